Context: an optimization exercise on an open-source flow, tuned for small area and a short achievable clock period. The choices shown serve that exercise and are no tape-out recipe. At most, simulation tests tie the RTL to the original design; equivalence was not proved. The runs stand in the order in which they began. Some may have run side by side, so a run need not build on the results above it, and the first need not be the original design. The series may have gaps, and a smaller design here may also do less where the tests do not look. For run 1, only the layout was checked, not whether the RTL still works. No driver is modelled on the clock port, so clocking that relies on it looks cheaper here than on a real chip.

==> design.v <==
module ALU (data1, data2, cu_aluOp, zero,   shamt, aluOut);
  input [31:0] data1;  
  input signed [31:0] data2;
  input [4:0] cu_aluOp;   
  input [4:0] shamt;  
  output reg [31:0] aluOut;  
  output zero;
  always @ (*) begin
    case(cu_aluOp[4:0])
      5'b00000: aluOut = data1;  
      5'b00001: aluOut = data1 + data2;  
      5'b00010: aluOut = data1 - data2;  
      5'b00011: aluOut = data2 + 1;  
      5'b00100: aluOut = data2 - 1;  
      5'b00101: aluOut = data1 & data2;  
      5'b00110: aluOut = data1 | data2;  
      5'b00111: aluOut = data1 ^ data2;  
      5'b01000: aluOut = ~ data1;  
      5'b01001: aluOut = data1 << shamt;  
      5'b01010: aluOut = data1 >> shamt;  
      5'b01011: aluOut = data1 < data2 ? 1 : 0;  
      5'b01100: aluOut = data1 * data2;  
      5'b01101: aluOut = (data2 == 0) ? 32'hFFFFFFFF : data1 / data2;  
      5'b01110: aluOut = (data2 == 0) ? data1 : data1 % data2;  
		5'b01111: aluOut = data2 + 0;  
		5'b10000: aluOut = data1 < data2 ? 1 : 0;  
		5'b10001: aluOut = data1 <= data2 ? 1 : 0;  
		5'b10010: aluOut = data1 > data2 ? 1 : 0;  
		5'b10011: aluOut = data1 >= data2 ? 1 : 0;  
		default: aluOut = 32'b0;
	endcase
  end
  assign zero = (aluOut == 0);  
endmodule  
module andmux (zero, cu_Branch, pcScr, opcode);
  input zero;
  input cu_Branch;
  input [5:0] opcode;
  output reg pcScr;
  always @ (*) begin
  if(zero && cu_Branch)
    pcScr = 1;
	else if((zero == 0) && (cu_Branch == 1) && (opcode == 6'b001010))
	 pcScr = 1;
	else
	 pcScr = 0;
  end
endmodule  
module controlUnity (opcode, cu_writeReg, cu_regDest, cu_memtoReg, cu_Jump, cu_inSignal, cu_aluScr, cu_writeEnable, cu_readEnable, cu_Branch, cu_aluOp, cu_hlt, cu_reset, cu_showDisplay, enterFlag);
  input [5:0] opcode;
  input enterFlag;
  output reg cu_writeReg, cu_regDest, cu_memtoReg, cu_inSignal, cu_aluScr, cu_writeEnable, cu_readEnable, cu_Branch, cu_hlt, cu_reset, cu_showDisplay;
  output reg [4:0] cu_aluOp;
  output reg [1:0] cu_Jump;
  always @ (opcode) begin
    case(opcode)
    6'b000000: begin  
    cu_writeReg = 1'b1;
    cu_regDest = 1'b0;	
    cu_memtoReg = 1'b0;
    cu_Jump = 2'b00;
    cu_inSignal = 1'b0;
    cu_aluScr = 1'b0;
    cu_writeEnable = 1'b0;
    cu_readEnable = 1'b0;
    cu_Branch = 1'b0;
    cu_aluOp = 5'b00001;
    cu_hlt = 1'b0;
    cu_reset = 1'b0;
	 cu_showDisplay = 1'b0;
    end
    6'b000001: begin  
    cu_writeReg = 1'b1;
    cu_regDest = 1'b0;
    cu_memtoReg = 1'b0;
    cu_Jump = 2'b00;
    cu_inSignal = 1'b0;
    cu_aluScr = 1'b0;
    cu_writeEnable = 1'b0;
    cu_readEnable = 1'b0;
    cu_Branch = 1'b0;
	 cu_aluOp = 5'b00010;
    cu_hlt = 1'b0;
    cu_reset = 1'b0;
	 cu_showDisplay = 1'b0;
    end
    6'b000010: begin  
    cu_writeReg = 1'b1;
    cu_regDest = 1'b0;
    cu_memtoReg = 1'b0;
    cu_Jump = 2'b00;
    cu_inSignal = 1'b0;
    cu_aluScr = 1'b0;
    cu_writeEnable = 1'b0;
    cu_readEnable = 1'b0;
    cu_Branch = 1'b0;
    cu_aluOp = 5'b00101;
    cu_hlt = 1'b0;
    cu_reset = 1'b0;
	 cu_showDisplay = 1'b0;
    end
    6'b000011: begin  
    cu_writeReg = 1'b1;
    cu_regDest = 1'b0;
    cu_memtoReg = 1'b0;
    cu_Jump = 2'b00;
    cu_inSignal = 1'b0;
    cu_aluScr = 1'b0;
    cu_writeEnable = 1'b0;
    cu_readEnable = 1'b0;
    cu_Branch = 1'b0;
    cu_aluOp = 5'b00110;
    cu_hlt = 1'b0;
    cu_reset = 1'b0;
	 cu_showDisplay = 1'b0;
    end
    6'b000100: begin  
    cu_writeReg = 1'b1;
    cu_regDest = 1'b0;
    cu_memtoReg = 1'b0;
    cu_Jump = 2'b00;
    cu_inSignal = 1'b0;
    cu_aluScr = 1'b0;
    cu_writeEnable = 1'b0;
    cu_readEnable = 1'b0;
    cu_Branch = 1'b0;
    cu_aluOp = 5'b00111;
    cu_hlt = 1'b0;
    cu_reset = 1'b0;
	 cu_showDisplay = 1'b0;
    end
    6'b000101: begin  
    cu_writeReg = 1'b1;
    cu_regDest = 1'b0;
    cu_memtoReg = 1'b0;
    cu_Jump = 2'b00;
    cu_inSignal = 1'b0;
    cu_aluScr = 1'b0;
    cu_writeEnable = 1'b0;
    cu_readEnable = 1'b0;
    cu_Branch = 1'b0;
    cu_aluOp = 5'b01011;
    cu_hlt = 1'b0;
    cu_reset = 1'b0;
	 cu_showDisplay = 1'b0;
    end
    6'b000110: begin  
    cu_writeReg = 1'b1;
    cu_regDest = 1'b0;
    cu_memtoReg = 1'b0;
    cu_Jump = 2'b00;
    cu_inSignal = 1'b0;
    cu_aluScr = 1'b0;
    cu_writeEnable = 1'b0;
    cu_readEnable = 1'b0;
    cu_Branch = 1'b0;
    cu_aluOp = 5'b01100;
    cu_hlt = 1'b0;
    cu_reset = 1'b0;
	 cu_showDisplay = 1'b0;
    end
    6'b000111: begin  
    cu_writeReg = 1'b1;
    cu_regDest = 1'b0;
    cu_memtoReg = 1'b0;
    cu_Jump = 2'b00;
    cu_inSignal = 1'b0;
    cu_aluScr = 1'b0;
    cu_writeEnable = 1'b0;
    cu_readEnable = 1'b0;
    cu_Branch = 1'b0;
    cu_aluOp = 5'b01101;
    cu_hlt = 1'b0;
    cu_reset = 1'b0;
	 cu_showDisplay = 1'b0;
    end
    6'b001000: begin  
    cu_writeReg = 1'b1;
    cu_regDest = 1'b0;
    cu_memtoReg = 1'b0;
    cu_Jump = 2'b00;
    cu_inSignal = 1'b0;
    cu_aluScr = 1'b0;
    cu_writeEnable = 1'b0;
    cu_readEnable = 1'b0;
    cu_Branch = 1'b0;
    cu_aluOp = 5'b01110;
    cu_hlt = 1'b0;
    cu_reset = 1'b0;
	 cu_showDisplay = 1'b0;
    end
    6'b001001: begin  
    cu_writeReg = 1'b0;
    cu_regDest = 1'b1;
    cu_memtoReg = 1'b0;
    cu_Jump = 2'b00;
    cu_inSignal = 1'b0;
    cu_aluScr = 1'b0;
    cu_writeEnable = 1'b0;
    cu_readEnable = 1'b0;
    cu_Branch = 1'b1;
    cu_aluOp = 5'b00010;
    cu_hlt = 1'b0;
    cu_reset = 1'b0;
	 cu_showDisplay = 1'b0;
    end
    6'b001010: begin  
    cu_writeReg = 1'b0;
    cu_regDest = 1'b1;
    cu_memtoReg = 1'b0;
    cu_Jump = 2'b00;
    cu_inSignal = 1'b0;
    cu_aluScr = 1'b0;
    cu_writeEnable = 1'b0;
    cu_readEnable = 1'b0;
    cu_Branch = 1'b1;
    cu_aluOp = 5'b00010;
    cu_hlt = 1'b0;
    cu_reset = 1'b0;
	 cu_showDisplay = 1'b0;
    end
    6'b001011: begin  
    cu_writeReg = 1'b1;
    cu_regDest = 1'b1;
    cu_memtoReg = 1'b0;
    cu_Jump = 2'b00;
    cu_inSignal = 1'b0;
    cu_aluScr = 1'b1;
    cu_writeEnable = 1'b0;
    cu_readEnable = 1'b0;
    cu_Branch = 1'b0;
    cu_aluOp = 5'b00001;
    cu_hlt = 1'b0;
    cu_reset = 1'b0;
	 cu_showDisplay = 1'b0;
    end
    6'b001100: begin  
    cu_writeReg = 1'b1;
    cu_regDest = 1'b1;
    cu_memtoReg = 1'b0;
    cu_Jump = 2'b00;
    cu_inSignal = 1'b0;
    cu_aluScr = 1'b1;
    cu_writeEnable = 1'b0;
    cu_readEnable = 1'b0;
    cu_Branch = 1'b0;
    cu_aluOp = 5'b00010;
    cu_hlt = 1'b0;
    cu_reset = 1'b0;
	 cu_showDisplay = 1'b0;
    end
    6'b001101: begin  
    cu_writeReg = 1'b1;
    cu_regDest = 1'b1;
    cu_memtoReg = 1'b0;
    cu_Jump = 2'b00;
    cu_inSignal = 1'b0;
    cu_aluScr = 1'b0;
    cu_writeEnable = 1'b0;
    cu_readEnable = 1'b0;
    cu_Branch = 1'b0;
    cu_aluOp = 5'b00011;
    cu_hlt = 1'b0;
    cu_reset = 1'b0;
	 cu_showDisplay = 1'b0;
    end
    6'b001110: begin  
    cu_writeReg = 1'b1;
    cu_regDest = 1'b1;
    cu_memtoReg = 1'b0;
    cu_Jump = 2'b00;
    cu_inSignal = 1'b0;
    cu_aluScr = 1'b0;
    cu_writeEnable = 1'b0;
    cu_readEnable = 1'b0;
    cu_Branch = 1'b0;
    cu_aluOp = 5'b00100;
    cu_hlt = 1'b0;
    cu_reset = 1'b0;
	 cu_showDisplay = 1'b0;
    end
    6'b001111: begin  
    cu_writeReg = 1'b1;
    cu_regDest = 1'b1;
    cu_memtoReg = 1'b1;
    cu_Jump = 2'b00;
    cu_inSignal = 1'b0;
    cu_aluScr = 1'b1;
    cu_writeEnable = 1'b0;
    cu_readEnable = 1'b1;
    cu_Branch = 1'b0;
    cu_aluOp = 5'b00001;
    cu_hlt = 1'b0;
    cu_reset = 1'b0;
	 cu_showDisplay = 1'b0;
    end
    6'b010000: begin  
    cu_writeReg = 1'b0;
    cu_regDest = 1'b1;
    cu_memtoReg = 1'b0;
    cu_Jump = 2'b00;
    cu_inSignal = 1'b0;
    cu_aluScr = 1'b1;
    cu_writeEnable = 1'b1;
    cu_readEnable = 1'b0;
    cu_Branch = 1'b0;
    cu_aluOp = 5'b00001;
    cu_hlt = 1'b0;
    cu_reset = 1'b0;
	 cu_showDisplay = 1'b0;
    end
    6'b010001: begin  
    cu_writeReg = 1'b1;
    cu_regDest = 1'b1;
    cu_memtoReg = 1'b0;
    cu_Jump = 2'b00;
    cu_inSignal = 1'b0;
    cu_aluScr = 1'b0;
    cu_writeEnable = 1'b0;
    cu_readEnable = 1'b0;
    cu_Branch = 1'b0;
    cu_aluOp = 5'b01000;
    cu_hlt = 1'b0;
    cu_reset = 1'b0;
	 cu_showDisplay = 1'b0;
    end
    6'b010010: begin  
    cu_writeReg = 1'b1;
    cu_regDest = 1'b1;
    cu_memtoReg = 1'b0;
    cu_Jump = 2'b00;
    cu_inSignal = 1'b0;
    cu_aluScr = 1'b1;
    cu_writeEnable = 1'b0;
    cu_readEnable = 1'b0;
    cu_Branch = 1'b0;
    cu_aluOp = 5'b01001;
    cu_hlt = 1'b0;
    cu_reset = 1'b0;
	 cu_showDisplay = 1'b0;
    end
    6'b010011: begin  
    cu_writeReg = 1'b1;
    cu_regDest = 1'b1;
    cu_memtoReg = 1'b0;
    cu_Jump = 2'b00;
    cu_inSignal = 1'b0;
    cu_aluScr = 1'b1;
    cu_writeEnable = 1'b0;
    cu_readEnable = 1'b0;
    cu_Branch = 1'b0;
    cu_aluOp = 5'b01010;
    cu_hlt = 1'b0;
    cu_reset = 1'b0;
	 cu_showDisplay = 1'b0;
    end
    6'b010100: begin  
    cu_writeReg = 1'b1;
    cu_regDest = 1'b1;
    cu_memtoReg = 1'b0;
    cu_Jump = 2'b00;
    cu_inSignal = 1'b0;
    cu_aluScr = 1'b1;
    cu_writeEnable = 1'b0;
    cu_readEnable = 1'b0;
    cu_Branch = 1'b0;
    cu_aluOp = 5'b00001;
    cu_hlt = 1'b0;
    cu_reset = 1'b0;
	 cu_showDisplay = 1'b0;
    end
    6'b010101: begin  
    cu_writeReg = 1'b1;
    cu_regDest = 1'b1;
    cu_memtoReg = 1'b0;
    cu_Jump = 2'b00;
    cu_inSignal = 1'b1;
    cu_aluScr = 1'b1;
    cu_writeEnable = 1'b0;
    cu_readEnable = 1'b0;
    cu_Branch = 1'b0;
    cu_aluOp = 5'b00001;
	 if (enterFlag)
			cu_hlt = 1'b1;
		else
			cu_hlt = 1'b0;
    cu_reset = 1'b0;
	 cu_showDisplay = 1'b0;
    end
    6'b010110: begin  
    cu_writeReg = 1'b0;
    cu_regDest = 1'b0;
    cu_memtoReg = 1'b0;
    cu_Jump = 2'b00;
    cu_inSignal = 1'b0;
    cu_aluScr = 1'b0;
    cu_writeEnable = 1'b0;
    cu_readEnable = 1'b0;
    cu_Branch = 1'b0;
    cu_aluOp = 5'b00000;
	 if (enterFlag)
			cu_hlt = 1'b1;
		else
			cu_hlt = 1'b0;
    cu_reset = 1'b0;
	 cu_showDisplay = 1'b1;
    end
    6'b010111: begin  
    cu_writeReg = 1'b0;
    cu_regDest = 1'b0;
    cu_memtoReg = 1'b0;
    cu_Jump = 2'b01;
    cu_inSignal = 1'b0;
    cu_aluScr = 1'b0;
    cu_writeEnable = 1'b0;
    cu_readEnable = 1'b0;
    cu_Branch = 1'b0;
    cu_aluOp = 5'b00000;
    cu_hlt = 1'b0;
    cu_reset = 1'b0;
	 cu_showDisplay = 1'b0;
    end
    6'b011000: begin  
    cu_writeReg = 1'b0;
    cu_regDest = 1'b0;
    cu_memtoReg = 1'b0;
    cu_Jump = 2'b00;
    cu_inSignal = 1'b0;
    cu_aluScr = 1'b0;
    cu_writeEnable = 1'b0;
    cu_readEnable = 1'b0;
    cu_Branch = 1'b0;
    cu_aluOp = 5'b00000;
    cu_hlt = 1'b1;
    cu_reset = 1'b0;
	 cu_showDisplay = 1'b0;
    end
    6'b011001: begin  
    cu_writeReg = 1'b0;
    cu_regDest = 1'b0;
    cu_memtoReg = 1'b0;
    cu_Jump = 2'b00;
    cu_inSignal = 1'b0;
    cu_aluScr = 1'b0;
    cu_writeEnable = 1'b0;
    cu_readEnable = 1'b0;
    cu_Branch = 1'b0;
    cu_aluOp = 5'b00000;
    cu_hlt = 1'b0;
    cu_reset = 1'b1;
	 cu_showDisplay = 1'b0;
    end
	 6'b011010: begin  
    cu_writeReg = 1'b1;
    cu_regDest = 1'b0;
    cu_memtoReg = 1'b0;
    cu_Jump = 2'b01;
    cu_inSignal = 1'b0;
    cu_aluScr = 1'b0;
    cu_writeEnable = 1'b0;
    cu_readEnable = 1'b0;
    cu_Branch = 1'b0;
    cu_aluOp = 5'b00000;
    cu_hlt = 1'b0;
    cu_reset = 1'b0;
	 cu_showDisplay = 1'b0;
    end
	 6'b011011: begin  
    cu_writeReg = 1'b0;
    cu_regDest = 1'b0;
    cu_memtoReg = 1'b0;
    cu_Jump = 2'b10;
    cu_inSignal = 1'b0;
    cu_aluScr = 1'b0;
    cu_writeEnable = 1'b0;
    cu_readEnable = 1'b0;
    cu_Branch = 1'b0;
    cu_aluOp = 5'b00000;
    cu_hlt = 1'b0;
    cu_reset = 1'b0;
	 cu_showDisplay = 1'b0;
    end
	  6'b011100: begin  
    cu_writeReg = 1'b0;
    cu_regDest = 1'b1;
    cu_memtoReg = 1'b0;
    cu_Jump = 2'b00;
    cu_inSignal = 1'b0;
    cu_aluScr = 1'b0;
    cu_writeEnable = 1'b0;
    cu_readEnable = 1'b0;
    cu_Branch = 1'b1;
    cu_aluOp = 5'b10000;
    cu_hlt = 1'b0;
    cu_reset = 1'b0;
	 cu_showDisplay = 1'b0;
    end
	 6'b011101: begin  
    cu_writeReg = 1'b0;
    cu_regDest = 1'b1;
    cu_memtoReg = 1'b0;
    cu_Jump = 2'b00;
    cu_inSignal = 1'b0;
    cu_aluScr = 1'b0;
    cu_writeEnable = 1'b0;
    cu_readEnable = 1'b0;
    cu_Branch = 1'b1;
    cu_aluOp = 5'b10001;
    cu_hlt = 1'b0;
    cu_reset = 1'b0;
	 cu_showDisplay = 1'b0;
    end
	 6'b011110: begin  
    cu_writeReg = 1'b0;
    cu_regDest = 1'b1;
    cu_memtoReg = 1'b0;
    cu_Jump = 2'b00;
    cu_inSignal = 1'b0;
    cu_aluScr = 1'b0;
    cu_writeEnable = 1'b0;
    cu_readEnable = 1'b0;
    cu_Branch = 1'b1;
    cu_aluOp = 5'b10010;
    cu_hlt = 1'b0;
    cu_reset = 1'b0;
	 cu_showDisplay = 1'b0;
    end
	 6'b011111: begin  
    cu_writeReg = 1'b0;
    cu_regDest = 1'b1;
    cu_memtoReg = 1'b0;
    cu_Jump = 2'b00;
    cu_inSignal = 1'b0;
    cu_aluScr = 1'b0;
    cu_writeEnable = 1'b0;
    cu_readEnable = 1'b0;
    cu_Branch = 1'b1;
    cu_aluOp = 5'b10011;
    cu_hlt = 1'b0;
    cu_reset = 1'b0;
	 cu_showDisplay = 1'b0;
    end
	 6'b100000: begin  
    cu_writeReg = 1'b1;
    cu_regDest = 1'b1;
    cu_memtoReg = 1'b0;
    cu_Jump = 2'b00;
    cu_inSignal = 1'b0;
    cu_aluScr = 1'b0;
    cu_writeEnable = 1'b0;
    cu_readEnable = 1'b0;
    cu_Branch = 1'b0;
    cu_aluOp = 5'b00000;
    cu_hlt = 1'b0;
    cu_reset = 1'b0;
	 cu_showDisplay = 1'b0;
    end
	 6'b100001: begin  
    cu_writeReg = 1'b1;
    cu_regDest = 1'b1;
    cu_memtoReg = 1'b0;
    cu_Jump = 2'b00;
    cu_inSignal = 1'b0;
    cu_aluScr = 1'b1;
    cu_writeEnable = 1'b0;
    cu_readEnable = 1'b0;
    cu_Branch = 1'b0;
    cu_aluOp = 5'b00000;
    cu_hlt = 1'b0;
    cu_reset = 1'b0;
	 cu_showDisplay = 1'b0;
    end
	 default: begin  
    cu_writeReg = 1'b0;
    cu_regDest = 1'b0;
    cu_memtoReg = 1'b0;
    cu_Jump = 2'b00;
    cu_inSignal = 1'b0;
    cu_aluScr = 1'b0;
    cu_writeEnable = 1'b0;
    cu_readEnable = 1'b0;
    cu_Branch = 1'b0;
    cu_aluOp = 5'b00000;
    cu_hlt = 1'b0;
    cu_reset = 1'b0;
	 cu_showDisplay = 1'b0;
    end
  endcase
 end
endmodule  
module dataMemory (memoryAddy, writeData, cu_writeEnable, clock, dataRAMOutput, cu_readEnable);
  input [4:0] memoryAddy;
  input [31:0] writeData;
  input cu_writeEnable, clock, cu_readEnable;
  output [31:0] dataRAMOutput;
  reg [31:0] RAM[31:0];
  always @ (posedge clock) begin
    if (cu_writeEnable == 1)
      RAM[memoryAddy] <= writeData;
  end
  assign dataRAMOutput = RAM[memoryAddy];
endmodule  
module registerBench (readAddy1, readAddy2, writeAddy, writeData, data1, data2, data3, clock, cu_writeReg, cu_Jump, pC);
  input [4:0] readAddy1;   
  input [4:0] readAddy2;   
  input [4:0] writeAddy;   
  input [31:0] writeData;  
  input [32:0] pC;  
  input clock, cu_writeReg, cu_Jump;  
  output [31:0] data1;   
  output [31:0] data2;   
  output [31:0] data3;   
  reg [31:0] regBench [31:0];
  always @ (posedge clock) begin
    if(cu_writeReg)begin
      regBench[writeAddy] <= writeData;
	end
	if(cu_writeReg && cu_Jump)begin
      regBench[31] <= pC + 1;
	end
	 regBench[0] <= 32'b0;
  end
  assign data1 = (regBench[readAddy1]);
  assign data2 = (regBench[readAddy2]);
  assign data3 = (regBench[writeAddy]);
endmodule  
module programCounter (inAddy, outAddy, hlt, clock, reset);
  input clock, reset;
  input [15:0] inAddy;
  input hlt;
  reg[15:0] novo;
  output reg [15:0] outAddy;
  always @ ( * ) begin
    novo = inAddy;
  end
  always @ (posedge clock) begin
    if(reset)begin
		outAddy <= 0;
    end  
    else if(hlt) begin
		 end 
    else
      outAddy <= novo;
  end
endmodule  
module muxPCScr (extenderOutputA, outAddy, out, pcScr);
  input pcScr;
  input [15:0] outAddy;
  input [31:0] extenderOutputA;
  output reg [31:0] out;
  always @ ( * ) begin
    if(pcScr)
      out = extenderOutputA;
    else
      out = outAddy + 1;
  end
endmodule  
module muxJump (muxPCScr, signExtenderJ, out, cu_Jump, data1);
  input [1:0] cu_Jump;
  input [31:0] muxPCScr;
  input [31:0] signExtenderJ;
  input [31:0] data1;
  output reg [31:0] out;
  always @ ( * ) begin
    if(cu_Jump == 2'b01)
      out = signExtenderJ;
    else if(cu_Jump == 2'b10)
      out = data1;
		else
			 out = muxPCScr;
  end
endmodule  
module muxALUScr (data2, extenderOutputA, out, cu_aluScr);
  input cu_aluScr;
  input [31:0] data2;
  input [31:0] extenderOutputA;
  output reg [31:0] out;
  always @ ( * ) begin
    if(cu_aluScr)
      out = extenderOutputA;
    else
      out = data2;
  end
endmodule  
module muxInSignal (immediate, switches, out, cu_inSignal);
  input cu_inSignal;
  input [15:0] immediate;
  input [15:0] switches;
  output reg [15:0] out;
  always @ ( * ) begin
    if(cu_inSignal)
      out = switches;
    else
      out = immediate;
  end
endmodule  
module muxMemtoReg (aluOut, dataRAMOutput, out, cu_memtoReg);
  input cu_memtoReg;
  input [31:0] aluOut;
  input [31:0] dataRAMOutput;
  output reg [31:0] out;
  always @ ( * ) begin
    if(cu_memtoReg)
      out = dataRAMOutput;
    else
      out = aluOut;
  end
endmodule  
module muxRegDest (readAddy2, writeAddy, out, cu_regDest);
  input cu_regDest;
  input [4:0] readAddy2;
  input [4:0] writeAddy;
  output reg [4:0] out;
  always @ ( * ) begin
    if(cu_regDest)
      out = readAddy2;
    else
      out = writeAddy;
  end
endmodule  
module signExtenderJ (inputB, extenderOutputB);
    input [25:0] inputB;   
    output reg [31:0] extenderOutputB;
    always @ ( * ) begin  
      extenderOutputB = inputB;
      if(inputB[25]) begin
        extenderOutputB = {{6{1'b1}}, inputB};
        end
      else begin
        extenderOutputB = {{6{1'b0}}, inputB};
		  end
	 end	  
endmodule  
module signExtenderR (inputA, extenderOutputA);
  input [15:0] inputA;   
  output reg [31:0] extenderOutputA;
  always @ ( * ) begin  
        extenderOutputA = inputA;
        if(inputA[15]) begin
          extenderOutputA = {{16{1'b1}}, inputA};
          end
        else begin
          extenderOutputA = {{16{1'b0}}, inputA};
		  end
  end
endmodule  
module binToBCD (in, centena, dezena, unidade, negative);
	input [7:0] in;
	reg [7:0] in2;
	output reg [3:0] centena, dezena, unidade;
	output reg negative;
	integer i ;
	always@(in)
		begin
			if(in[7])
				begin
					in2 = ~in + 1;
				end
			else
				begin
					in2 = in;
				end
		centena = 4'd0;
		dezena = 4'd0;
		unidade = 4'd0;
		for(i = 7; i >= 0; i = i - 1)
			begin
				if(centena >= 5)
					centena = centena + 4'd3;
				if(dezena >= 5)
					dezena = dezena + 4'd3;
				if(unidade >= 5)
					unidade = unidade + 4'd3;
				centena = centena << 1;
				centena [0] = dezena [3];
				dezena = dezena << 1;
				dezena [0] = unidade [3];
				unidade = unidade << 1;
				unidade [0] = in2 [i];
			end
	end
endmodule
module display (Entrada, Saida, cu_showDisplay) ;
	input [3:0] Entrada;
	output reg [6:0] Saida;
	input cu_showDisplay;
	always@( * )
		begin
			if(cu_showDisplay)begin
			case (Entrada)
				4'b0000 : Saida = 7'b0000001 ;
				4'b0001 : Saida = 7'b1001111 ;
				4'b0010 : Saida = 7'b0010010 ;
				4'b0011 : Saida = 7'b0000110 ;
				4'b0100 : Saida = 7'b1001100 ;
				4'b0101 : Saida = 7'b0100100 ;
				4'b0110 : Saida = 7'b0100000 ;
				4'b0111 : Saida = 7'b0001111 ;
				4'b1000 : Saida = 7'b0000000 ;
				4'b1001 : Saida = 7'b0001100 ;
				default : Saida = 7'b1111111 ;
			endcase
			end
			else
				Saida = 7'b1111111 ;
		end
endmodule
module outModule(in, out1, out2, out3, negative, cu_showDisplay);
	input [32:0] in;
	input cu_showDisplay;
	wire [3:0] centena, dezena, unidade;
	output wire negative;
	output wire [6:0] out1, out2, out3;
		binToBCD b2bcd(.in(in [7:0]), .centena(centena), .dezena(dezena), .unidade(unidade));
		assign negative = (in[7] && cu_showDisplay) ? 0 : 1;
		display d1(.Entrada(centena), .Saida(out1), .cu_showDisplay(cu_showDisplay));
		display d2(.Entrada(dezena), .Saida(out2), .cu_showDisplay(cu_showDisplay));
		display d3(.Entrada(unidade), .Saida(out3), .cu_showDisplay(cu_showDisplay));
endmodule
module bbtronenhancedCPU (clock, reset, switches, instr_addr, instr_data, wire_out1, wire_out2, wire_out3, wire_negative);
  input clock;
  input reset;
  input [15:0] switches;
  output [15:0] instr_addr;
  input [31:0] instr_data;
  wire wire_cu_writeReg;
  wire wire_cu_regDest;
  wire wire_cu_memtoReg;
  wire [1:0] wire_cu_Jump;
  wire wire_cu_inSignal;
  wire wire_cu_aluScr;
  wire wire_cu_writeEnable;
  wire wire_cu_readEnable;
  wire wire_cu_Branch;
  wire [4:0] wire_cu_aluOp;
  wire wire_cu_hlt;
  wire wire_cu_reset;
  wire wire_cu_showDisplay;
  wire [15:0] wire_outAddy;
  wire [31:0] wire_RAMOutput;
  wire [31:0] wire_extenderOutputA;
  wire [31:0] wire_extenderOutputB;
  wire [31:0] wire_data1;
  wire [31:0] wire_data2;
  wire [31:0] wire_data3;
  wire [31:0] wire_dataRAMOutput;
  wire [31:0] wire_aluOut;
  wire wire_zero;
  output wire [6:0] wire_out1;
  output wire [6:0] wire_out2;
  output wire [6:0] wire_out3;
  output wire wire_negative;
  wire [4:0] wire_out_regdest;
  wire [31:0] wire_out_memtoreg;
  wire [31:0] wire_out_jump;
  wire [15:0] wire_out_insignal;
  wire [31:0] wire_out_aluscr;
  wire wire_out_andmux;
  wire [31:0] wire_out_pcsrc;
  wire wire_enterFlag;
  wire wire_clock;
  assign wire_clock = clock;
  assign wire_RAMOutput = instr_data;
  assign instr_addr = wire_outAddy;
  assign wire_enterFlag = 1'b0;
  programCounter inst_programCounter(.inAddy(wire_out_jump [15:0]), .outAddy(wire_outAddy [15:0]), .hlt(wire_cu_hlt), .clock(wire_clock), .reset(reset));
  signExtenderR inst_signExtenderR(.inputA(wire_out_insignal [15:0]), .extenderOutputA(wire_extenderOutputA [31:0]));
  signExtenderJ inst_signExtenderJ(.inputB(wire_RAMOutput [25:0]), .extenderOutputB(wire_extenderOutputB [31:0]));
  registerBench inst_registerBench(.readAddy1(wire_RAMOutput [25:21]), .readAddy2(wire_RAMOutput [20:16]), .writeAddy(wire_out_regdest [4:0]), .writeData(wire_out_memtoreg [31:0]), .data1(wire_data1 [31:0]), .data2(wire_data2 [31:0]), .data3(wire_data3 [31:0]), .clock(wire_clock), .cu_writeReg(wire_cu_writeReg), .cu_Jump(wire_cu_Jump[0]), .pC({17'b0, wire_outAddy [15:0]}));
  controlUnity inst_controlUnity(.opcode(wire_RAMOutput [31:26]), .cu_writeReg(wire_cu_writeReg), .cu_regDest(wire_cu_regDest), .cu_memtoReg(wire_cu_memtoReg), .cu_Jump(wire_cu_Jump[1:0]), .cu_inSignal(wire_cu_inSignal), .cu_aluScr(wire_cu_aluScr), .cu_writeEnable(wire_cu_writeEnable), .cu_readEnable(wire_cu_readEnable), .cu_Branch(wire_cu_Branch), .cu_aluOp(wire_cu_aluOp[4:0]), .cu_hlt(wire_cu_hlt), .cu_reset(wire_cu_reset), .cu_showDisplay(wire_cu_showDisplay), .enterFlag(wire_enterFlag));
  dataMemory inst_dataMemory(.memoryAddy(wire_aluOut [4:0]), .writeData(wire_data2 [31:0]), .cu_writeEnable(wire_cu_writeEnable), .clock(wire_clock), .dataRAMOutput(wire_dataRAMOutput [31:0]), .cu_readEnable(wire_cu_readEnable));
  ALU inst_ALU(.data1(wire_data1 [31:0]), .data2(wire_out_aluscr [31:0]), .cu_aluOp(wire_cu_aluOp [4:0]), .zero(wire_zero), .shamt(wire_RAMOutput [10:6]), .aluOut(wire_aluOut [31:0]));
  outModule inst_outModule(.in({1'b0, wire_data1 [31:0]}), .out1(wire_out1 [6:0]), .out2(wire_out2 [6:0]), .out3(wire_out3 [6:0]), .negative(wire_negative), .cu_showDisplay(wire_cu_showDisplay));
  muxRegDest inst_muxRegDest(.readAddy2(wire_RAMOutput [20:16]), .writeAddy(wire_RAMOutput [15:11]), .out(wire_out_regdest [4:0]), .cu_regDest(wire_cu_regDest));
  muxMemtoReg inst_muxMemtoReg(.aluOut(wire_aluOut [31:0]), .dataRAMOutput(wire_dataRAMOutput [31:0]), .out(wire_out_memtoreg [31:0]), .cu_memtoReg(wire_cu_memtoReg));
  muxJump inst_muxJump(.muxPCScr(wire_out_pcsrc [31:0]), .signExtenderJ(wire_extenderOutputB [31:0]), .out(wire_out_jump[31:0]), .cu_Jump(wire_cu_Jump[1:0]), .data1(wire_data1[31:0]));
  muxInSignal inst_muxInSignal(.immediate(wire_RAMOutput [15:0]), .switches(switches), .out(wire_out_insignal [15:0]), .cu_inSignal(wire_cu_inSignal));
  muxALUScr inst_muxALUScr(.data2(wire_data2 [31:0]), .extenderOutputA(wire_extenderOutputA [31:0]), .out(wire_out_aluscr [31:0]), .cu_aluScr(wire_cu_aluScr));
  andmux inst_andmux(.zero(wire_zero), .cu_Branch(wire_cu_Branch), .pcScr(wire_out_andmux), .opcode(wire_RAMOutput [31:26]));
  muxPCScr inst_muxPCScr(.extenderOutputA(wire_extenderOutputA [31:0]), .outAddy(wire_outAddy [15:0]), .out(wire_out_pcsrc [31:0]), .pcScr(wire_out_andmux));
endmodule  
==> run.sh <==
#!/bin/bash
# synth_recipe.tcl (not shown) runs the flow's synth.tcl, then flattens the netlist and writes it again
# the make line also repeats each setting of config.mk as NAME=value (left out here)
make -C /OpenROAD-flow-scripts/flow DESIGN_CONFIG=/design/flow/config.mk WORK_HOME=/design/flow/orfs CLKGATE_MAP_FILE= SYNTH_SCRIPT=/design/flow/synth_recipe.tcl finish
==> config.mk <==
export PLATFORM = sky130hd
export DESIGN_NAME = bbtronenhancedCPU
export DESIGN_NICKNAME = bbtronenhancedCPU
export VERILOG_FILES = /design/flow/design.v
export SDC_FILE = /design/flow/constraint.sdc
export NUM_CORES = 4
export LEC_CHECK = 0
export CAP_MARGIN = 20
export CORE_MARGIN = 2
export CORE_UTILIZATION = 40
export PLACE_DENSITY = 0.6
export SLEW_MARGIN = 20
==> constraint.sdc <==
create_clock -name core_clock -period 140.0 [get_ports {clock}]
set_input_delay 28.0000 -clock core_clock [delete_from_list [all_inputs] [get_ports {clock}]]
set_output_delay 28.0000 -clock core_clock [all_outputs]
set_load 0.01 [all_outputs]
==> results.txt, run 1 <==
* Clk latency of the worst-skew pair at 0.87 ns
* Fraction of layout cells with a size suffix above 1 at 0.118
* Crit end category: flip-flop
* Reg2reg setup slack at 37.05 ns
* WHS Path Cells at 1
* Most frequent cells in the layout: edfxtp_1, nand2_1, nor2_1
* FF/Latch Area at 0.0607 mm²
* Wire per inst at 36.4 µm
* Area growth syn-to-layout at 9.98%
* Clock-pin slew on the worst setup and hold paths at 0.07 ns
* Final GP Congestion at 1.09
* CTS Buffer Depth at 4
* Slew @ Worst Pin at 1.31 ns
* TNS Setup at 0 ns
* CP required at 140.60 ns
* Num rows at 224
* Number of max-cap violations at 0
* Max incr delay on CP at 1.06 ns
* DRT Pass-1 Iters at 6
* Syn Area/Cell at 10.5 µm²
* Pin count of the biggest net entering global routing at 148
* Most common cell on crit path: ha_1
* Synth unique cells at 126
* Core area at 0.373 mm²
* CP arrival at 132.26 ns
* Fill cells at 35001
* Reg2reg end: inst_registerBench.regBench[31][6]$_DFFE_PP_
* Final worst slack at 8.34 ns
* Die span in y at 617 µm
* Die ar. at 0.380 mm²
* CP max FO at 112
* Period utilization at 0.940
* Final Util at 0.443
* Most used DFF post-synth: edfxtp_1
* Min-delay src: inst_registerBench.regBench[31][29]$_SDFFE_PP0P_
* Post-route antenna net violation count at 0
* Post-DP HPWL at 499000 µm
* Clk_skew at 0.0658 ns
* Worst hold path class: reg -> reg
* Post-cts sizing count at 0
* Final routed DRC violation total at 0
* Crit path launch type: input port
* # setup viols final at 0
* Starting Density at 0.403
* Cell depth of the worst flop-to-flop path at 345
* Max-slew headroom at 0.114
* Status: no timing/DRC/antenna violations
* IO Port Bufs at 87
* # nets final at 15596
* Post-synthesis register bit count at 2032
* Commonest non-fill, non-tap cell in the layout: edfxtp_1
* Vias per cell at 6.66
* Clk sink count at 2032
* DR vias at 129757
* H-Tree Level Count at 4
* RSZ-0062 raised after global routing: false
* I/O pin count at 88
* CTS Hold Bufs at 0
* Crit path time final at 131.66 ns
* Global-route wire length before repair at 975000 µm
* Final Max Slew Viols at 0
* TritonCTS Buffers at 194
* DRT iter0 DRCs at 18577
* Root Driver: clkbuf_16
* Hold worst-path end: inst_registerBench.regBench[31][29]$_SDFFE_PP0P_
* Net Count, Synth at 15625
* R2r startpoint: inst_registerBench.regBench[29][22]$_DFFE_PP_
* WS Path Type: in -> reg
* Register area share after synthesis at 0.404
* Slowest CP cell: o41ai_4
* Antenna violations before repair at 62
* Die span in x at 617 µm
* Final hold viol count at 0
* Ys Warns at 16
* Total global routing track utilization at 0.362
* Cell Area, Synth at 0.150 mm²
* Drt total wl at 709000 µm
* Global route overflow at 0
* Number of flops mapped to enable cells by yosys at 2001
* Vias in the first global route at 122241
* Pre-CTS WS at 11.31 ns
* Fmax at 7.60 MHz
* TritonCTS clock tree: yes
* Multi-input logic area at 0.0844 mm²
* Post-Synthesis Cells at 14353
* Synth async-reset ratio at 0
* Post-CTS setup buffer count at 0
-- sequential cells by signal, indices dropped and copies added, names as in the netlist --
name,count
inst_dataMemory.RAM,1024
inst_registerBench.regBench,992
inst_programCounter.outAddy,16
-- cell families after synthesis --
kind of cell    count (synthesis)  synth area share
flops                        2032             0.404
xor+xnor                      523            0.0305
compound gates               3519             0.161
simple gates                 4289             0.132
mux                          1208             0.107
buf+inv                      1560            0.0430
fa+ha+maj                    1222             0.122
-- area by class of cell --
class,count,area share
sequential,2032,0.368
clock buffer,236,0.0308
inverter,716,0.0163
multi-input combinational,10761,0.511
antenna,32,0.000485
timing repair buffer,619,0.0301
clock inverter,108,0.00583
tap,4972,0.0377
-- how the worst max path moves through the flow --
stage / slack [ns] / startpoint / depth (start not counted) / endpoint
6_report: 8.34 / instr_data[16] / 348 / inst_registerBench.regBench[31][6]$_DFFE_PP_
5_1_grt: 3.67 / instr_data[16] / 349 / inst_registerBench.regBench[31][6]$_DFFE_PP_
4_1_cts: 11.90 / instr_data[16] / 344 / inst_registerBench.regBench[31][6]$_DFFE_PP_
3_5_place_dp: 11.31 / instr_data[16] / 344 / inst_registerBench.regBench[31][6]$_DFFE_PP_
3_3_place_gp: 12.38 / instr_data[16] / 343 / inst_registerBench.regBench[31][18]$_SDFFE_PP0P_
2_1_floorplan: 31.75 / instr_data[16] / 370 / inst_registerBench.regBench[10][1]$_DFFE_PP_
-- synthesized netlist by cell type (80+ instances only) --
| master | number | share of area |
|---|---|---|
| mux4_2 | 295 | 0.044 |
| a22oi_1 | 190 | 0.0095 |
| nor2_1 | 1386 | 0.035 |
| nand2b_1 | 91 | 0.0038 |
| nor3_1 | 240 | 0.0080 |
| inv_1 | 703 | 0.018 |
| a221oi_1 | 93 | 0.0054 |
| buf_2 | 231 | 0.0077 |
| mux2i_1 | 719 | 0.048 |
| and3_1 | 243 | 0.010 |
| o21a_1 | 162 | 0.0081 |
| o22ai_1 | 138 | 0.0057 |
| a211oi_1 | 201 | 0.010 |
| buf_1 | 126 | 0.0031 |
| fa_1 | 412 | 0.055 |
| a31oi_1 | 153 | 0.0064 |
| o21ai_0 | 517 | 0.017 |
| nand4_1 | 87 | 0.0036 |
| edfxtp_1 | 2001 | 0.40 |
| and2_1 | 80 | 0.0033 |
| o211ai_1 | 117 | 0.0058 |
| a21oi_1 | 772 | 0.026 |
| mux2_2 | 185 | 0.014 |
| a21o_1 | 231 | 0.012 |
| ha_1 | 810 | 0.067 |
| nand3_1 | 260 | 0.0087 |
| nand2_1 | 1398 | 0.035 |
| nor2b_1 | 101 | 0.0042 |
| xor2_1 | 204 | 0.012 |
| clkbuf_1 | 427 | 0.011 |
| xnor2_1 | 319 | 0.019 |
-- through the flow --
step | cell area (µm²) | hold WS (ns) | std cells
6_report | 165000 | 0.502 | 19476
5_1_grt | 165000 | 0.515 | 19455
4_1_cts | 165000 | 0.503 | 19442
3_5_place_dp | 159000 | 0.480 | 19098
3_3_place_gp | 159000 | 0.479 | 19097
2_1_floorplan | 150000 | 0.454 | 14353
-- worst max-delay path, delay by kind of cell --
family                   cells  cell delay [ns]
buffers and inverters       33            10.45
multiplexers                 6             1.91
AO/OA/AOI/OAI              160            47.23
adder cells (fa/ha/maj)     31            10.27
AND/OR/NAND/NOR            118            33.63
-- layer usage --
metal  global-route usage  share of wire  vias to the layer above
li1                     -              -                    53809
met1                0.459           0.37                    64622
met2                0.539           0.43                     9066
met3                0.101           0.12                     2224
met4                0.245          0.081                       36
met5                    0        0.00053                        -
Power of run 1 is left out: the tool's default activity adds up to more than one toggle a clock period on the data nets, which glitch-free logic cannot reach.
==> run 2: changes to the inputs <==
==> design.v (replaced) <==
module mdu_sel (est, dk, p2, p1, m1, m2);
  input [6:0] est;
  input [3:0] dk;
  output p2, p1, m1, m2;
  reg [6:0] t2, t1, t0, tm;
  wire [6:0] eu = est ^ 7'h40;
  always @(*) begin
    case (dk)
      4'd0: begin t2 = 76; t1 = 68; t0 = 60; tm = 51; end
      4'd1: begin t2 = 77; t1 = 68; t0 = 59; tm = 50; end
      4'd2: begin t2 = 77; t1 = 68; t0 = 59; tm = 50; end
      4'd3: begin t2 = 78; t1 = 69; t0 = 59; tm = 49; end
      4'd4: begin t2 = 79; t1 = 69; t0 = 59; tm = 48; end
      4'd5: begin t2 = 80; t1 = 69; t0 = 59; tm = 48; end
      4'd6: begin t2 = 81; t1 = 69; t0 = 58; tm = 47; end
      4'd7: begin t2 = 82; t1 = 70; t0 = 58; tm = 46; end
      4'd8: begin t2 = 82; t1 = 70; t0 = 58; tm = 46; end
      4'd9: begin t2 = 83; t1 = 70; t0 = 57; tm = 45; end
      4'd10: begin t2 = 84; t1 = 70; t0 = 57; tm = 44; end
      4'd11: begin t2 = 84; t1 = 70; t0 = 57; tm = 43; end
      4'd12: begin t2 = 85; t1 = 71; t0 = 57; tm = 42; end
      4'd13: begin t2 = 86; t1 = 71; t0 = 56; tm = 41; end
      4'd14: begin t2 = 86; t1 = 71; t0 = 56; tm = 41; end
      default: begin t2 = 87; t1 = 72; t0 = 56; tm = 40; end
    endcase
  end
  wire g2 = eu >= t2;
  wire g1 = eu >= t1;
  wire g0 = eu >= t0;
  wire gm = eu >= tm;
  assign p2 = g2;
  assign p1 = g1 & ~g2;
  assign m1 = gm & ~g0;
  assign m2 = ~gm;
endmodule
module mdu (a, b, mul, prod, quo, rem);
  input [31:0] a, b;
  input mul;
  output [31:0] prod, quo, rem;
  wire z16 = ~|b[31:16];
  wire [31:0] b1 = z16 ? {b[15:0], 16'b0} : b;
  wire [63:0] a1 = z16 ? {16'b0, a, 16'b0} : {32'b0, a};
  wire z8 = ~|b1[31:24];
  wire [31:0] b2 = z8 ? {b1[23:0], 8'b0} : b1;
  wire [63:0] a2 = z8 ? {a1[55:0], 8'b0} : a1;
  wire z4 = ~|b2[31:28];
  wire [31:0] b3 = z4 ? {b2[27:0], 4'b0} : b2;
  wire [63:0] a3 = z4 ? {a2[59:0], 4'b0} : a2;
  wire z2 = ~|b3[31:30];
  wire [31:0] b4 = z2 ? {b3[29:0], 2'b0} : b3;
  wire [63:0] a4 = z2 ? {a3[61:0], 2'b0} : a3;
  wire z1 = ~b4[31];
  wire [31:0] dn = z1 ? {b4[30:0], 1'b0} : b4;
  wire [63:0] xn = z1 ? {a4[62:0], 1'b0} : a4;
  wire [4:0] s = {z16, z8, z4, z2, z1};
  wire [31:0] dm = mul ? a : dn;
  wire [63:0] x = mul ? 64'b0 : xn;
  wire [32:0] ws [0:17];
  wire [32:0] wc [0:17];
  wire [33:0] qp, qn;
  assign ws[0] = {3'b0, x[63:34]};
  assign wc[0] = 33'b0;
  wire [32:0] d1 = {1'b0, dm};
  wire [32:0] d2 = {dm, 1'b0};
  genvar j;
  generate
    for (j = 1; j <= 17; j = j + 1) begin : row
      wire [34:0] ts = {ws[j-1], x[35-2*j:34-2*j]};
      wire [34:0] tc = {wc[j-1], 2'b00};
      wire [6:0] est = ts[34:28] + tc[34:28];
      wire sp2, sp1, sm1, sm2;
      mdu_sel sel (.est(est), .dk(dm[30:27]), .p2(sp2), .p1(sp1), .m1(sm1), .m2(sm2));
      wire bh = (2*(17-j)+1 <= 31) ? b[(2*(17-j)+1 <= 31) ? 2*(17-j)+1 : 0] : 1'b0;
      wire bm = (2*(17-j) <= 31) ? b[(2*(17-j) <= 31) ? 2*(17-j) : 0] : 1'b0;
      wire bl = (j == 17) ? 1'b0 : b[(j == 17) ? 0 : 2*(17-j)-1];
      wire bp2 = bh & ~bm & ~bl;
      wire bp1 = bh & (bm ^ bl);
      wire bm1 = ~bh & (bm ^ bl);
      wire bm2 = ~bh & bm & bl;
      wire p2 = mul ? bp2 : sp2;
      wire p1 = mul ? bp1 : sp1;
      wire m1 = mul ? bm1 : sm1;
      wire m2 = mul ? bm2 : sm2;
      wire [32:0] o = ({33{p2}} & ~d2) | ({33{p1}} & ~d1) | ({33{m1}} & d1) | ({33{m2}} & d2);
      wire [32:0] t3s = ts[32:0];
      wire [32:0] t3c = tc[32:0];
      assign ws[j] = t3s ^ t3c ^ o;
      wire [32:0] cy = (t3s & t3c) | (t3s & o) | (t3c & o);
      assign wc[j] = {cy[31:0], p2 | p1};
      assign qp[2*(17-j)+1 : 2*(17-j)] = {p2, p1};
      assign qn[2*(17-j)+1 : 2*(17-j)] = {m2, m1};
    end
  endgenerate
  wire [32:0] w = ws[17] + wc[17];
  wire neg = w[32];
  wire [32:0] rs3 = ws[17] ^ wc[17] ^ d1;
  wire [32:0] rc3 = (ws[17] & wc[17]) | (ws[17] & d1) | (wc[17] & d1);
  wire [32:0] wd = rs3 + {rc3[31:0], 1'b0};
  wire [31:0] r = neg ? wd[31:0] : w[31:0];
  wire [31:0] q = qp[31:0] + ~qn[31:0] + {31'b0, ~neg};
  wire bz = ~|b;
  assign prod = w[31:0];
  assign quo = bz ? 32'hFFFFFFFF : q;
  assign rem = bz ? a : (r >> s);
endmodule
module outModule (v, show, out1, out2, out3, negative);
  input [7:0] v;
  input show;
  output [6:0] out1, out2, out3;
  output negative;
  wire [7:0] m = v[7] ? (~v + 8'd1) : v;
  wire [3:0] hun = (m >= 8'd100) ? 4'd1 : 4'd0;
  wire [6:0] r = (m >= 8'd100) ? m - 8'd100 : m;
  wire [3:0] ten = r / 7'd10;
  wire [3:0] uni = r % 7'd10;
  assign out1 = show ? seg(hun) : 7'b1111111;
  assign out2 = show ? seg(ten) : 7'b1111111;
  assign out3 = show ? seg(uni) : 7'b1111111;
  assign negative = ~(v[7] & show);
  function [6:0] seg;
    input [3:0] d;
    case (d)
      4'd0: seg = 7'b0000001;
      4'd1: seg = 7'b1001111;
      4'd2: seg = 7'b0010010;
      4'd3: seg = 7'b0000110;
      4'd4: seg = 7'b1001100;
      4'd5: seg = 7'b0100100;
      4'd6: seg = 7'b0100000;
      4'd7: seg = 7'b0001111;
      4'd8: seg = 7'b0000000;
      default: seg = 7'b0001100;
    endcase
  endfunction
endmodule
module bbtronenhancedCPU (clock, reset, switches, instr_addr, instr_data, wire_out1, wire_out2, wire_out3, wire_negative);
  input clock;
  input reset;
  input [15:0] switches;
  output [15:0] instr_addr;
  input [31:0] instr_data;
  output [6:0] wire_out1;
  output [6:0] wire_out2;
  output [6:0] wire_out3;
  output wire_negative;
  reg [15:0] pc;
  reg [31:0] regBench [1:31];
  reg [31:0] RAM [0:31];
  wire [5:0] op = instr_data[31:26];
  wire [4:0] rs = instr_data[25:21];
  wire [4:0] rt = instr_data[20:16];
  wire [4:0] rd = instr_data[15:11];
  wire [4:0] sh = instr_data[10:6];
  wire [15:0] imm = instr_data[15:0];
  wire o_add  = op == 6'h00;
  wire o_sub  = op == 6'h01;
  wire o_and  = op == 6'h02;
  wire o_or   = op == 6'h03;
  wire o_xor  = op == 6'h04;
  wire o_slt  = op == 6'h05;
  wire o_mul  = op == 6'h06;
  wire o_div  = op == 6'h07;
  wire o_rem  = op == 6'h08;
  wire o_beq  = op == 6'h09;
  wire o_bne  = op == 6'h0A;
  wire o_addi = op == 6'h0B;
  wire o_subi = op == 6'h0C;
  wire o_inc  = op == 6'h0D;
  wire o_dec  = op == 6'h0E;
  wire o_lw   = op == 6'h0F;
  wire o_sw   = op == 6'h10;
  wire o_not  = op == 6'h11;
  wire o_sll  = op == 6'h12;
  wire o_srl  = op == 6'h13;
  wire o_lwi  = op == 6'h14;
  wire o_in   = op == 6'h15;
  wire o_out  = op == 6'h16;
  wire o_j    = op == 6'h17;
  wire o_halt = op == 6'h18;
  wire o_jal  = op == 6'h1A;
  wire o_jr   = op == 6'h1B;
  wire o_blt  = op == 6'h1C;
  wire o_ble  = op == 6'h1D;
  wire o_bgt  = op == 6'h1E;
  wire o_bge  = op == 6'h1F;
  wire o_mov  = op == 6'h20;
  wire o_la   = op == 6'h21;
  wire rtype = op <= 6'h08;
  wire wr = rtype | o_addi | o_subi | o_inc | o_dec | o_lw | o_not | o_sll | o_srl |
            o_lwi | o_in | o_jal | o_mov | o_la;
  wire [4:0] wa = (rtype | o_jal) ? rd : rt;
  wire [31:0] A = (rs == 5'd0) ? 32'd0 : regBench[rs];
  wire [31:0] B = (rt == 5'd0) ? 32'd0 : regBench[rt];
  wire cmp = o_sub | o_slt | o_beq | o_blt | o_ble | o_bgt | o_bge;
  wire [15:0] ins = o_in ? switches : imm;
  wire [31:0] simm = {{16{ins[15]}}, ins};
  wire useB = o_add | cmp;
  wire useI = o_addi | o_subi | o_lwi | o_in;
  wire inv = cmp | o_subi | o_dec;
  wire [31:0] y = ((useB ? B : 32'd0) | (useI ? simm : 32'd0)) ^ {32{inv}};
  wire [31:0] x = (o_inc | o_dec) ? B : A;
  wire cin = cmp | o_subi | o_inc;
  wire [32:0] sum = {1'b0, x} + {1'b0, y} + {32'd0, cin};
  wire lt = ~sum[32];
  wire eq = sum[31:0] == 32'd0;
  wire [31:0] prod, quo, remd;
  mdu u_mdu (.a(A), .b(B), .mul(o_mul), .prod(prod), .quo(quo), .rem(remd));
  wire [4:0] maddr = A[4:0] + imm[4:0];
  wire [31:0] mrd = RAM[maddr];
  wire [31:0] shl = A << sh;
  wire [31:0] shr = A >> sh;
  wire arith = o_add | o_sub | o_addi | o_subi | o_inc | o_dec | o_lwi | o_in;
  wire pass = o_jal | o_mov | o_la;
  wire [31:0] wdata =
      ({32{arith}} & sum[31:0]) |
      ({32{o_and}} & (A & B)) |
      ({32{o_or}}  & (A | B)) |
      ({32{o_xor}} & (A ^ B)) |
      ({32{o_not}} & ~A) |
      ({32{o_slt}} & {31'd0, lt}) |
      ({32{o_mul}} & prod) |
      ({32{o_div}} & quo) |
      ({32{o_rem}} & remd) |
      ({32{o_sll}} & shl) |
      ({32{o_srl}} & shr) |
      ({32{o_lw}}  & mrd) |
      ({32{pass}}  & A);
  wire [16:0] pc1 = {1'b0, pc} + 17'd1;
  integer i;
  always @(posedge clock) begin
    for (i = 1; i < 32; i = i + 1)
      if (wr && wa == i)
        regBench[i] <= wdata;
    if (o_jal)
      regBench[31] <= {15'd0, pc1};
    if (o_sw)
      RAM[maddr] <= B;
  end
  wire taken = o_bne | (o_beq & eq) | (o_blt & ~lt) | (o_ble & ~lt & ~eq) |
               (o_bgt & (lt | eq)) | (o_bge & lt);
  always @(posedge clock) begin
    if (reset)
      pc <= 16'd0;
    else if (o_halt)
      pc <= pc;
    else if (o_j | o_jal | taken)
      pc <= imm;
    else if (o_jr)
      pc <= A[15:0];
    else
      pc <= pc1[15:0];
  end
  assign instr_addr = pc;
  outModule u_out (.v(A[7:0]), .show(o_out), .out1(wire_out1), .out2(wire_out2), .out3(wire_out3), .negative(wire_negative));
endmodule
--- a/config.mk
+++ b/config.mk
@@ -7,2 +7,3 @@
 export LEC_CHECK = 0
+export ABC_AREA = 1
 export CAP_MARGIN = 20
==> results.txt, run 2 <==
* Most common cell on crit path: inv_1
* Post-cts sizing count at 0
* Synth unique cells at 100
* CP required at 140.56 ns
* Clk_skew at 0.108 ns
* R2r startpoint: regBench[15][25]$_DFFE_PP_
* CTS Buffer Depth at 4
* Post-synth top cells: nand2_1, edfxtp_1, inv_1, o21ai_0, o22ai_1
* Antenna violations before repair at 58
* Vias per cell at 6.46
* Post-CTS setup buffer count at 0
* Commonest non-fill, non-tap cell in the layout: nand2_1
* Xor and xnor area share after synthesis at 0.0154
* Most frequent cells in the layout: nand2_1, edfxtp_1, inv_1
* Clk sink count at 2032
* Pin count of the biggest net entering global routing at 140
* Most used DFF post-synth: edfxtp_1
* Slowest CP cell: clkdlybuf4s50_1
* Design Area, Final at 0.155 mm²
* Die span in y at 602 µm
* Clock-pin slew on the worst setup and hold paths at 0.06 ns
* Final Max Slew Viols at 0
* DRT iter0 DRCs at 20944
* Wire per inst at 35.1 µm
* Synth Area in Adders at 0.131
* Fill cells at 34326
* Starting Density at 0.402
* Met2 wire len at 289000 µm
* DR vias at 125871
* TritonCTS clock tree: yes
* Worst hold path class: reg -> reg
* Num rows at 219
* Final Util at 0.436
* Final GP Congestion at 1.06
* CP startpoint: instr_data[16]
* Ranking of synthesized cells by area: edfxtp_1, fa_1, nand2_1
* Final routed DRC violation total at 0
* # setup viols final at 0
* Ys Warns at 37
* Fraction of layout cells with a size suffix above 1 at 0.121
* Count leader, synth: nand2_1
* Total global routing track utilization at 0.367
* TritonCTS Buffers at 212
* Global-route wire length before repair at 942000 µm
* CTS Hold Bufs at 0
* Post-DP Area at 0.148 mm²
* Number of flops mapped to enable cells by yosys at 2001
* WS Path Type: in -> reg
* Synth async-reset ratio at 0
* CP max FO at 76
* Cell depth of the worst flop-to-flop path at 379
* Post-DP HPWL at 481000 µm
* Crit path launch type: input port
* Max reg flops at 1024
* Post-synthesis register bit count at 2032
* Core area at 0.356 mm²
* Crit end category: flip-flop
* Root Driver: clkbuf_16
* I/O pin count at 88
* Number of max-cap violations at 0
* RSZ-0062 raised after global routing: false
* Cell Area, Synth at 0.143 mm²
* Die span in x at 602 µm
* Main combinational cell family by area after synthesis: compound AO/OA/AOI/OAI gates
* DRT Pass-1 Iters at 10
* Yosys top cell area share at 0.420
* Die ar. at 0.363 mm²
* Reg2reg end: regBench[21][27]$_DFFE_PP_
* Register area share after synthesis at 0.424
* Post-synthesis compound-gate area fraction at 0.180
* H-Tree Level Count at 4
* Status: no timing/DRC/antenna violations
* Simple-gate share of the synthesized area at 0.160
* Period utilization at 0.821
* Max-slew headroom at 0.157
* Global route overflow at 0
* Vias in the first global route at 117381
* # nets final at 15764
* Post-synth top area cell: edfxtp_1
* CP endpoint: regBench[21][27]$_DFFE_PP_
* Mux contribution to synthesized area at 0.00217
* Slew @ Worst Pin at 1.26 ns
* Clk latency of the worst-skew pair at 0.95 ns
* TNS Setup at 0 ns
* Highest routing layer actually used: met5
* Max incr delay on CP at 0.79 ns
* M1 WL at 258000 µm
* Post-route antenna net violation count at 0
* Reg2reg setup slack at 54.06 ns
* Drt total wl at 685000 µm
* CP arrival at 115.56 ns
* Net Count, Synth at 15966
* Largest reg by FF count: RAM
* Crit path time final at 115.00 ns
* Top flop regs: RAM: 1024 flops, regBench: 992 flops, pc: 16 flops
* Syn Area/Cell at 9.71 µm²
* Post-Synthesis Cells at 14735
* Fmax at 8.70 MHz
* Area growth syn-to-layout at 8.44%
* Final hold viol count at 0
* Met3 WL at 86700 µm
* IO Port Bufs at 86
==> run 2: metrics by stage <==
step	worst slack (ns)	hold slack, ns	instances
6_report	25.00	0.487	19489
5_1_grt	19.59	0.502	19457
4_1_cts	26.72	0.483	19451
3_5_place_dp	26.02	0.465	19067
3_3_place_gp	26.60	0.462	19066
2_1_floorplan	41.85	0.443	14735
==> run 2: cells by family (layout without fill, tap and decap cells) <==
kind of cell / count (synthesis) / count (layout)
XOR/XNOR: 251 / 251
adder cells (fa/ha/maj): 1181 / 1181
other: 1 / 36
flip-flops: 2032 / 2032
AND/OR/NAND/NOR: 4640 / 4640
multiplexers: 29 / 29
AO/OA/AOI/OAI: 4027 / 4027
buffers and inverters: 2574 / 2542
==> run 2: worst max-delay path: cells and delay by family <==
family	cells	cell delay (ns)
AND/OR/NAND/NOR	113	17.14
buffers and inverters	65	15.13
adder cells (fa/ha/maj)	70	27.57
AO/OA/AOI/OAI	123	22.40
XOR/XNOR	14	4.69
==> run 2: worst min path at each step <==
stage | cells past startpoint | slack [ns] | startpoint | to
after floorplan | 2 | 0.44 | regBench[31][27]$_SDFFE_PP0P_ | regBench[31][27]$_SDFFE_PP0P_
final | 2 | 0.49 | regBench[31][28]$_SDFFE_PP0P_ | regBench[31][28]$_SDFFE_PP0P_
after CTS | 2 | 0.48 | regBench[31][28]$_SDFFE_PP0P_ | regBench[31][28]$_SDFFE_PP0P_
after detailed placement | 2 | 0.47 | regBench[31][23]$_SDFFE_PP0P_ | regBench[31][23]$_SDFFE_PP0P_
after global placement | 2 | 0.46 | regBench[31][17]$_SDFFE_PP0P_ | regBench[31][17]$_SDFFE_PP0P_
after global routing | 2 | 0.50 | regBench[31][28]$_SDFFE_PP0P_ | regBench[31][28]$_SDFFE_PP0P_
==> run 2: final cells by class <==
cell class	instances	area, µm²	share of cell area
well taps	4751	5940	0.0383
repair buffers	558	4490	0.0289
flip-flops and latches	2032	60700	0.391
diodes	35	87.6	0.000564
multi-input cells	10129	71100	0.458
clock inverters	119	1140	0.00733
clock buffers	265	5530	0.0357
inverters	1600	6160	0.0397
==> run 2: metal layers <==
metal,vias up,GRT usage
li1,52874,-
met4,36,0.227
met5,-,0
met2,9288,0.541
met1,61616,0.474
met3,2057,0.104
Power of run 2 is left out for the same reason.
==> run 3: changes to the inputs <==
--- a/design.v
+++ b/design.v
@@ -26,6 +26,20 @@
   end
-  wire g2 = eu >= t2;
-  wire g1 = eu >= t1;
-  wire g0 = eu >= t0;
-  wire gm = eu >= tm;
+  wire [7:0] c2, c1, c0, cm;
+  assign c2[0] = 1'b1;
+  assign c1[0] = 1'b1;
+  assign c0[0] = 1'b1;
+  assign cm[0] = 1'b1;
+  genvar i;
+  generate
+    for (i = 0; i < 7; i = i + 1) begin : cmp
+      assign c2[i+1] = (eu[i] & ~t2[i]) | (eu[i] & c2[i]) | (~t2[i] & c2[i]);
+      assign c1[i+1] = (eu[i] & ~t1[i]) | (eu[i] & c1[i]) | (~t1[i] & c1[i]);
+      assign c0[i+1] = (eu[i] & ~t0[i]) | (eu[i] & c0[i]) | (~t0[i] & c0[i]);
+      assign cm[i+1] = (eu[i] & ~tm[i]) | (eu[i] & cm[i]) | (~tm[i] & cm[i]);
+    end
+  endgenerate
+  wire g2 = c2[7];
+  wire g1 = c1[7];
+  wire g0 = c0[7];
+  wire gm = cm[7];
   assign p2 = g2;
@@ -146,4 +160,2 @@
   reg [15:0] pc;
-  reg [31:0] regBench [1:31];
-  reg [31:0] RAM [0:31];
   wire [5:0] op = instr_data[31:26];
@@ -191,4 +203,15 @@
   wire [4:0] wa = (rtype | o_jal) ? rd : rt;
-  wire [31:0] A = (rs == 5'd0) ? 32'd0 : regBench[rs];
-  wire [31:0] B = (rt == 5'd0) ? 32'd0 : regBench[rt];
+  wire [31:0] rv [0:31];
+  wire [31:0] mv [0:31];
+  assign rv[0] = 32'd0;
+  reg [31:0] A, B, mrd;
+  integer k;
+  always @(*) begin
+    A = 32'd0;
+    B = 32'd0;
+    for (k = 1; k < 32; k = k + 1) begin
+      A = A | (rv[k] & {32{rs == k}});
+      B = B | (rv[k] & {32{rt == k}});
+    end
+  end
   wire cmp = o_sub | o_slt | o_beq | o_blt | o_ble | o_bgt | o_bge;
@@ -208,3 +231,7 @@
   wire [4:0] maddr = A[4:0] + imm[4:0];
-  wire [31:0] mrd = RAM[maddr];
+  always @(*) begin
+    mrd = 32'd0;
+    for (k = 0; k < 32; k = k + 1)
+      mrd = mrd | (mv[k] & {32{maddr == k}});
+  end
   wire [31:0] shl = A << sh;
@@ -228,12 +255,22 @@
   wire [16:0] pc1 = {1'b0, pc} + 17'd1;
-  integer i;
-  always @(posedge clock) begin
-    for (i = 1; i < 32; i = i + 1)
-      if (wr && wa == i)
-        regBench[i] <= wdata;
-    if (o_jal)
-      regBench[31] <= {15'd0, pc1};
-    if (o_sw)
-      RAM[maddr] <= B;
-  end
+  genvar g;
+  generate
+    for (g = 1; g < 32; g = g + 1) begin : rf
+      reg [31:0] r;
+      always @(posedge clock) begin
+        if (g == 31 && o_jal)
+          r <= {15'd0, pc1};
+        else if (wr && wa == g)
+          r <= wdata;
+      end
+      assign rv[g] = r;
+    end
+    for (g = 0; g < 32; g = g + 1) begin : dm
+      reg [31:0] m;
+      always @(posedge clock)
+        if (o_sw && maddr == g)
+          m <= B;
+      assign mv[g] = m;
+    end
+  endgenerate
   wire taken = o_bne | (o_beq & eq) | (o_blt & ~lt) | (o_ble & ~lt & ~eq) |
==> results.txt, run 3 <==
* Status: no timing/DRC/antenna violations
* # nets final at 15227
* Root Driver: clkbuf_16
* Global-route wire length before repair at 883000 µm
* H-Tree Level Count at 4
* Die span in y at 582 µm
* Worst hold path class: reg -> reg
* Net Count, Synth at 15422
* Syn Area/Cell at 9.23 µm²
* Fmax at 9.01 MHz
* TritonCTS clock tree: yes
* CP arrival at 111.41 ns
* Clk latency of the worst-skew pair at 0.90 ns
* Clock-pin slew on the worst setup and hold paths at 0.06 ns
* CTS Hold Bufs at 0
* IO Port Bufs at 86
* Total global routing track utilization at 0.367
* Fraction of layout cells with a size suffix above 1 at 0.0781
* M1 WL at 225000 µm
* Starting Density at 0.401
* Most common cell on crit path: inv_1
* DRT iter0 DRCs at 22265
* Final Max Slew Viols at 0
* CP required at 140.41 ns
* Crit end category: flip-flop
* Area growth syn-to-layout at 10.4%
* Number of flops mapped to enable cells by yosys at 2001
* TNS Setup at 0 ns
* Die span in x at 582 µm
* Combined buffer and inverter count along the critical path at 96
* Ys Warns at 4
* TritonCTS Buffers at 202
* Post-synth top area cell: edfxtp_1
* Post-synth top cells: nand2_1, edfxtp_1, inv_1, nand3_1, nor2_1
* WS Path Type: in -> reg
* Post-Synthesis Cells at 14471
* CTS Buffer Depth at 4
* Register area share after synthesis at 0.455
* I/O pin count at 88
* Core area at 0.333 mm²
* Vias in the first global route at 113982
* Reg2reg setup slack at 58.65 ns
* Crit path time final at 111.01 ns
* Count leader, synth: nand2_1
* DRT Pass-1 Iters at 13
* Met2 wire len at 264000 µm
* # setup viols final at 0
* Antenna violations before repair at 53
* Clk_skew at 0.0748 ns
* Post-CTS setup buffer count at 0
* Yosys top cell area share at 0.450
* Max incr delay on CP at 1.00 ns
* Synth unique cells at 73
* Pre-CTS WS at 29.98 ns
* Die ar. at 0.338 mm²
* Period utilization at 0.793
* Largest reg by FF count: dm.m
* Met3 WL at 92000 µm
* Synth async-reset ratio at 0
* Final hold viol count at 0
* Pin count of the biggest net entering global routing at 99
* Post-DP HPWL at 434000 µm
* Post-route antenna net violation count at 0
* Ranking of synthesized cells by area: edfxtp_1, nand2_1, fa_1
* Final GP Congestion at 1.09
* Top flop regs: dm.m: 1024 flops, rf.r: 992 flops, pc: 16 flops
* Final worst slack at 28.99 ns
* Post-synthesis register bit count at 2032
* Wire per inst at 34.1 µm
* DR vias at 124179
* Post-DP Area at 0.141 mm²
* Most used DFF post-synth: edfxtp_1
* RSZ-0062 raised after global routing: false
* Worst path top cell family by delay: compound AO/OA/AOI/OAI gates
* Clk sink count at 2032
* Commonest non-fill, non-tap cell in the layout: nand2_1
* Slew @ Worst Pin at 1.28 ns
* Number of max-cap violations at 0
* Design Area, Final at 0.147 mm²
* Final routed DRC violation total at 0
* Highest routing layer actually used: met5
* Num rows at 212
* Drt total wl at 644000 µm
* Crit path launch type: input port
* Hold WS at 0.475 ns
* Slowest CP cell: nand2_2
* Cell Area, Synth at 0.134 mm²
* Max reg flops at 1024
* Max-slew headroom at 0.142
* Vias per cell at 6.58
* Global route overflow at 0
* CP max FO at 89
* Post-cts sizing count at 0
* Most frequent cells in the layout: nand2_1, edfxtp_1, inv_1
==> run 3: cell types whose count changed in the layout (fill, tap and decap cells not counted), moves of 142 or more <==
cell      previous run  this run
o21ai_0           1124       745
o22ai_1           1071       710
nand4_1            169       335
nand3_2            155        11
nand2_2            241        61
nand3_1            656       798
nor2_1             526       694
inv_1             1508      1308
a221oi_1           567       721
ha_1               648       368
nand2_1           2281      3331
==> run 3: area by class of cell <==
| type | count | area, µm² |
|---|---|---|
| Antenna cell | 46 | 115 |
| Clock buffer | 249 | 5310 |
| Fill cell | 31939 | 186000 |
| Clock inverter | 111 | 1220 |
| Tap cell | 4387 | 5490 |
| Timing Repair Buffer | 560 | 4510 |
| Inverter | 1398 | 5250 |
| Sequential cell | 2032 | 60700 |
| Multi-Input combinational cell | 10082 | 64800 |
==> run 3: path summary, 6_finish.rpt <==
kind                        startpoint                   endpoint  cells past startpoint
max                     instr_data[18]     rf[26].r[27]$_DFFE_PP_                    396
min          rf[31].r[23]$_SDFFE_PP0P_  rf[31].r[23]$_SDFFE_PP0P_                      2
max reg2reg      rf[2].r[20]$_DFFE_PP_     rf[26].r[27]$_DFFE_PP_                    390
min reg2reg  rf[31].r[23]$_SDFFE_PP0P_  rf[31].r[23]$_SDFFE_PP0P_                      2
==> run 3: stage by stage <==
step | instances | util
finish | 18865 | 0.443
detailed placement | 18453 | 0.422
CTS | 18813 | 0.442
floorplan | 14471 | -
global placement | 18450 | 0.422
global route | 18824 | 0.442
==> run 3: kinds of logic (layout without fill, tap and decap cells) <==
kind of cell | Yosys count | after routing | synth area share
other | 1 | 47 | 0.0000281
multiplexers | 46 | 46 | 0.00346
AO/OA/AOI/OAI | 3276 | 3276 | 0.164
buffers and inverters | 2357 | 2318 | 0.0686
AND/OR/NAND/NOR | 5587 | 5587 | 0.177
flip-flops | 2032 | 2032 | 0.455
adder cells (fa/ha/maj) | 916 | 916 | 0.116
XOR/XNOR | 256 | 256 | 0.0168
==> run 3: worst reg2reg max path, delay by kind of cell, from the launching register on <==
family          cells  cell delay [ns]
buf+inv            93            15.96
fa+ha+maj          51            19.20
compound gates    120            26.20
xor+xnor           16             3.22
simple gates      110            15.81
flops               1             0.41
==> run 3: routing by layer <==
metal,global-route usage,up-vias
met4,0.286,30
met2,0.526,10079
met1,0.445,59596
li1,-,51468
met5,0.00595,-
met3,0.134,3006
Power of run 3 is left out for the same reason.
==> run 4: changes to the inputs <==
==> flow/run.sh (new file) <==
#!/bin/bash
# The standard layout (standard.sh) with one extra step: after clock tree
# synthesis, flow/post_cts.tcl runs a further setup repair pass (ORFS's
# POST_CTS_TCL hook). Each tool's output goes to a log file in this folder.
set -euo pipefail
here=$(pwd)
export POST_CTS_TCL="$here/flow/post_cts.tcl"
bash standard.sh synth > "$here/standard_synth.log" 2>&1
bash standard.sh > "$here/standard_layout.log" 2>&1
==> flow/post_cts.tcl (new file) <==
# Extra setup repair after CTS. The design's clock period leaves positive
# slack, so ORFS's own repair pass stops at once; this one keeps resizing and
# buffering the critical paths until they gain the margin below (or no move
# helps), then legalises the placement again.
if { [env_var_exists_and_non_empty DONT_USE_CELLS] } {
  set_dont_use $::env(DONT_USE_CELLS)
}
estimate_parasitics -placement
report_worst_slack -max
repair_timing -setup -setup_margin 80 -repair_tns 0 -verbose
detailed_placement
check_placement -verbose
estimate_parasitics -placement
report_worst_slack -max
report_worst_slack -min
==> standard.sh (new file) <==
#!/bin/bash
# synth_recipe.tcl (not shown) runs the flow's synth.tcl, then flattens the netlist and writes it again
# the make line also repeats each setting of config.mk as NAME=value (left out here)
make -C /OpenROAD-flow-scripts/flow DESIGN_CONFIG=/design/flow/config.mk WORK_HOME=/design/flow/orfs CLKGATE_MAP_FILE= SYNTH_SCRIPT=/design/flow/synth_recipe.tcl "${@:-finish}"
removed: run.sh
==> results.txt, run 4 <==
* Synth async-reset ratio at 0
* Worst path top cell family by delay: compound AO/OA/AOI/OAI gates
* TritonCTS clock tree: yes
* Global route overflow at 0
* Cell Area, Synth at 0.134 mm²
* Max-slew headroom at 0.136
* Clock-pin slew on the worst setup and hold paths at 0.07 ns
* Final routed DRC violation total at 0
* Drt total wl at 674000 µm
* I/O pin count at 88
* IO Port Bufs at 86
* Final Max Slew Viols at 0
* Fraction of layout cells with a size suffix above 1 at 0.133
* Die ar. at 0.338 mm²
* Slew @ Worst Pin at 1.30 ns
* Starting Density at 0.401
* DRT iter0 DRCs at 23024
* # nets final at 15702
* Crit path time final at 90.63 ns
* Num rows at 212
* Antenna violations before repair at 58
* Top flop regs: dm.m: 1024 flops, rf.r: 992 flops, pc: 16 flops
* Pin count of the biggest net entering global routing at 99
* Multi-input logic area at 0.0674 mm²
* Most used DFF post-synth: edfxtp_1
* DR vias at 128525
* Area growth syn-to-layout at 16.5%
* TNS Setup at 0 ns
* Crit end category: flip-flop
* Hold WS at 0.476 ns
* Post-synthesis register bit count at 2032
* Vias in the first global route at 118787
* Number of flops mapped to enable cells by yosys at 2001
* CP arrival at 91.22 ns
* CP required at 140.60 ns
* Count leader, synth: nand2_1
* Clk_skew at 0.0744 ns
* FF/Latch Area at 0.0607 mm²
* Wire per inst at 34.8 µm
* Post-DP Area at 0.141 mm²
* Max incr delay on CP at 1.00 ns
* Final hold viol count at 0
* Global-route wire length before repair at 922000 µm
* Fmax at 11.0 MHz
* Max reg flops at 1024
* Syn Area/Cell at 9.23 µm²
* Fill cells at 31216
* Worst hold path class: reg -> reg
* Clk sink count at 2032
* Commonest non-fill, non-tap cell in the layout: nand2_1
* Crit path launch type: input port
* Final GP Congestion at 1.09
* Register area share after synthesis at 0.455
* Reg2reg setup slack at 77.56 ns
* Status: no timing/DRC/antenna violations
* Post-Synthesis Cells at 14471
* Core area at 0.333 mm²
* Yosys top cell area share at 0.450
* Post-route antenna net violation count at 0
* Ranking of synthesized cells by area: edfxtp_1, nand2_1, fa_1
* Net Count, Synth at 15422
* Largest reg by FF count: dm.m
* Synth unique cells at 73
* # setup viols final at 0
* Post-DP HPWL at 434000 µm
* DRT Pass-1 Iters at 8
* CP max FO at 31
* Most common cell on crit path: inv_1
* Post-synth top area cell: edfxtp_1
* Die span in y at 582 µm
* Final Util at 0.467
* Total global routing track utilization at 0.384
* Post-synth top cells: nand2_1, edfxtp_1, inv_1, nand3_1, nor2_1
* WS Path Type: in -> reg
* RSZ-0062 raised after global routing: false
* Die span in x at 582 µm
* Design Area, Final at 0.156 mm²
* Slowest CP cell: nand3_1
* Number of max-cap violations at 0
* Period utilization at 0.647
* Ys Warns at 4
* Most frequent cells in the layout: nand2_1, edfxtp_1, inv_1
* Clk latency of the worst-skew pair at 0.90 ns
* Combined buffer and inverter count along the critical path at 103
* Vias per cell at 6.65
## run 4: layout make-up
cell class	count	area share
sequential	2032	0.390
multi-input combinational	10108	0.433
antenna	35	0.000563
clock buffer	249	0.0342
clock inverter	111	0.00782
timing repair inverter	14	0.000595
timing repair buffer	995	0.0630
tap	4387	0.0353
inverter	1398	0.0353
## run 4: worst paths after layout
kind,startpoint,endpoint,depth (start not counted)
worst min register to register,rf[31].r[25]$_SDFFE_PP0P_,rf[31].r[25]$_SDFFE_PP0P_,2
worst max register to register,rf[19].r[19]$_DFFE_PP_,rf[1].r[24]$_DFFE_PP_,381
worst min-delay path,rf[31].r[25]$_SDFFE_PP0P_,rf[31].r[25]$_SDFFE_PP0P_,2
worst max-delay path,instr_data[19],rf[1].r[24]$_DFFE_PP_,384
## run 4: metrics by stage
step / instances / setup slack [ns]
6_report: 19329 / 49.37
5_1_grt: 19295 / 45.35
3_5_place_dp: 18453 / 29.98
3_3_place_gp: 18450 / 31.22
2_1_floorplan: 14471 / 47.25
## run 4: tightest hold or removal path, delay by kind of cell, from the launching register on
kind             cells  cell delay (ns)
DFF                  1             0.32
and+or+nand+nor      2             0.12
## run 4: metal layers
metal  routed length [µm]  vias up  track usage  share of wire
li1                     -    52490            -              -
met1               229000    61512        0.457           0.34
met2               272000    11051        0.547           0.40
met3               101000     3430        0.151           0.15
met4                70200       42        0.310           0.10
met5                  496        -      0.00425        0.00074
## run 4: kinds of logic (layout without fill, tap and decap cells)
family	count (synthesis)	in the layout	synth area share
multiplexers	46	46	0.00346
AND/OR/NAND/NOR	5587	5608	0.177
buffers and inverters	2357	2767	0.0686
adder cells (fa/ha/maj)	916	916	0.116
XOR/XNOR	256	256	0.0168
other	1	36	0.0000281
flip-flops	2032	2032	0.455
AO/OA/AOI/OAI	3276	3281	0.164
Power of run 4 is left out for the same reason.
==> run 5: changes to the inputs <==
--- a/flow/post_cts.tcl
+++ b/flow/post_cts.tcl
@@ -3,3 +3,5 @@
 # buffering the critical paths until they gain the margin below (or no move
-# helps), then legalises the placement again.
+# helps), then legalises the placement again. Only resizing and buffering:
+# no pin swaps, gate clones or buffer removal, so the netlist keeps the
+# synthesized logic structure gate for gate.
 if { [env_var_exists_and_non_empty DONT_USE_CELLS] } {
@@ -9,3 +11,3 @@
 report_worst_slack -max
-repair_timing -setup -setup_margin 80 -repair_tns 0 -verbose
+repair_timing -setup -setup_margin 80 -repair_tns 0 -skip_pin_swap -skip_gate_cloning -skip_buffer_removal -verbose
 detailed_placement
==> results.txt, run 5 <==
* Status: no timing/DRC/antenna violations
* Vias per cell at 6.66
* Final routed DRC violation total at 0
* Final hold viol count at 0
* Final Max Slew Viols at 0
* Pre-CTS WS at 29.98 ns
* RSZ-0062 raised after global routing: false
* Number of flops mapped to enable cells by yosys at 2001
* Period utilization at 0.637
* Antenna violations before repair at 80
* Fmax at 11.2 MHz
* Num rows at 212
* Area growth syn-to-layout at 19.0%
* Cell Area, Synth at 0.134 mm²
* Net Count, Synth at 15422
* Post-synthesis register bit count at 2032
* Slowest CP cell: nand2_1
* DR vias at 130908
* Crit end category: flip-flop
* Die span in y at 582 µm
* Register area share after synthesis at 0.455
* Syn Area/Cell at 9.23 µm²
* CP arrival at 89.43 ns
* Max incr delay on CP at 0.78 ns
* Post-Synthesis Cells at 14471
* Die span in x at 582 µm
* Final Util at 0.477
* Most frequent cells in the layout: nand2_1, edfxtp_1, inv_1
* # setup viols final at 0
* Yosys top cell area share at 0.450
* Slew @ Worst Pin at 1.28 ns
* Die ar. at 0.338 mm²
* Drt total wl at 686000 µm
* Synth async-reset ratio at 0
* Max reg flops at 1024
* Synth unique cells at 73
* Final GP Congestion at 1.09
* Largest reg by FF count: dm.m
* CP required at 140.28 ns
* Most used DFF post-synth: edfxtp_1
* Fill cells at 30745
* Final worst slack at 50.84 ns
* Clk latency of the worst-skew pair at 0.90 ns
* Starting Density at 0.401
* Clock-pin slew on the worst setup and hold paths at 0.07 ns
* Ys Warns at 4
* DRT iter0 DRCs at 24020
* Worst hold path class: reg -> reg
* Crit path time final at 89.16 ns
* IO Port Bufs at 86
* Post-synth top area cell: edfxtp_1
* Global route overflow at 0
* Most common cell on crit path: inv_1
* Crit path launch type: input port
* Vias in the first global route at 121462
* I/O pin count at 88
* Max-slew headroom at 0.146
* Commonest non-fill, non-tap cell in the layout: nand2_1
* Total global routing track utilization at 0.392
* Number of max-cap violations at 0
* TNS Setup at 0 ns
* Count leader, synth: nand2_1
* Ranking of synthesized cells by area: edfxtp_1, nand2_1, fa_1
* # nets final at 15974
* Post-DP HPWL at 434000 µm
* Clk_skew at 0.0742 ns
* Clk sink count at 2032
* Pin count of the biggest net entering global routing at 99
* Post-synth top cells: nand2_1, edfxtp_1, inv_1, nand3_1, nor2_1
* Post-route antenna net violation count at 0
* Fraction of layout cells with a size suffix above 1 at 0.159
* Core area at 0.333 mm²
* Top flop regs: dm.m: 1024 flops, rf.r: 992 flops, pc: 16 flops
* Global-route wire length before repair at 940000 µm
* WS Path Type: in -> reg
* TritonCTS clock tree: yes
* DRT Pass-1 Iters at 13
* Wire per inst at 34.9 µm
* CP max FO at 31
-- run 5: final cells by class --
type / instances / area (µm²) / area share
sequential: 2032 / 60700 / 0.382
clock buffer: 249 / 5310 / 0.0334
inverter: 1398 / 5540 / 0.0349
clock inverter: 111 / 1220 / 0.00765
timing repair buffer: 1307 / 12600 / 0.0794
tap: 4387 / 5490 / 0.0345
multi-input combinational: 10082 / 67800 / 0.427
antenna: 81 / 203 / 0.00128
-- run 5: layer usage --
layer	wire, µm	GRT usage	vias up
met5	969	0.0135	-
met4	73600	0.325	46
met1	231000	0.458	62271
li1	-	-	53043
met3	105000	0.170	3913
met2	275000	0.552	11635
-- run 5: cells by family (layout without fill, tap and decap cells) --
family,after synthesis,count (layout),synth area share
other,1,82,0.0000281
multiplexers,46,46,0.00346
flip-flops,2032,2032,0.455
AND/OR/NAND/NOR,5587,5587,0.177
AO/OA/AOI/OAI,3276,3276,0.164
buffers and inverters,2357,3065,0.0686
adder cells (fa/ha/maj),916,916,0.116
XOR/XNOR,256,256,0.0168
-- run 5: critical path: cells and delay by family --
family,cells,cell delay (ns)
AOI/OAI and AO/OA,108,16.58
buffers and inverters,118,13.08
xor gates and xnor gates,15,2.97
and+or+nand+nor,91,12.09
adders and majority gates,43,16.49
-- run 5: path summary, 6_finish.rpt --
| path | end | slack [ns] | cells past startpoint | start |
|---|---|---|---|---|
| min | rf[31].r[25]$_SDFFE_PP0P_ | 0.47 | 2 | rf[31].r[25]$_SDFFE_PP0P_ |
| max reg2reg | rf[11].r[20]$_DFFE_PP_ | 78.76 | 389 | rf[24].r[28]$_DFFE_PP_ |
| max | rf[16].r[20]$_DFFE_PP_ | 50.84 | 375 | instr_data[22] |
| min reg2reg | rf[31].r[25]$_SDFFE_PP0P_ | 0.47 | 2 | rf[31].r[25]$_SDFFE_PP0P_ |
-- run 5: metrics by stage --
step                hold WS (ns)  instance area [µm²]  cells
floorplan                  0.445               134000  14471
global placement           0.461               141000  18450
detailed placement         0.463               141000  18453
global route               0.487               159000  19568
finish                     0.473               159000  19647
Power of run 5 is left out for the same reason.
==> run 6: changes to the inputs <==
--- a/design.v
+++ b/design.v
@@ -53,18 +53,28 @@
   output [31:0] prod, quo, rem;
-  wire z16 = ~|b[31:16];
-  wire [31:0] b1 = z16 ? {b[15:0], 16'b0} : b;
-  wire [63:0] a1 = z16 ? {16'b0, a, 16'b0} : {32'b0, a};
-  wire z8 = ~|b1[31:24];
-  wire [31:0] b2 = z8 ? {b1[23:0], 8'b0} : b1;
-  wire [63:0] a2 = z8 ? {a1[55:0], 8'b0} : a1;
-  wire z4 = ~|b2[31:28];
-  wire [31:0] b3 = z4 ? {b2[27:0], 4'b0} : b2;
-  wire [63:0] a3 = z4 ? {a2[59:0], 4'b0} : a2;
-  wire z2 = ~|b3[31:30];
-  wire [31:0] b4 = z2 ? {b3[29:0], 2'b0} : b3;
-  wire [63:0] a4 = z2 ? {a3[61:0], 2'b0} : a3;
-  wire z1 = ~b4[31];
-  wire [31:0] dn = z1 ? {b4[30:0], 1'b0} : b4;
-  wire [63:0] xn = z1 ? {a4[62:0], 1'b0} : a4;
+  wire [15:0] pz;
+  wire [7:0] nz;
+  wire [3:0] yz;
+  genvar i;
+  generate
+    for (i = 0; i < 16; i = i + 1) begin : lz2
+      assign pz[i] = ~|b[2*i+1:2*i];
+    end
+    for (i = 0; i < 8; i = i + 1) begin : lz4
+      assign nz[i] = ~|b[4*i+3:4*i];
+    end
+    for (i = 0; i < 4; i = i + 1) begin : lz8
+      assign yz[i] = ~|b[8*i+7:8*i];
+    end
+  endgenerate
+  wire z16 = yz[3] & yz[2];
+  wire z8 = z16 ? yz[1] : yz[3];
+  wire [1:0] bi = {~z16, ~z8};
+  wire z4 = nz[{bi, 1'b1}];
+  wire [2:0] ni = {bi, ~z4};
+  wire z2 = pz[{ni, 1'b1}];
+  wire [3:0] pi = {ni, ~z2};
+  wire z1 = ~b[{pi, 1'b1}];
   wire [4:0] s = {z16, z8, z4, z2, z1};
+  wire [31:0] dn = b << s;
+  wire [63:0] xn = {32'b0, a} << s;
   wire [31:0] dm = mul ? a : dn;
@@ -229,3 +239,6 @@
   wire [31:0] prod, quo, remd;
-  mdu u_mdu (.a(A), .b(B), .mul(o_mul), .prod(prod), .quo(quo), .rem(remd));
+  wire shift = o_sll | o_srl;
+  wire [31:0] bsh = 32'd1 << sh;
+  wire [31:0] bm = shift ? bsh : B;
+  mdu u_mdu (.a(A), .b(bm), .mul(o_mul | o_sll), .prod(prod), .quo(quo), .rem(remd));
   wire [4:0] maddr = A[4:0] + imm[4:0];
@@ -236,4 +249,2 @@
   end
-  wire [31:0] shl = A << sh;
-  wire [31:0] shr = A >> sh;
   wire arith = o_add | o_sub | o_addi | o_subi | o_inc | o_dec | o_lwi | o_in;
@@ -247,7 +258,5 @@
       ({32{o_slt}} & {31'd0, lt}) |
-      ({32{o_mul}} & prod) |
-      ({32{o_div}} & quo) |
+      ({32{o_mul | o_sll}} & prod) |
+      ({32{o_div | o_srl}} & quo) |
       ({32{o_rem}} & remd) |
-      ({32{o_sll}} & shl) |
-      ({32{o_srl}} & shr) |
       ({32{o_lw}}  & mrd) |
==> results.txt, run 6 <==
* Ranking of synthesized cells by area: edfxtp_1, nand2_1, fa_1
* CP arrival at 95.03 ns
* Global-route wire length before repair at 897000 µm
* DR vias at 124799
* Count leader, synth: nand2_1
* Largest reg by FF count: dm.m
* Worst hold path class: reg -> reg
* Final Util at 0.461
* Reg2reg setup slack at 73.19 ns
* Synth unique cells at 72
* Global route overflow at 0
* Clk_skew at 0.0878 ns
* Final GP Congestion at 1.05
* WS Path Type: in -> reg
* Most frequent cells in the layout: nand2_1, edfxtp_1, inv_1
* Starting Density at 0.401
* R2r startpoint: rf[31].r[12]$_DFFE_PP_
* Fmax at 10.6 MHz
* CP required at 140.54 ns
* Area growth syn-to-layout at 14.8%
* Drt total wl at 655000 µm
* Antenna violations before repair at 68
* Total global routing track utilization at 0.380
* Crit end category: flip-flop
* Final routed DRC violation total at 0
* Wire per inst at 34.5 µm
* Crit path time final at 94.49 ns
* Top flop regs: dm.m: 1024 flops, rf.r: 992 flops, pc: 16 flops
* Post-synthesis register bit count at 2032
* TritonCTS clock tree: yes
* Post-DP HPWL at 426000 µm
* Most used DFF post-synth: edfxtp_1
* Cell Area, Synth at 0.132 mm²
* Die span in y at 579 µm
* Clock-pin slew on the worst setup and hold paths at 0.06 ns
* Final Max Slew Viols at 0
* Commonest non-fill, non-tap cell in the layout: nand2_1
* Core area at 0.330 mm²
* Clk sink count at 2032
* Synth async-reset ratio at 0
* Crit path launch type: input port
* WHS Path Cells at 2
* Pin count of the biggest net entering global routing at 83
* CP startpoint: instr_data[20]
* Fraction of layout cells with a size suffix above 1 at 0.118
* Ys Warns at 4
* Post-DP Area at 0.139 mm²
* IO Port Bufs at 86
* Max incr delay on CP at 0.62 ns
* Status: no timing/DRC/antenna violations
* Final hold viol count at 0
* Number of max-cap violations at 0
* DRT iter0 DRCs at 23137
* Post-route antenna net violation count at 0
* TNS Setup at 0 ns
* Die ar. at 0.336 mm²
* Max reg flops at 1024
* CP max FO at 35
* Vias per cell at 6.57
* Syn Area/Cell at 9.27 µm²
* Vias in the first global route at 113588
* Number of flops mapped to enable cells by yosys at 2001
* Most common cell on crit path: inv_1
* CP endpoint: rf[27].r[23]$_DFFE_PP_
* Design Area, Final at 0.152 mm²
* Register area share after synthesis at 0.458
* Reg2reg end: rf[27].r[23]$_DFFE_PP_
* # nets final at 15397
* Min-delay src: rf[31].r[21]$_SDFFE_PP0P_
* Hold WS at 0.481 ns
* I/O pin count at 88
* Yosys top cell area share at 0.454
* Slew @ Worst Pin at 1.26 ns
* Post-Synthesis Cells at 14280
* Num rows at 211
* Post-synth top cells: nand2_1, edfxtp_1, inv_1, nand3_1, nor2_1
* Post-synth top area cell: edfxtp_1
* Die span in x at 579 µm
* Net Count, Synth at 15234
* DRT Pass-1 Iters at 10
* # setup viols final at 0
* RSZ-0062 raised after global routing: false
* Max-slew headroom at 0.152
* Slowest CP cell: fa_1
* Clk latency of the worst-skew pair at 0.90 ns
* Period utilization at 0.675
* Cell depth of the worst flop-to-flop path at 394
==> run 6: changes by cell type in the layout (fill, tap and decap cells not counted), sizes merged, moves of 31 or more <==
cell,before,now
inv,1340,1294
buf,1203,805
nand2,3404,3697
diode,81,50
nand3,811,884
a21oi,500,396
nor2,823,746
o22ai,711,634
o221ai,18,76
o21ai,781,657
==> run 6: worst min path at each step <==
stage / endpoint / slack [ns]
after floorplan: rf[31].r[17]$_SDFFE_PP0P_ / 0.44
after global placement: rf[31].r[28]$_SDFFE_PP0P_ / 0.46
after detailed placement: rf[31].r[21]$_SDFFE_PP0P_ / 0.46
after global routing: rf[31].r[22]$_SDFFE_PP0P_ / 0.49
final: rf[31].r[21]$_SDFFE_PP0P_ / 0.48
==> run 6: worst max-delay path: cells and delay by family <==
family                   cells  cell delay (ns)
AND/OR/NAND/NOR            120            13.73
AO/OA/AOI/OAI              110            16.99
buffers and inverters      114            13.25
XOR/XNOR                     6             1.49
adder cells (fa/ha/maj)     51            21.21
==> run 6: kinds of logic after synthesis <==
logic type	count (synthesis)	synth area share
buffers and inverters	2256	0.0679
other	1	0.0000283
adder cells (fa/ha/maj)	923	0.117
AND/OR/NAND/NOR	5828	0.185
flip-flops	2032	0.458
AO/OA/AOI/OAI	2956	0.152
XOR/XNOR	267	0.0177
multiplexers	17	0.00129
==> run 6: metal layers <==
metal	GRT usage	up-vias	part of all wire
met1	0.497	60097	0.36
met5	0.000993	-	0.00073
met3	0.137	2531	0.16
met4	0.249	42	0.082
met2	0.526	10831	0.40
li1	-	51298	-
==> run 6: metrics by stage <==
stage / setup WS [ns] / std cells
detailed placement: 26.56 / 18251
floorplan: 43.05 / 14280
finish: 45.51 / 19009
global placement: 27.32 / 18240
global route: 40.72 / 18978
==> run 6: layout make-up <==
| cell class | count | area [µm²] |
|---|---|---|
| clock inverters | 108 | 967 |
| clock buffers | 238 | 5050 |
| well taps | 4366 | 5460 |
| fillers | 31336 | 178000 |
| repair buffers | 894 | 8710 |
| diodes | 50 | 125 |
| inverters | 1329 | 5210 |
| multi-input cells | 9992 | 65800 |
| flip-flops and latches | 2032 | 60700 |
Power of run 6 is left out for the same reason.
==> run 7: changes to the inputs <==
--- a/design.v
+++ b/design.v
@@ -53,28 +53,18 @@
   output [31:0] prod, quo, rem;
-  wire [15:0] pz;
-  wire [7:0] nz;
-  wire [3:0] yz;
-  genvar i;
-  generate
-    for (i = 0; i < 16; i = i + 1) begin : lz2
-      assign pz[i] = ~|b[2*i+1:2*i];
-    end
-    for (i = 0; i < 8; i = i + 1) begin : lz4
-      assign nz[i] = ~|b[4*i+3:4*i];
-    end
-    for (i = 0; i < 4; i = i + 1) begin : lz8
-      assign yz[i] = ~|b[8*i+7:8*i];
-    end
-  endgenerate
-  wire z16 = yz[3] & yz[2];
-  wire z8 = z16 ? yz[1] : yz[3];
-  wire [1:0] bi = {~z16, ~z8};
-  wire z4 = nz[{bi, 1'b1}];
-  wire [2:0] ni = {bi, ~z4};
-  wire z2 = pz[{ni, 1'b1}];
-  wire [3:0] pi = {ni, ~z2};
-  wire z1 = ~b[{pi, 1'b1}];
+  wire z16 = ~|b[31:16];
+  wire [31:0] b1 = z16 ? {b[15:0], 16'b0} : b;
+  wire [63:0] a1 = z16 ? {16'b0, a, 16'b0} : {32'b0, a};
+  wire z8 = ~|b1[31:24];
+  wire [31:0] b2 = z8 ? {b1[23:0], 8'b0} : b1;
+  wire [63:0] a2 = z8 ? {a1[55:0], 8'b0} : a1;
+  wire z4 = ~|b2[31:28];
+  wire [31:0] b3 = z4 ? {b2[27:0], 4'b0} : b2;
+  wire [63:0] a3 = z4 ? {a2[59:0], 4'b0} : a2;
+  wire z2 = ~|b3[31:30];
+  wire [31:0] b4 = z2 ? {b3[29:0], 2'b0} : b3;
+  wire [63:0] a4 = z2 ? {a3[61:0], 2'b0} : a3;
+  wire z1 = ~b4[31];
+  wire [31:0] dn = z1 ? {b4[30:0], 1'b0} : b4;
+  wire [63:0] xn = z1 ? {a4[62:0], 1'b0} : a4;
   wire [4:0] s = {z16, z8, z4, z2, z1};
-  wire [31:0] dn = b << s;
-  wire [63:0] xn = {32'b0, a} << s;
   wire [31:0] dm = mul ? a : dn;
@@ -239,6 +229,3 @@
   wire [31:0] prod, quo, remd;
-  wire shift = o_sll | o_srl;
-  wire [31:0] bsh = 32'd1 << sh;
-  wire [31:0] bm = shift ? bsh : B;
-  mdu u_mdu (.a(A), .b(bm), .mul(o_mul | o_sll), .prod(prod), .quo(quo), .rem(remd));
+  mdu u_mdu (.a(A), .b(B), .mul(o_mul), .prod(prod), .quo(quo), .rem(remd));
   wire [4:0] maddr = A[4:0] + imm[4:0];
@@ -249,2 +236,4 @@
   end
+  wire [31:0] shl = A << sh;
+  wire [31:0] shr = A >> sh;
   wire arith = o_add | o_sub | o_addi | o_subi | o_inc | o_dec | o_lwi | o_in;
@@ -258,5 +247,7 @@
       ({32{o_slt}} & {31'd0, lt}) |
-      ({32{o_mul | o_sll}} & prod) |
-      ({32{o_div | o_srl}} & quo) |
+      ({32{o_mul}} & prod) |
+      ({32{o_div}} & quo) |
       ({32{o_rem}} & remd) |
+      ({32{o_sll}} & shl) |
+      ({32{o_srl}} & shr) |
       ({32{o_lw}}  & mrd) |
--- a/config.mk
+++ b/config.mk
@@ -10,4 +10,4 @@
 export CORE_MARGIN = 2
-export CORE_UTILIZATION = 40
-export PLACE_DENSITY = 0.6
+export CORE_UTILIZATION = 45
+export PLACE_DENSITY = 0.65
 export SLEW_MARGIN = 20
==> results.txt, run 7 <==
* Status: no timing/DRC/antenna violations
* Crit path launch type: input port
* # nets final at 15824
* R2r startpoint: rf[23].r[30]$_DFFE_PP_
* Clk_skew at 0.112 ns
* Crit path time final at 89.30 ns
* CP startpoint: instr_data[24]
* Number of max-cap violations at 0
* CP arrival at 89.94 ns
* Clock-pin slew on the worst setup and hold paths at 0.06 ns
* Global route overflow at 0
* Fraction of layout cells with a size suffix above 1 at 0.147
* Reg2reg end: rf[12].r[24]$_DFFE_PP_
* Antenna violations before repair at 79
* Cell depth of the worst flop-to-flop path at 380
* Hold WS at 0.478 ns
* Max incr delay on CP at 0.86 ns
* TNS Setup at 0 ns
* Vias per cell at 6.93
* Post-Synthesis Cells at 14471
* Crit end category: flip-flop
* Slew @ Worst Pin at 1.32 ns
* Cell Area, Synth at 0.134 mm²
* Post-route antenna net violation count at 0
* DR vias at 132050
* Post-synthesis register bit count at 2032
* Slowest CP cell: a31oi_1
* Die span in y at 549 µm
* Syn Area/Cell at 9.23 µm²
* Num rows at 200
* Max-slew headroom at 0.119
* Period utilization at 0.638
* Post-synth top area cell: edfxtp_1
* # setup viols final at 0
* DRT Pass-1 Iters at 13
* Reg2reg setup slack at 78.25 ns
* Most frequent cells in the layout: nand2_1, edfxtp_1, inv_1
* Drt total wl at 677000 µm
* Largest reg by FF count: dm.m
* Post-DP HPWL at 423000 µm
* Final routed DRC violation total at 0
* Clk latency of the worst-skew pair at 0.96 ns
* Core area at 0.296 mm²
* Commonest non-fill, non-tap cell in the layout: nand2_1
* DRT iter0 DRCs at 26288
* Area growth syn-to-layout at 17.8%
* Most used DFF post-synth: edfxtp_1
* Most common cell on crit path: inv_1
* CP required at 140.64 ns
* Ranking of synthesized cells by area: edfxtp_1, nand2_1, fa_1
* Top flop regs: dm.m: 1024 flops, rf.r: 992 flops, pc: 16 flops
* Count leader, synth: nand2_1
* Worst hold path class: reg -> reg
* Max reg flops at 1024
* Final GP Congestion at 1.14
* CP max FO at 31
* Number of flops mapped to enable cells by yosys at 2001
* Global-route wire length before repair at 927000 µm
* Final hold viol count at 0
* Fill cells at 26372
* Wire per inst at 35.5 µm
* Synth unique cells at 73
* WS Path Type: in -> reg
* Net Count, Synth at 15422
* RSZ-0062 raised after global routing: false
* Fmax at 11.2 MHz
* Pin count of the biggest net entering global routing at 101
* Starting Density at 0.451
* Register area share after synthesis at 0.455
* CP endpoint: rf[12].r[24]$_DFFE_PP_
* Total global routing track utilization at 0.436
* Yosys top cell area share at 0.450
* TritonCTS clock tree: yes
* Die span in x at 549 µm
* Vias in the first global route at 120794
* Synth async-reset ratio at 0
* Final Max Slew Viols at 0
* Ys Warns at 4
* IO Port Bufs at 86
* Clk sink count at 2032
* Post-synth top cells: nand2_1, edfxtp_1, inv_1, nand3_1, nor2_1
* Die ar. at 0.301 mm²
* I/O pin count at 88
run 7: cell count changes after synthesis, moves of 25 or more:
cell and delta:
nand2_1 -296, o21ai_0 +151, a21oi_1 +103, clkbuf_1 +100, o22ai_1 +77, nor2_1 +73, nand3_1 -70, o221ai_1 -58
inv_1 +53, buf_4 -49, buf_2 -42, mux2i_1 +29, a221oi_1 +28, a21o_1 -25
run 7: layout make-up:
class                      count  area, µm²  share of cell area
multi-input combinational  10082      67500               0.429
sequential                  2032      60700               0.386
timing repair buffer        1154      11600              0.0739
inverter                    1398       5580              0.0355
clock buffer                 240       5400              0.0343
tap                         3939       4930              0.0313
clock inverter               131       1390             0.00882
antenna                       85        213             0.00135
run 7: per-stage QoR:
step / cells / utilization / area [µm²] / setup WS [ns]
after floorplan: 14471 / - / 134000 / 47.25
after detailed placement: 17994 / 0.473 / 140000 / 30.07
after global routing: 18983 / 0.531 / 157000 / 46.83
after global placement: 17992 / 0.473 / 140000 / 31.38
final: 19061 / 0.532 / 157000 / 50.70
run 7: layer usage:
metal,vias to the layer above,share of wire,GRT usage
met3,4191,0.16,0.201
met2,12635,0.39,0.600
li1,52780,-,-
met5,-,0.0018,0.0264
met1,62390,0.33,0.511
met4,54,0.11,0.370
run 7: kinds of logic (layout without fill, tap and decap cells):
logic type                 count (synthesis)  after routing  share of synthesized area
adders and majority gates                916            916                      0.116
xor gates and xnor gates                 256            256                     0.0168
muxes                                     46             46                    0.00346
AOI/OAI and AO/OA                       3276           3276                      0.164
and+or+nand+nor                         5587           5587                      0.177
DFF                                     2032           2032                      0.455
buffers and inverters                   2357           2923                     0.0686
other                                      1             86                  0.0000281
run 7: how the worst min path moves through the flow:
stage / startpoint / to / slack, ns / cells after the start
floorplan: rf[31].r[18]$_SDFFE_PP0P_ / rf[31].r[18]$_SDFFE_PP0P_ / 0.44 / 2
global placement: rf[31].r[21]$_SDFFE_PP0P_ / rf[31].r[21]$_SDFFE_PP0P_ / 0.46 / 2
detailed placement: rf[31].r[21]$_SDFFE_PP0P_ / rf[31].r[21]$_SDFFE_PP0P_ / 0.46 / 2
global route: rf[31].r[30]$_SDFFE_PP0P_ / rf[31].r[30]$_SDFFE_PP0P_ / 0.50 / 2
finish: rf[31].r[18]$_SDFFE_PP0P_ / rf[31].r[18]$_SDFFE_PP0P_ / 0.48 / 2
run 7: worst max-delay path, delay by kind of cell:
kind	cells	cell delay [ns]
xor+xnor	17	3.63
simple gates	96	10.63
compound gates	112	17.67
fa+ha+maj	48	17.80
buf+inv	104	11.97
Power of run 7 is left out for the same reason.
==> run 8: changes to the inputs <==
==> flow/post_cts.tcl (replaced) <==
if { [env_var_exists_and_non_empty DONT_USE_CELLS] } {
  set_dont_use $::env(DONT_USE_CELLS)
}
estimate_parasitics -placement
report_worst_slack -max
repair_timing -setup -setup_margin 53 -repair_tns 0 -skip_pin_swap -skip_gate_cloning -skip_buffer_removal -verbose
detailed_placement
check_placement -verbose
estimate_parasitics -placement
report_worst_slack -max
report_worst_slack -min
--- a/config.mk
+++ b/config.mk
@@ -10,4 +10,4 @@
 export CORE_MARGIN = 2
-export CORE_UTILIZATION = 45
-export PLACE_DENSITY = 0.65
+export CORE_UTILIZATION = 40
+export PLACE_DENSITY = 0.6
 export SLEW_MARGIN = 20
==> results.txt, run 8 <==
* Status: no timing/DRC/antenna violations
* Crit path time final at 89.49 ns
* Syn Area/Cell at 9.23 µm²
* Simple-gate share of the synthesized area at 0.177
* Largest reg by FF count: dm.m
* Clk sink count at 2032
* WS Path Type: in -> reg
* Min-delay src: rf[31].r[23]$_SDFFE_PP0P_
* TNS Setup at 0 ns
* TritonCTS clock tree: yes
* Fraction of layout cells with a size suffix above 1 at 0.134
* # setup viols final at 0
* Top flop regs: dm.m: 1024 flops, rf.r: 992 flops, pc: 16 flops
* I/O pin count at 88
* Die span in y at 582 µm
* Commonest non-fill, non-tap cell in the layout: nand2_1
* Global route overflow at 0
* Ranking of synthesized cells by area: edfxtp_1, nand2_1, fa_1
* Slew @ Worst Pin at 1.22 ns
* Main combinational cell family by area after synthesis: simple AND/OR/NAND/NOR gates
* Clk latency of the worst-skew pair at 0.90 ns
* Post-synth top area cell: edfxtp_1
* Global-route wire length before repair at 923000 µm
* Ys Warns at 4
* Starting Density at 0.401
* Crit end category: flip-flop
* Fmax at 11.2 MHz
* CP arrival at 90.21 ns
* # nets final at 15724
* CP required at 140.72 ns
* Fill cells at 31098
* RSZ-0062 raised after global routing: false
* Post-DP HPWL at 434000 µm
* Final Util at 0.468
* Period utilization at 0.639
* Mux contribution to synthesized area at 0.00346
* Post-synth top cells: nand2_1, edfxtp_1, inv_1, nand3_1, nor2_1
* DRT iter0 DRCs at 23194
* R2r startpoint: rf[19].r[19]$_DFFE_PP_
* Pin count of the biggest net entering global routing at 99
* Post-Synthesis Cells at 14471
* DRT Pass-1 Iters at 8
* Number of flops mapped to enable cells by yosys at 2001
* Final routed DRC violation total at 0
* Vias in the first global route at 118847
* Post-route antenna net violation count at 0
* Antenna violations before repair at 70
* Yosys top cell area share at 0.450
* Final GP Congestion at 1.09
* Most frequent cells in the layout: nand2_1, edfxtp_1, inv_1
* Total global routing track utilization at 0.385
* Post-synthesis register bit count at 2032
* Post-synthesis compound-gate area fraction at 0.164
* Count leader, synth: nand2_1
* Xor and xnor area share after synthesis at 0.0168
* Net Count, Synth at 15422
* Synth unique cells at 73
* Core area at 0.333 mm²
* Drt total wl at 675000 µm
* Cell Area, Synth at 0.134 mm²
* Synth async-reset ratio at 0
* Multi-input logic area at 0.0670 mm²
* Most used DFF post-synth: edfxtp_1
* Area growth syn-to-layout at 16.6%
* Number of max-cap violations at 0
* Final Max Slew Viols at 0
* Die span in x at 582 µm
* Clk_skew at 0.0728 ns
* Die ar. at 0.338 mm²
* Register area share after synthesis at 0.455
* CP startpoint: instr_data[23]
* CP max FO at 31
* Wire per inst at 34.8 µm
* Crit path launch type: input port
* IO Port Bufs at 86
* FF/Latch Area at 0.0607 mm²
* Vias per cell at 6.65
* Max-slew headroom at 0.163
* DR vias at 128845
* Final hold viol count at 0
* Slowest CP cell: clkdlybuf4s50_1
* Max reg flops at 1024
* Num rows at 212
* Worst hold path class: reg -> reg
* Max incr delay on CP at 0.76 ns
* Clock-pin slew on the worst setup and hold paths at 0.06 ns
* Synth Area in Adders at 0.116
* Most common cell on crit path: inv_1
==> run 8: cell counts after synthesis <==
Identical to the previous run, type by type.
==> run 8: layout make-up <==
cell class              instances  area share
multi-input cells           10082       0.430
flip-flops and latches       2032       0.390
repair buffers               1057      0.0663
well taps                    4387      0.0353
inverters                    1398      0.0352
clock buffers                 249      0.0341
clock inverters               111     0.00781
diodes                         59    0.000948
==> run 8: worst max-delay path: cells and delay by family <==
kind	cells	cell delay (ns)
xor+xnor	15	3.14
simple gates	100	12.10
compound gates	118	17.91
buf+inv	107	12.89
fa+ha+maj	41	15.98
==> run 8: logic make-up (layout without fill, tap and decap cells) <==
group                    count (synthesis)  count (layout)
AND/OR/NAND/NOR                       5587            5587
AO/OA/AOI/OAI                         3276            3276
buffers and inverters                 2357            2815
flip-flops                            2032            2032
adder cells (fa/ha/maj)                916             916
XOR/XNOR                               256             256
multiplexers                            46              46
other                                    1              60
==> run 8: path summary, 6_finish.rpt <==
check,endpoint,slack [ns],cells past startpoint
worst max-delay path,rf[8].r[30]$_DFFE_PP_,50.51,381
worst min-delay path,rf[31].r[23]$_SDFFE_PP0P_,0.48,2
worst max register to register,rf[8].r[30]$_DFFE_PP_,78.23,392
worst min register to register,rf[31].r[23]$_SDFFE_PP0P_,0.48,2
==> run 8: metrics by stage <==
step           setup WS [ns]  instances  area (µm²)  hold slack, ns
3_5_place_dp           29.98      18453      141000           0.463
3_3_place_gp           31.22      18450      141000           0.461
2_1_floorplan          47.25      14471      134000           0.445
6_report               50.51      19375      156000           0.477
5_1_grt                46.13      19320      156000           0.487
==> run 8: routing by layer <==
layer / wire, µm / GRT usage / part of all wire
met2: 272000 / 0.547 / 0.40
met3: 101000 / 0.156 / 0.15
met4: 71000 / 0.312 / 0.11
met1: 231000 / 0.457 / 0.34
met5: 516 / 0.00454 / 0.00076
Power of run 8 is left out for the same reason.

-- static timing again, ports no longer ideal --
The flow's constraints put no driver on any port. The routed layouts listed below were extracted and timed again, unchanged, in two steps.
Step 1 (the two cells are an assumption about what drives the block):
set clk [get_ports {clock}]
set_driving_cell -lib_cell sky130_fd_sc_hd__clkbuf_16 $clk
set_driving_cell -lib_cell sky130_fd_sc_hd__buf_2 [delete_from_list [all_inputs] $clk]
Step 2, shift: input delay + t, output delay - t, t = (earliest + latest rising clock arrival at the registers) / 2. This alone moves slack from input paths to output paths.
Slacks: no drivers / after step 1 / after step 2; pairs: no drivers / after step 1.
| run | t (ns) | setup WS [ns] | latest minus earliest clock arrival (ns) | worst register clock-pin slew, ns |
|---|---|---|---|---|
| run 1 | 0.939 | 8.340 / 8.232 / 7.293 | 0.065 / 0.066 | 0.07 / 0.07 |
| run 2 | 1.012 | 25.002 / 25.063 / 24.051 | 0.108 / 0.108 | 0.07 / 0.07 |
| run 3 | 0.924 | 28.994 / 29.035 / 28.110 | 0.079 / 0.079 | 0.07 / 0.07 |
| run 4 | 0.932 | 49.374 / 49.411 / 48.479 | 0.079 / 0.080 | 0.07 / 0.07 |
| run 5 | 0.930 | 50.841 / 50.866 / 49.936 | 0.078 / 0.078 | 0.07 / 0.07 |
| run 6 | 0.976 | 45.510 / 45.542 / 44.567 | 0.088 / 0.087 | 0.07 / 0.07 |
| run 7 | 0.977 | 50.700 / 50.716 / 49.739 | 0.121 / 0.122 | 0.07 / 0.07 |
| run 8 | 0.932 | 50.507 / 50.552 / 49.620 | 0.080 / 0.080 | 0.07 / 0.07 |
After both steps every run listed still meets setup and hold. For run 1, which loses most, drivers alone change the setup slack by -0.108 ns; drivers and shift together by -1.047 ns.
